Context: an optimization exercise on an open-source flow, tuned for small area. The choices shown serve that exercise and are no tape-out recipe.
At most, simulation tests tie the RTL to the original design; equivalence was not proved.
The runs stand in the order in which they began. Some may have run side by side, so a run need not build on the results above it, and the first need not be the original design.
Some runs may be left out. An edit can pass the tests and still lose a function that they never use.
Function not checked in runs 2 and 3: the RTL went through the layout flow alone.
Power and IR drop assume default switching activity.

$ cat config.mk
export PLATFORM = sky130hd
export DESIGN_NAME = edfic_top
export DESIGN_NICKNAME = edfic_top
export VERILOG_FILES = /design/flow/design.v
export SDC_FILE = /design/flow/constraint.sdc
export NUM_CORES = 4
export LEC_CHECK = 0
export CAP_MARGIN = 20
export CORE_MARGIN = 2
export CORE_UTILIZATION = 40
export SLEW_MARGIN = 20
$ cat constraint.sdc
create_clock -name core_clock -period 40.0 [get_ports {clk_i}]
set_input_delay 8.0000 -clock core_clock [delete_from_list [all_inputs] [get_ports {clk_i}]]
set_output_delay 8.0000 -clock core_clock [all_outputs]
set_load 0.01 [all_outputs]
$ cat design.v
module edfic_gateway #(
  parameter int unsigned NrInputs = 32
)(
  input  logic                clk_i,
  input  logic                rst_ni,
  input  logic [NrInputs-1:0] trig_type_i,
  input  logic [NrInputs-1:0] trig_polarity_i,
  input  logic [NrInputs-1:0] irqs_i,
  input  logic [NrInputs-1:0] ip_i,
  output logic [NrInputs-1:0] irqs_o
);
logic [NrInputs-1:0] irqs_d, irqs_q;
assign irqs_d = irqs_i;
always @(posedge clk_i) begin
  if (~rst_ni) begin
    irqs_q <= '0;
  end else begin
    irqs_q <= irqs_d;
  end
end
for (genvar i=0; i<NrInputs; i++) begin : g_lines
  always_comb begin : output_assign
    irqs_o[i] = 1'b0;
    unique case ({trig_polarity_i[i], trig_type_i[i]})
      2'b00: begin  
        irqs_o[i] = irqs_i[i] & ~irqs_q[i];
      end
      2'b01: begin  
        irqs_o[i] = irqs_i[i] & irqs_q[i] & ~ip_i[i];
      end
      2'b10: begin  
        irqs_o[i] = ~irqs_i[i] & irqs_q[i];
      end
      2'b11: begin  
        irqs_o[i] = ~irqs_i[i] & ~irqs_q[i] & ~ip_i[i];
      end
      default:;
    endcase
  end : output_assign
end : g_lines
endmodule
module edfic_arbiter #(
  parameter  int unsigned NrInputs  = 32,
  parameter  int unsigned PrioWidth = 8,
  localparam int unsigned IdxWidth  = $clog2(NrInputs)
)(
  input  logic [NrInputs-1:0]                valid_i,
  output logic                               valid_o,
  input  logic [NrInputs-1:0][PrioWidth-1:0] prio_i,
  output logic               [PrioWidth-1:0] prio_o,
  output logic                [IdxWidth-1:0] idx_o
);
localparam int unsigned NrNodes = NrInputs-1;
typedef enum logic {SEL_A, SEL_B} sel_e;
/*verilator lint_off UNOPTFLAT*/
logic [NrNodes-1:0][PrioWidth-1:0] nodes_prio;
logic [NrNodes-1:0][IdxWidth-1:0]  nodes_idx;
logic [NrNodes-1:0]                nodes_valid;
/*verilator lint_on UNOPTFLAT*/
assign valid_o = nodes_valid[NrNodes-1];
assign idx_o   = nodes_idx[NrNodes-1];
assign prio_o  = nodes_prio[NrNodes-1];
for (genvar i=0; i<IdxWidth; i++) begin : g_levels
 if (i == IdxWidth-1) begin : g_input
    for (genvar k=0; k<NrInputs/2; k++) begin : g_result
      localparam int unsigned IdxA = 2*k;
      localparam int unsigned IdxB = 2*k+1;
      sel_e sel;
      assign sel = arbitrate( valid_i[IdxA], valid_i[IdxB],
                    prio_i[IdxA], prio_i[IdxB]);
      assign nodes_prio[k]  = (sel == SEL_A) ? prio_i[IdxA]    : prio_i[IdxB];
      assign nodes_valid[k] = (sel == SEL_A) ? valid_i[IdxA]   : valid_i[IdxB];
      assign nodes_idx[k]   = (sel == SEL_A) ? IdxWidth'(IdxA) : IdxWidth'(IdxB);
    end : g_result
  end : g_input
  else begin : g_sort_nodes
    localparam int unsigned LayerBaseIdx  = NrInputs-(2**(i+2));
    localparam int unsigned OutputBaseIdx = NrInputs-(2**(i+1));
    localparam int unsigned LayerSizeOut  = 2**i;
    for (genvar k=0; k<LayerSizeOut; k++) begin : g_result
      localparam int unsigned IdxA = LayerBaseIdx  + 2*k;
      localparam int unsigned IdxB = LayerBaseIdx  + 2*k+1;
      localparam int unsigned IdxO = OutputBaseIdx + k;
/*verilator lint_off UNOPTFLAT*/
      sel_e sel;
/*verilator lint_on UNOPTFLAT*/
      assign sel = arbitrate( nodes_valid[IdxA], nodes_valid[IdxB],
                    nodes_prio[IdxA], nodes_prio[IdxB]);
      assign nodes_prio[IdxO]  = (sel == SEL_A) ? nodes_prio[IdxA]  : nodes_prio[IdxB];
      assign nodes_idx[IdxO]   = (sel == SEL_A) ? nodes_idx[IdxA]   : nodes_idx[IdxB];
      assign nodes_valid[IdxO] = (sel == SEL_A) ? nodes_valid[IdxA] : nodes_valid[IdxB];
    end : g_result
  end : g_sort_nodes
end : g_levels
function automatic sel_e arbitrate(
  input logic valid_a,
  input logic valid_b,
  input logic [PrioWidth-1:0] prio_a,
  input logic [PrioWidth-1:0] prio_b
);
  sel_e sel;
  sel = SEL_A;
  if(valid_b) begin
    if (~valid_a) sel = SEL_B;
    else if ($signed(prio_a) > $signed(prio_b)) sel = SEL_B;
  end
  arbitrate = sel;
endfunction
endmodule
module edfic_top #(
    parameter  int unsigned NrIrqs     = 16,
    parameter  int unsigned TsWidth    = 24,
    parameter  int unsigned TsClip     = 0,
    parameter  int unsigned BaseAddr   = 0,
    localparam int unsigned OutTsWidth = TsWidth + TsClip,
    localparam int unsigned IdWidth    = $clog2(NrIrqs)
) (
    input logic clk_i,
    input logic rst_ni,
    input  logic        cfg_req_i,
    input  logic        cfg_we_i,
    input  logic [31:0] cfg_addr_i,
    input  logic [31:0] cfg_wdata_i,
    output logic [31:0] cfg_rdata_o,
    input  logic [63:0] mtime_i,
    input  logic [NrIrqs-1:0] irq_i,
    output logic [IdWidth-1:0] irq_id_o,
    input  logic [IdWidth-1:0] irq_id_i,
    output logic [OutTsWidth-1:0] irq_dl_o,
    output logic irq_valid_o,
    input  logic irq_ack_i
);
logic [NrIrqs-1:0]                ip_d, ip_q;
logic [NrIrqs-1:0]                ie_d, ie_q;
logic [NrIrqs-1:0]                type_d, type_q;
logic [NrIrqs-1:0]                pol_d, pol_q;
logic [NrIrqs-1:0][TsWidth-2:0]   dl_d, dl_q;  
logic [NrIrqs-1:0][TsWidth-1:0]   ts_d, ts_q;
logic [IdWidth-1:0] local_addr;
assign local_addr = cfg_addr_i[(IdWidth+2)-1:2];
logic [TsWidth-1:0] irq_dl_arb;
logic read_event, write_event;
assign read_event  = cfg_req_i & ~cfg_we_i;
assign write_event = cfg_req_i &  cfg_we_i;
logic [NrIrqs-1:0]              trig_type;
logic [NrIrqs-1:0]              trig_polarity;
logic [NrIrqs-1:0]              valid;
logic [NrIrqs-1:0]              ip;
logic [NrIrqs-1:0]              gated;
logic [NrIrqs-1:0][TsWidth-1:0] ts;
for (genvar i=0;i<NrIrqs;i++) begin : g_line
  assign ip[i]            = ip_q[i];
  assign valid[i]         = ie_q[i] & ip_q[i];
  assign ts[i]            = ts_q[i] - mtime_i[(TsWidth-1)+TsClip:TsClip];  
  assign trig_type[i]     = type_q[i];
  assign trig_polarity[i] = pol_q[i];
end
always_ff @(posedge clk_i or negedge rst_ni) begin
  if (~rst_ni) begin
    ip_q   <= '0;
    ie_q   <= '0;
    type_q <= '0;
    pol_q  <= '0;
    dl_q   <= '0;
    ts_q   <= '0;
  end else begin
    ip_q   <= ip_d;
    ie_q   <= ie_d;
    type_q <= type_d;
    pol_q  <= pol_d;
    dl_q   <= dl_d;
    ts_q   <= ts_d;
  end
end
always_comb begin : main_comb
  ip_d   = ip_q;
  ie_d   = ie_q;
  type_d = type_q;
  pol_d  = pol_q;
  dl_d   = dl_q;
  ts_d   = ts_q;
  cfg_rdata_o = 32'h0;
  if (write_event) begin
    dl_d[local_addr]   = cfg_wdata_i[(TsWidth+8-1)-1:8];
    pol_d[local_addr]  = cfg_wdata_i[3];
    type_d[local_addr] = cfg_wdata_i[2];
    ip_d[local_addr]   = cfg_wdata_i[1];
    ie_d[local_addr]   = cfg_wdata_i[0];
    if (cfg_wdata_i[1]) begin
      ts_d[local_addr] = {1'b0, dl_q[local_addr]} + mtime_i[(TsWidth-1)+TsClip:TsClip];
    end
  end
  else if (read_event) begin
    cfg_rdata_o = 32'({
      1'b0,
      dl_q[local_addr],
      4'b0,
      pol_q[local_addr],
      type_q[local_addr],
      ip_q[local_addr],
      ie_q[local_addr]
      });
  end
  if (|gated) begin
    for(int i=0; i<NrIrqs; i++) begin
      if(gated[i]) begin
        ip_d[i] = 1'b1;
        ts_d[i] = {1'b0, dl_q[i]} + mtime_i[(TsWidth-1)+TsClip:TsClip];
      end
    end
  end
  if (irq_ack_i) begin
    ip_d[irq_id_i] = 1'b0;
  end
end : main_comb
edfic_arbiter #(
  .NrInputs (NrIrqs),
  .PrioWidth(TsWidth)
) i_arb (
  .valid_i (valid),
  .valid_o (irq_valid_o),
  .prio_i  (ts),
  .prio_o  (irq_dl_arb),
  .idx_o   (irq_id_o)
);
edfic_gateway #(
  .NrInputs (NrIrqs)
) i_gw (
  .clk_i,
  .rst_ni,
  .trig_polarity_i (trig_polarity),
  .trig_type_i     (trig_type),
  .ip_i            (ip),
  .irqs_i          (irq_i),
  .irqs_o          (gated)
);
if (TsClip == 0) begin
  assign irq_dl_o = irq_dl_arb;
end else begin
  assign irq_dl_o = {irq_dl_arb, (TsClip'(0))};
end
endmodule
$ cat run.sh
#!/bin/bash
# synth_recipe.tcl (not shown) runs the flow's synth.tcl, then flattens the netlist and writes it again
# the make line also repeats each setting of config.mk as NAME=value (left out here)
make -C /OpenROAD-flow-scripts/flow DESIGN_CONFIG=/design/flow/config.mk WORK_HOME=/design/flow/orfs CLKGATE_MAP_FILE= SYNTH_SCRIPT=/design/flow/synth_recipe.tcl finish
==> summary.txt, run 1 <==
Synth
  • Number of different library cells in the post-synthesis netlist: 110
  • Average footprint of a synthesized cell: 8.70 um^2
  • Synth Cell Area: 0.0866 mm^2
  • Portion of the post-synthesis area used by sequential elements: 23.9%
  • Gate count after technology mapping: 9960
  • Dominant register cell in the synthesized netlist: dfrtp_1
  • Seq cells post-synth: 832
  • EDFF count, synth: 0
  • FFs w/ async S/R, synth: 98.1%
  • Number of warnings reported in the yosys synthesis log: 3

CTS
  • Cell at the root of the clock tree: clkbuf_16
  • Clock transition time at the flip-flop clock pins of the worst setup and hold paths: 0.06 ns
  • Post-cts repair resize count: 0
  • Number of sinks handled by clock tree synthesis: 832
  • Clock Tree Buf Depth: 3
  • Number of H-tree levels: 3
  • Total clock buffers created by CTS: 91
  • Number of post-CTS setup repair buffers: 0
  • Clock latency of the later-clocked register in the worst-skew pair: 0.78 ns
  • Quantity of hold-fixing buffers added after cts: 0
  • Clock tree from TritonCTS: built

Placement
  • Final estimated routing congestion in global placement: 1.06
  • Post-detailed-placement half-perimeter wirelength: 382000 um
  • Input/output buffers: 135
  • Total placed cells including tap cells: 12800
  • Dpl ws: 3.76 ns

Hold path
  • Hold/Removal Path Class: reg2reg

Global routing
  • Maximum number of pins on one net before global-route repair: 153
  • Global-route wire length before repair: 634000 um
  • Initial antenna violation count: 32
  • Overall fraction of global-route tracks in use: 41.0%
  • Vias in the first global route: 78700
  • Leftover overflow at the end of global routing: 0

Power and ir drop
  • Sequential cell fraction of total power: 14.2%
  • Cell Int Power: 0.00485 W
  • Power Dens Cells: 116 mW/mm^2
  • Share of total power consumed by net switching: 56.2%
  • P_leak: 43.1 nW
  • Maximum resistive drop on vdd: 0.123 mV
  • Part of the total power dissipated in combinational logic: 77.5%
  • Proportion of power drawn by the clock network: 8.4%
  • Psw: 0.00622 W

Status
  • Run status: complete, no violations

Routing
  • Remaining DRCs: 0
  • Iteration-0 DRC Markers: 11900
  • Router iterations before antenna repair: 9
  • Overall routed net length: 471000 um
  • Via-per-instance ratio: 6.69
  • Count of vias placed by the detailed router: 86800
  • Final antenna-violating net count: 0
  • Routed wirelength normalized by instance count: 36.3 um

Finish
  • Post-route insts no fill: 13000
  • Relative area change from synthesis to final layout: 10.3%
  • Commonest non-fill, non-tap cell in the layout: ha_1
  • Final net count: 11400
  • Leading cell types in the layout, fill and taps excluded: ha_1 (1120), a21oi_1 (943), dfrtp_1 (816), nor2_1 (690), nand2_1 (584)
  • Ratio of cells with drive above 1 in the final layout: 8.97%

Critical path
  • Critical path's slowest cell: a2111oi_1
  • CP required: 32.00 ns
  • Data arrival time at the worst-slack endpoint: 28.76 ns
  • Startpoint kind of the worst setup timing path: primary input
  • Setup crit end kind: primary output
  • WS Path Type: in2out
  • Dominant cell type by count on the critical path: o21a_1
  • Worst-path fanout max: 34
  • Longest individual stage delay on the worst path: 0.89 ns

Job
  • Max-Cap Viols: 0

Floorplan
  • Number of rows in the core area: 170
  • Initial core utilization: 40.3%
  • Die ar.: 0.220 mm^2
  • Die Y: 469 um
  • Die W: 469 um
  • Placeable Area: 0.215 mm^2
  • Total I/O pin count: 214

Timing
  • Summed negative setup slack over all endpoints: 0 ns
  • Share of the clock period used by the worst path: 91.9%
  • Worst clock skew: 0.0506 ns
  • Time the final worst path needs with I/O delays and setup: 36.76 ns
  • Upper clock frequency limit: 27.2 MHz
  • Setup repair after global routing missed its margin: false
  • Slew Limit Fails: 0
  • Measured slew at the worst slew-check pin: 1.35 ns
  • Post-route setup slack: 3.24 ns
  • Number of setup violations in the final report: 0
  • Normalized max-slew margin: 10.1%
  • Hold Vio Cnt, Final: 0
[kinds of logic (layout without fill, tap and decap cells)]
group / count (synthesis) / in the layout / share of synthesized area [%]
flip-flops: 832 / 832 / 23.9
adder cells (fa/ha/maj): 1159 / 1159 / 17.0
other: 1 / 23 / 0.00433
XOR/XNOR: 652 / 652 / 6.62
AO/OA/AOI/OAI: 3405 / 3405 / 26.6
AND/OR/NAND/NOR: 2537 / 2537 / 14.3
buffers and inverters: 922 / 1083 / 4.09
multiplexers: 452 / 452 / 7.42
[cells in the mapped netlist, types with 85 or more instances]
master	number	area share (%)
nand3_1	214	1.2
mux4_2	135	3.5
and3_1	87	0.63
nor3_1	192	1.1
o21a_1	136	1.2
a31oi_1	88	0.64
a21o_1	318	2.8
nor2b_1	111	0.80
a221oi_1	237	2.4
nand2b_1	143	1.0
a22oi_1	104	0.90
nor2_1	702	3.0
xnor2_1	405	4.1
a211oi_1	85	0.74
dfrtp_1	816	24
mux2_2	171	2.2
clkbuf_1	309	1.3
and2_1	132	0.95
a22o_1	326	3.3
mux2i_1	146	1.7
o21ai_0	525	3.0
xor2_1	245	2.5
inv_1	547	2.4
a21oi_1	949	5.5
nand4_1	94	0.68
nand2_1	586	2.5
ha_1	1120	16
[registers in the layout (all words and copies together) (netlist names)]
signal       flops
ts_q           384
dl_q           368
i_gw.irqs_q     16
ie_q            16
ip_q            16
pol_q           16
type_q          16
[power by group through the flow]
stage,sequential (W),clock [W],combinational [W]
after floorplan,0.00128,0,0.00521
after global placement,0.00153,0,0.00817
after detailed placement,0.00154,0,0.00827
after CTS,0.00152,0.000922,0.00832
after global routing,0.00156,0.000952,0.00918
final,0.00157,0.000925,0.00857
[critical path, delay by kind of cell]
family	cells	cell delay, ns
compound gates	37	8.99
xor+xnor	1	0.29
fa+ha+maj	5	1.90
buf+inv	11	4.53
mux	2	0.89
simple gates	11	3.95
[per-stage QoR]
step	total power [W]	area (um^2)	hold slack [ns]	utilization, %
after floorplan	0.00649	86700	0.471	-
after detailed placement	0.00980	92300	0.517	42.9
final	0.0111	95600	0.530	44.5
after global placement	0.00970	92300	0.506	42.9
after CTS	0.0108	95400	0.531	44.4
after global routing	0.0117	95600	0.549	44.4
[layer usage]
metal / global-route usage [%] / routed length [um] / vias up / part of all wire, %
met5: 0 / 265 / - / 0.056
met4: 24.6 / 33200 / 8 / 7.1
met3: 13.5 / 59000 / 891 / 13
met2: 55.5 / 182000 / 5255 / 39
met1: 56.0 / 197000 / 42900 / 42
li1: - / - / 37800 / -
[final timing paths]
check,from,endpoint,slack [ns],depth (start not counted)
min reg2reg,ie_q[8]$_DFFE_PN0P_,ie_q[8]$_DFFE_PN0P_,0.53,1
min in group asynchronous,rst_ni,ts_q[191]$_DFF_PN0_,7.21,1
max in group asynchronous,rst_ni,dl_q[354]$_DFFE_PN0P_,28.94,5
min,ie_q[8]$_DFFE_PN0P_,ie_q[8]$_DFFE_PN0P_,0.53,1
max,mtime_i[1],irq_dl_o[22],3.24,67
max reg2reg,dl_q[162]$_DFFE_PN0P_,ts_q[287]$_DFF_PN0_,33.29,17
[area by class of cell]
type,instances,area (um^2)
fill,21000,119000
multi-input combinational,8210,62900
sequential,832,20700
tap,2838,3550
timing repair buffer,369,3160
clock buffer,122,2560
inverter,551,2070
clock inverter,41,528
antenna,18,45.0
==> run 2, diff against run 1 <==
==> design.v (replaced) <==
module edfic_gateway (
  input  logic irq_i,
  input  logic prev_i,
  input  logic pol_i,
  input  logic type_i,
  input  logic ip_i,
  output logic trig_o
);
logic x, p;
assign x = irq_i  ^ pol_i;
assign p = prev_i ^ pol_i;
assign trig_o = x & (type_i ? (p & ~ip_i) : ~p);
endmodule
module edfic_arbiter #(
  parameter int unsigned W = 25
)(
  input  logic [15:0]        valid_i,
  input  logic [15:0][W-1:0] key_i,
  output logic               valid_o,
  output logic [W-1:0]       key_o,
  output logic [3:0]         idx_o
);
function automatic logic lt(input logic [W-1:0] a, input logic [W-1:0] b);
  logic c;
  c = 1'b0;
  for (int k = 0; k < W; k++) c = (~a[k] & b[k]) | (~a[k] & c) | (b[k] & c);
  lt = c;
endfunction
logic [7:0]        v1;
logic [7:0][W-1:0] k1;
logic [7:0][0:0]   i1;
for (genvar n = 0; n < 8; n++) begin : g_l1
  logic selb;
  assign selb  = valid_i[2*n+1] & (~valid_i[2*n] | lt(key_i[2*n+1], key_i[2*n]));
  assign v1[n] = valid_i[2*n] | valid_i[2*n+1];
  assign k1[n] = selb ? key_i[2*n+1] : key_i[2*n];
  assign i1[n] = selb;
end
logic [3:0]        v2;
logic [3:0][W-1:0] k2;
logic [3:0][1:0]   i2;
for (genvar n = 0; n < 4; n++) begin : g_l2
  logic selb;
  assign selb  = v1[2*n+1] & (~v1[2*n] | lt(k1[2*n+1], k1[2*n]));
  assign v2[n] = v1[2*n] | v1[2*n+1];
  assign k2[n] = selb ? k1[2*n+1] : k1[2*n];
  assign i2[n] = selb ? {1'b1, i1[2*n+1]} : {1'b0, i1[2*n]};
end
logic [1:0]        v3;
logic [1:0][W-1:0] k3;
logic [1:0][2:0]   i3;
for (genvar n = 0; n < 2; n++) begin : g_l3
  logic selb;
  assign selb  = v2[2*n+1] & (~v2[2*n] | lt(k2[2*n+1], k2[2*n]));
  assign v3[n] = v2[2*n] | v2[2*n+1];
  assign k3[n] = selb ? k2[2*n+1] : k2[2*n];
  assign i3[n] = selb ? {1'b1, i2[2*n+1]} : {1'b0, i2[2*n]};
end
logic sel4;
assign sel4    = v3[1] & (~v3[0] | lt(k3[1], k3[0]));
assign valid_o = v3[0] | v3[1];
assign key_o   = sel4 ? k3[1] : k3[0];
assign idx_o   = sel4 ? {1'b1, i3[1]} : {1'b0, i3[0]};
endmodule
module edfic_top #(
    parameter  int unsigned NrIrqs     = 16,
    parameter  int unsigned TsWidth    = 24,
    parameter  int unsigned TsClip     = 0,
    parameter  int unsigned BaseAddr   = 0,
    localparam int unsigned OutTsWidth = TsWidth + TsClip,
    localparam int unsigned IdWidth    = $clog2(NrIrqs)
) (
    input logic clk_i,
    input logic rst_ni,
    input  logic        cfg_req_i,
    input  logic        cfg_we_i,
    input  logic [31:0] cfg_addr_i,
    input  logic [31:0] cfg_wdata_i,
    output logic [31:0] cfg_rdata_o,
    input  logic [63:0] mtime_i,
    input  logic [NrIrqs-1:0] irq_i,
    output logic [IdWidth-1:0] irq_id_o,
    input  logic [IdWidth-1:0] irq_id_i,
    output logic [OutTsWidth-1:0] irq_dl_o,
    output logic irq_valid_o,
    input  logic irq_ack_i
);
localparam int unsigned N = 16;
logic [23:0] mt;
assign mt = mtime_i[23:0];
logic [3:0] addr;
assign addr = cfg_addr_i[5:2];
logic write_event;
assign write_event = cfg_req_i & cfg_we_i;
logic [N-1:0]         ip_q, ie_q, type_q, pol_q, prev_q;
logic [N-1:0][22:0]   dl_q;
logic [N-1:0][23:0]   ts_q;
logic [N-1:0]         trig, wsel, ack, ld;
logic [N-1:0][23:0]   stamp;
logic [N-1:0]         flag;
logic [N-1:0][24:0]   key;
logic [N-1:0]         valid;
logic [23:0] mthr;
assign mthr = {~mt[23], mt[22:0]};
function automatic logic [23:0] add_dl(input logic [22:0] a, input logic [23:0] b);
  logic c;
  c = 1'b0;
  for (int k = 0; k < 23; k++) begin
    add_dl[k] = a[k] ^ b[k] ^ c;
    c = (a[k] & b[k]) | (a[k] & c) | (b[k] & c);
  end
  add_dl[23] = b[23] ^ c;
endfunction
function automatic logic lt24(input logic [23:0] a, input logic [23:0] b);
  logic c;
  c = 1'b0;
  for (int k = 0; k < 24; k++) c = (~a[k] & b[k]) | (~a[k] & c) | (b[k] & c);
  lt24 = c;
endfunction
for (genvar i = 0; i < N; i++) begin : g_line
  assign wsel[i]  = write_event & (addr == 4'(i));
  assign ack[i]   = irq_ack_i & (irq_id_i == 4'(i));
  assign ld[i]    = trig[i] | (wsel[i] & cfg_wdata_i[1]);
  assign stamp[i] = add_dl(dl_q[i], mt);
  assign valid[i] = ie_q[i] & ip_q[i];
  assign flag[i]  = lt24(ts_q[i], mthr);
  assign key[i]   = {flag[i], ts_q[i]};
  edfic_gateway i_gw (
    .irq_i  (irq_i[i]),
    .prev_i (prev_q[i]),
    .pol_i  (pol_q[i]),
    .type_i (type_q[i]),
    .ip_i   (ip_q[i]),
    .trig_o (trig[i])
  );
  always_ff @(posedge clk_i or negedge rst_ni) begin
    if (~rst_ni) begin
      ip_q[i]   <= 1'b0;
      ie_q[i]   <= 1'b0;
      type_q[i] <= 1'b0;
      pol_q[i]  <= 1'b0;
      dl_q[i]   <= '0;
    end else begin
      if (wsel[i]) begin
        ie_q[i]   <= cfg_wdata_i[0];
        type_q[i] <= cfg_wdata_i[2];
        pol_q[i]  <= cfg_wdata_i[3];
        dl_q[i]   <= cfg_wdata_i[30:8];
      end
      ip_q[i] <= ~ack[i] & (trig[i] | (wsel[i] ? cfg_wdata_i[1] : ip_q[i]));
    end
  end
  always_ff @(posedge clk_i) begin
    if (ld[i]) ts_q[i] <= stamp[i];
    prev_q[i] <= rst_ni & irq_i[i];
  end
end
always_comb begin
  cfg_rdata_o = '0;
  for (int i = 0; i < N; i++)
    if (addr == 4'(i))
      cfg_rdata_o = {1'b0, dl_q[i], 4'b0, pol_q[i], type_q[i], ip_q[i], ie_q[i]};
end
logic [24:0] win_key;
edfic_arbiter #(.W(25)) i_arb (
  .valid_i (valid),
  .key_i   (key),
  .valid_o (irq_valid_o),
  .key_o   (win_key),
  .idx_o   (irq_id_o)
);
assign irq_dl_o = win_key[23:0] - mt;
endmodule
==> run 2 against run 1 <==
Net effect:
- still clean
- utilization is 0.17 points higher
- maximum frequency is 6.7% higher
- synthesized area is 31% lower
- global-route usage is 8.3 points lower
- die area is 31% lower
==> summary.txt, run 2 <==
Placement
  • Final estimated routing congestion in global placement: 1.03
  • Post-detailed-placement half-perimeter wirelength: 198000 um
  • Cell area after placement: 0.0633 mm^2
  • Input/output buffers: 135

Routing
  • Count of vias placed by the detailed router: 49800
  • Routed wirelength normalized by instance count: 32.5 um
  • Iteration-0 DRC Markers: 6813
  • Router iterations before antenna repair: 9
  • Remaining DRCs: 0
  • Final antenna-violating net count: 0
  • Overall routed net length: 253000 um
  • Via-per-instance ratio: 6.40

Finish
  • Relative area change from synthesis to final layout: 11.1%
  • Largest register by flop count: ts_q
  • Area of all sequential standard cells: 0.0227 mm^2
  • Post-Route Utilization: 44.6%
  • Commonest non-fill, non-tap cell in the layout: mux2_2
  • Multi-input logic area: 0.0344 mm^2
  • Final net count: 6294
  • Max FFs per register: 384
  • Leading cell types in the layout, fill and taps excluded: mux2_2 (441), dfrtp_1 (432), edfxtp_1 (384), inv_1 (381), fa_1 (353)
  • Count of fill cells added during filler insertion: 14000
  • Ratio of cells with drive above 1 in the final layout: 15.8%
  • Largest regs: ts_q: 384 flops, dl_q: 368 flops
  • Final Instance Area: 0.0666 mm^2

Synth
  • Gate count after technology mapping: 5647
  • Synth Cell Area: 0.0599 mm^2
  • Portion of the post-synthesis area used by sequential elements: 37.8%
  • EDFF count, synth: 384
  • Average footprint of a synthesized cell: 10.6 um^2
  • Dominant register cell in the synthesized netlist: dfrtp_1
  • Number of different library cells in the post-synthesis netlist: 136
  • Number of warnings reported in the yosys synthesis log: 2
  • Main area contributors after synthesis: edfxtp_1 (19%), dfrtp_1 (18%), fa_1 (12%)
  • Dominant cell by count in the synthesized netlist: mux2_2
  • Area share of the largest cell type after synthesis: 19.2%
  • Most common library cells after synthesis: mux2_2 (441), dfrtp_1 (432), edfxtp_1 (384), inv_1 (382), fa_1 (353)
  • Seq cells post-synth: 832
  • Top cell type by total area after synthesis: edfxtp_1
  • FFs w/ async S/R, synth: 51.9%

Critical path
  • CP required: 32.00 ns
  • Gate family responsible for the most delay along the worst path: compound AO/OA/AOI/OAI gates
  • WS Path Type: in2out
  • Critical R2R Capture: ts_q[71]$_DFFE_PP_
  • Dominant cell type by count on the critical path: a21oi_1
  • Worst-path fanout max: 30
  • Data arrival time at the worst-slack endpoint: 26.45 ns
  • Critical path's slowest cell: clkdlybuf4s50_1
  • Setup crit end kind: primary output
  • Startpoint of the worst-slack reg-to-reg timing path: dl_q[46]$_DFFE_PN0P_
  • Crit path buffers/inverters: 8
  • Startpoint kind of the worst setup timing path: primary input
  • Cell count of the worst reg-to-reg path: 26
  • Longest individual stage delay on the worst path: 1.05 ns
  • Worst-case register-to-register setup slack: 29.87 ns

Power and ir drop
  • Total power of the final layout: 0.00489 W
  • Psw: 0.00217 W
  • Part of the total power dissipated in combinational logic: 53.0%
  • Share of total power consumed by net switching: 44.5%
  • Proportion of power drawn by the clock network: 19.2%
  • Power Dens Cells: 73.4 mW/mm^2
  • Maximum resistive drop on vdd: 0.0645 mV
  • P_leak: 26.6 nW
  • Sequential cell fraction of total power: 27.8%
  • Cell Int Power: 0.00271 W

Floorplan
  • Die ar.: 0.153 mm^2
  • Die Y: 391 um
  • Initial core utilization: 40.2%
  • Total I/O pin count: 214
  • Number of rows in the core area: 142
  • Placeable Area: 0.149 mm^2
  • Die W: 391 um

CTS
  • Quantity of hold-fixing buffers added after cts: 0
  • Clock latency of the later-clocked register in the worst-skew pair: 0.74 ns
  • Clock tree from TritonCTS: built
  • Clock Tree Buf Depth: 3
  • Number of sinks handled by clock tree synthesis: 832
  • Total clock buffers created by CTS: 94
  • Clock transition time at the flip-flop clock pins of the worst setup and hold paths: 0.05 ns
  • Cell at the root of the clock tree: clkbuf_16
  • Post-cts repair resize count: 0
  • Number of post-CTS setup repair buffers: 0
  • Number of H-tree levels: 3

Global routing
  • Leftover overflow at the end of global routing: 0
  • Global-route wire length before repair: 356000 um
  • Initial antenna violation count: 21
  • Vias in the first global route: 47400
  • Overall fraction of global-route tracks in use: 32.7%
  • Maximum number of pins on one net before global-route repair: 140

Timing
  • Upper clock frequency limit: 29.0 MHz
  • Slew Limit Fails: 0
  • Hold Vio Cnt, Final: 0
  • Number of setup violations in the final report: 0
  • Summed negative setup slack over all endpoints: 0 ns
  • Time the final worst path needs with I/O delays and setup: 34.45 ns
  • Share of the clock period used by the worst path: 86.1%
  • Normalized max-slew margin: 16.4%
  • Setup repair after global routing missed its margin: false
  • Worst clock skew: 0.0367 ns
  • Measured slew at the worst slew-check pin: 1.22 ns
  • Hold Slack: 0.532 ns

Hold path
  • WHS Endpoint: ie_q[12]$_DFFE_PN0P_
  • Hold/Removal Path Class: reg2reg
  • Startpoint of the lowest-slack hold path: ie_q[12]$_DFFE_PN0P_
  • Worst Hold Depth: 1

Job
  • Max-Cap Viols: 0

Status
  • Run status: complete, no violations
## run 2: changes by cell type in the layout (fill, tap and decap cells not counted), sizes merged, moves of 190 or more
cell    before  now
ha        1120   39
a21oi      949  341
xnor2      405   13
dfrtp      816  432
edfxtp       0  384
nor2       703  340
fa          34  353
a22o       326   35
a21o       318   30
mux2       171  452
o21ai      541  270
nand2      588  353
xor2       245   25
a221oi     243   53
## run 2: area by class of cell
class	instances	area share (%)
Clock buffer	136	4.12
Tap cell	1944	3.65
Antenna cell	6	0.0225
Timing Repair Buffer	272	3.46
Inverter	407	2.29
Multi-Input combinational cell	4142	51.6
Clock inverter	42	0.798
Sequential cell	832	34.0
## run 2: cells by family (layout without fill, tap and decap cells)
logic type	count (synthesis)	count (layout)	share of synthesized area, %
other cells	1	11	0.00626
buf+inv	677	857	5.13
simple gates	1326	1326	10.9
flops	832	832	37.8
fa+ha+maj	547	547	15.2
compound gates	1593	1593	18.7
xor+xnor	38	38	0.555
mux	633	633	11.6
## run 2: power by group through the flow
stage	Combinational [W]	Sequential [W]	Clock [W]
2_1_floorplan	0.00160	0.00127	0
5_1_grt	0.00279	0.00138	0.000974
3_5_place_dp	0.00253	0.00137	0
3_3_place_gp	0.00249	0.00136	0
4_1_cts	0.00254	0.00135	0.000945
6_report	0.00259	0.00136	0.000937
## run 2: metrics by stage
stage	instances	worst slack [ns]
finish	7781	5.55
global route	7776	4.56
CTS	7774	6.29
detailed placement	7596	6.33
global placement	7595	6.37
floorplan	5651	12.18
## run 2: worst max path at each step
stage / end / slack (ns) / start / cells past startpoint
global route: irq_dl_o[23] / 4.56 / mtime_i[1] / 65
CTS: irq_dl_o[23] / 6.29 / mtime_i[1] / 64
finish: irq_dl_o[23] / 5.55 / mtime_i[1] / 64
global placement: irq_dl_o[23] / 6.37 / mtime_i[1] / 63
floorplan: irq_dl_o[23] / 12.18 / mtime_i[1] / 67
detailed placement: irq_dl_o[23] / 6.33 / mtime_i[1] / 65
## run 2: worst reg2reg max path, stage by stage (launching register included)
cell	delay, ns
dfrtp_1	0.40
ha_1	0.19
inv_1	0.06
fa_1	0.16
inv_1	0.06
fa_1	0.38
fa_1	0.42
fa_1	0.42
fa_1	0.42
fa_1	0.44
fa_1	0.43
fa_1	0.41
fa_1	0.42
fa_1	0.41
fa_1	0.44
fa_1	0.43
fa_1	0.40
fa_1	0.41
fa_1	0.48
fa_1	0.48
fa_1	0.41
fa_1	0.40
fa_1	0.40
fa_1	0.47
fa_1	0.42
fa_1	0.38
xor2_1	0.15
## run 2: layer usage
metal,up-vias,track usage (%),wire length (um)
li1,21200,-,-
met2,2981,46.7,105000
met3,467,10.6,31000
met5,-,0,13
met4,2,13.5,11000
met1,25100,45.5,106000
==> run 3, diff against run 2 <==
--- a/design.v
+++ b/design.v
@@ -22,8 +22,8 @@
 );
 function automatic logic lt(input logic [W-1:0] a, input logic [W-1:0] b);
-  logic c;
-  c = 1'b0;
-  for (int k = 0; k < W; k++) c = (~a[k] & b[k]) | (~a[k] & c) | (b[k] & c);
-  lt = c;
+  logic nc;
+  nc = 1'b1;
+  for (int k = 0; k < W; k++) nc = (a[k] & ~b[k]) | (a[k] & nc) | (~b[k] & nc);
+  lt = ~nc;
 endfunction
 logic [7:0]        v1;
@@ -113,8 +113,8 @@
 endfunction
 function automatic logic lt24(input logic [23:0] a, input logic [23:0] b);
-  logic c;
-  c = 1'b0;
-  for (int k = 0; k < 24; k++) c = (~a[k] & b[k]) | (~a[k] & c) | (b[k] & c);
-  lt24 = c;
+  logic nc;
+  nc = 1'b1;
+  for (int k = 0; k < 24; k++) nc = (a[k] & ~b[k]) | (a[k] & nc) | (~b[k] & nc);
+  lt24 = ~nc;
 endfunction
 for (genvar i = 0; i < N; i++) begin : g_line
==> flow/run.sh (new file) <==
#!/bin/bash
# Layout flow: the standard flow (standard.sh), with one change in
# synthesis: ABC maps the logic with an area-oriented script (area.abc)
# instead of ORFS's speed script. Everything else, including the
# synthesis steps before and after ABC and the register mapping, is
# synth_recipe.tcl unchanged.
set -euo pipefail
WORK=$(cd "$(dirname "${BASH_SOURCE[0]}")/.." && pwd)
cd "$WORK"

# synth_recipe.tcl, preceded by a wrapper that swaps abc's -script
{
  cat <<TCL
proc abc {args} {
  set i [lsearch -exact \$args -script]
  if {\$i >= 0} { set args [lreplace \$args [expr {\$i + 1}] [expr {\$i + 1}] {$WORK/flow/area.abc}] }
  yosys abc {*}\$args
}
TCL
  cat synth_recipe.tcl
} > area_synth.tcl

grep -q 'SYNTH_SCRIPT=' standard.sh
sed "s|SYNTH_SCRIPT=[^ ]*|SYNTH_SCRIPT=$WORK/area_synth.tcl|" standard.sh > area_standard.sh

# the whole ORFS run's output; each step's own log is under orfs/logs/
bash area_standard.sh > "$WORK/flow_make.log" 2>&1
==> flow/area.abc (new file) <==
strash
&get -n
&st
&dch
&nf -a
&put
topo
==> standard.sh (new file) <==
#!/bin/bash
# synth_recipe.tcl (not shown) runs the flow's synth.tcl, then flattens the netlist and writes it again
# the make line also repeats each setting of config.mk as NAME=value (left out here)
make -C /OpenROAD-flow-scripts/flow DESIGN_CONFIG=/design/flow/config.mk WORK_HOME=/design/flow/orfs CLKGATE_MAP_FILE= SYNTH_SCRIPT=/design/flow/synth_recipe.tcl "${@:-finish}"
--- a/config.mk
+++ b/config.mk
@@ -6,6 +6,9 @@
 export NUM_CORES = 4
 export LEC_CHECK = 0
-export CAP_MARGIN = 20
+export CAP_MARGIN = 0
 export CORE_MARGIN = 2
-export CORE_UTILIZATION = 40
-export SLEW_MARGIN = 20
+export CORE_UTILIZATION = 65
+export CTS_CLUSTER_DIAMETER = 80
+export CTS_CLUSTER_SIZE = 30
+export PLACE_DENSITY = 0.75
+export SLEW_MARGIN = 0
removed: run.sh
==> run 3 against run 2 <==
Net effect:
- still clean on timing, DRC and antenna
- count of clock-buffer cells in the layout is 91 lower
- sequential share of layout area is 5.7 points higher
- flip-flop and latch count stayed put
- global-route usage is 3.0 points higher
- first-iteration DRC count is 35% lower
- routed wire length is 43% lower
- power is 17% lower
- worst hold slack worse by 0.0077 ns
- sequential power hardly changed
- critical path type unchanged
- largest cell class unchanged
- largest power group unchanged
- highest routed layer is now met4
==> summary.txt, run 3 <==
Global routing
  • Global-route wire length before repair: 222000 um
  • Overall fraction of global-route tracks in use: 35.7%
  • Initial antenna violation count: 3
  • Vias in the first global route: 39600
  • Leftover overflow at the end of global routing: 0
  • Maximum number of pins on one net before global-route repair: 150

Hold path
  • Hold/Removal Path Class: reg2reg

Critical path
  • Critical path's slowest cell: clkinv_1
  • WS Path Type: in2out
  • Startpoint kind of the worst setup timing path: primary input
  • Setup crit end kind: primary output
  • CP required: 32.00 ns
  • Worst-path fanout max: 33
  • Dominant cell type by count on the critical path: a21oi_1
  • Data arrival time at the worst-slack endpoint: 29.74 ns
  • Worst-case register-to-register setup slack: 30.07 ns
  • Longest individual stage delay on the worst path: 0.93 ns

Synth
  • Portion of the post-synthesis area used by sequential elements: 43.6%
  • Most common library cells after synthesis: dfrtp_1 (432), mux2_1 (425), clkinv_1 (391), edfxtp_1 (384), nand2_1 (383)
  • EDFF count, synth: 384
  • Number of different library cells in the post-synthesis netlist: 49
  • Dominant register cell in the synthesized netlist: dfrtp_1
  • Number of warnings reported in the yosys synthesis log: 2
  • Area share of the largest cell type after synthesis: 22.2%
  • Synth Cell Area: 0.0520 mm^2
  • Main area contributors after synthesis: edfxtp_1 (22%), dfrtp_1 (21%), fa_1 (14%)
  • Dominant cell by count in the synthesized netlist: dfrtp_1
  • Seq cells post-synth: 832
  • Top cell type by total area after synthesis: edfxtp_1
  • Gate count after technology mapping: 4480
  • Average footprint of a synthesized cell: 11.6 um^2
  • FFs w/ async S/R, synth: 51.9%

Power and ir drop
  • Total power of the final layout: 0.00407 W
  • Power Dens Cells: 71.3 mW/mm^2
  • P_leak: 22.3 nW
  • Maximum resistive drop on vdd: 0.0760 mV

Placement
  • Final estimated routing congestion in global placement: 0.921
  • Dpl ws: 2.41 ns
  • Post-detailed-placement half-perimeter wirelength: 112000 um
  • Input/output buffers: 135

Job
  • Max-Cap Viols: 0

CTS
  • Quantity of hold-fixing buffers added after cts: 0
  • Clock tree from TritonCTS: built
  • Total clock buffers created by CTS: 40
  • Clock transition time at the flip-flop clock pins of the worst setup and hold paths: 0.10 ns
  • Clock Tree Buf Depth: 3
  • Number of H-tree levels: 2
  • Cell at the root of the clock tree: clkbuf_16
  • Number of post-CTS setup repair buffers: 0
  • Clock latency of the later-clocked register in the worst-skew pair: 0.62 ns
  • Post-cts repair resize count: 0
  • Number of sinks handled by clock tree synthesis: 832

Timing
  • Share of the clock period used by the worst path: 94.4%
  • Setup repair after global routing missed its margin: false
  • Measured slew at the worst slew-check pin: 1.06 ns
  • Normalized max-slew margin: 29.0%
  • Slew Limit Fails: 0
  • Time the final worst path needs with I/O delays and setup: 37.74 ns
  • Post-route setup slack: 2.26 ns
  • Upper clock frequency limit: 26.5 MHz
  • Hold Slack: 0.525 ns
  • Worst clock skew: 0.0221 ns
  • Summed negative setup slack over all endpoints: 0 ns
  • Hold Vio Cnt, Final: 0
  • Number of setup violations in the final report: 0

Routing
  • Iteration-0 DRC Markers: 4415
  • Remaining DRCs: 0
  • Count of vias placed by the detailed router: 39600
  • Routed wirelength normalized by instance count: 24.8 um
  • Final antenna-violating net count: 0
  • Via-per-instance ratio: 6.76
  • Overall routed net length: 145000 um
  • Router iterations before antenna repair: 9

Floorplan
  • Initial core utilization: 65.7%
  • Placeable Area: 0.0791 mm^2
  • Die Y: 287 um
  • Die W: 287 um
  • Number of rows in the core area: 103
  • Total I/O pin count: 214
  • Die ar.: 0.0823 mm^2

Finish
  • Ratio of cells with drive above 1 in the final layout: 5.11%
  • Final net count: 5312
  • Leading cell types in the layout, fill and taps excluded: dfrtp_1 (432), mux2_1 (425), clkinv_1 (393), edfxtp_1 (384), nand2_1 (383)
  • Max FFs per register: 384
  • Largest register by flop count: ts_q
  • Relative area change from synthesis to final layout: 9.76%
  • Largest regs: ts_q: 384 flops, dl_q: 368 flops
  • Commonest non-fill, non-tap cell in the layout: dfrtp_1

Status
  • Run status: complete, no violations
-- run 3: cell type report --
type,instances,area [um^2]
Tap cell,1050,1310
Inverter,391,1470
Clock inverter,27,302
Fill cell,5739,22100
Clock buffer,45,1040
Sequential cell,832,22700
Timing Repair Buffer,247,2120
Antenna cell,6,15.0
Multi-Input combinational cell,3255,28100
-- run 3: final timing paths --
kind,start,endpoint,cells after the start
max in group asynchronous,rst_ni,ie_q[5]$_DFFE_PN0P_,3
setup reg to reg,dl_q[276]$_DFFE_PN0P_,ts_q[311]$_DFFE_PP_,24
setup / recovery,mtime_i[4],irq_dl_o[22],92
min in group asynchronous,rst_ni,dl_q[115]$_DFFE_PN0P_,1
hold / removal,ie_q[5]$_DFFE_PN0P_,ie_q[5]$_DFFE_PN0P_,1
hold reg to reg,ie_q[5]$_DFFE_PN0P_,ie_q[5]$_DFFE_PN0P_,1
-- run 3: cells by family (layout without fill, tap and decap cells) --
family                   after synthesis  count (layout)  synth area share [%]
AO/OA/AOI/OAI                       1346            1346                  19.0
XOR/XNOR                              71              71                  1.20
adder cells (fa/ha/maj)              406             406                  14.8
buffers and inverters                397             710                  2.91
flip-flops                           832             832                  43.6
multiplexers                         501             501                  10.7
other                                  1              11               0.00721
AND/OR/NAND/NOR                      926             926                  7.88
-- run 3: metrics by stage --
step	area, um^2	std cells	utilization (%)
finish	57100	5853	72.1
global placement	55700	5775	70.4
floorplan	52000	4484	-
CTS	57100	5847	72.1
global route	57100	5850	72.1
detailed placement	55700	5775	70.4
-- run 3: metal layers --
| layer | vias to the layer above | GRT usage [%] | routed length [um] |
|---|---|---|---|
| met5 | - | 0 | 0 |
| met4 | 0 | 12.2 | 4790 |
| met3 | 215 | 4.72 | 12300 |
| met2 | 1752 | 58.7 | 69600 |
| met1 | 19900 | 49.7 | 58800 |
| li1 | 17700 | - | - |
-- run 3: worst max-delay path: cells and delay by family --
kind                     cells  cell delay, ns
AO/OA/AOI/OAI               70           15.01
buffers and inverters        7            2.81
AND/OR/NAND/NOR              5            0.51
adder cells (fa/ha/maj)      6            1.99
multiplexers                 3            1.15
XOR/XNOR                     1            0.16
-- run 3: where the power goes --
part           switching, W  leakage, nW  internal, W
Clock              0.000300        0.655     0.000209
Combinational       0.00129         12.5     0.000923
Sequential         0.000191         9.17      0.00116
Total               0.00178         22.3      0.00229
==> run 4, diff against run 3 <==
--- a/design.v
+++ b/design.v
@@ -21,10 +21,4 @@
   output logic [3:0]         idx_o
 );
-function automatic logic lt(input logic [W-1:0] a, input logic [W-1:0] b);
-  logic nc;
-  nc = 1'b1;
-  for (int k = 0; k < W; k++) nc = (a[k] & ~b[k]) | (a[k] & nc) | (~b[k] & nc);
-  lt = ~nc;
-endfunction
 logic [7:0]        v1;
 logic [7:0][W-1:0] k1;
@@ -32,5 +26,7 @@
 for (genvar n = 0; n < 8; n++) begin : g_l1
   logic selb;
-  assign selb  = valid_i[2*n+1] & (~valid_i[2*n] | lt(key_i[2*n+1], key_i[2*n]));
+  logic blt;
+  edfic_lt #(.W(W)) i_lt (.a_i(key_i[2*n+1]), .b_i(key_i[2*n]), .lt_o(blt));
+  assign selb  = valid_i[2*n+1] & (~valid_i[2*n] | blt);
   assign v1[n] = valid_i[2*n] | valid_i[2*n+1];
   assign k1[n] = selb ? key_i[2*n+1] : key_i[2*n];
@@ -42,5 +38,7 @@
 for (genvar n = 0; n < 4; n++) begin : g_l2
   logic selb;
-  assign selb  = v1[2*n+1] & (~v1[2*n] | lt(k1[2*n+1], k1[2*n]));
+  logic blt;
+  edfic_lt #(.W(W)) i_lt (.a_i(k1[2*n+1]), .b_i(k1[2*n]), .lt_o(blt));
+  assign selb  = v1[2*n+1] & (~v1[2*n] | blt);
   assign v2[n] = v1[2*n] | v1[2*n+1];
   assign k2[n] = selb ? k1[2*n+1] : k1[2*n];
@@ -52,5 +50,7 @@
 for (genvar n = 0; n < 2; n++) begin : g_l3
   logic selb;
-  assign selb  = v2[2*n+1] & (~v2[2*n] | lt(k2[2*n+1], k2[2*n]));
+  logic blt;
+  edfic_lt #(.W(W)) i_lt (.a_i(k2[2*n+1]), .b_i(k2[2*n]), .lt_o(blt));
+  assign selb  = v2[2*n+1] & (~v2[2*n] | blt);
   assign v3[n] = v2[2*n] | v2[2*n+1];
   assign k3[n] = selb ? k2[2*n+1] : k2[2*n];
@@ -58,8 +58,33 @@
 end
 logic sel4;
-assign sel4    = v3[1] & (~v3[0] | lt(k3[1], k3[0]));
+logic lt4;
+edfic_lt #(.W(W)) i_lt4 (.a_i(k3[1]), .b_i(k3[0]), .lt_o(lt4));
+assign sel4    = v3[1] & (~v3[0] | lt4);
 assign valid_o = v3[0] | v3[1];
 assign key_o   = sel4 ? k3[1] : k3[0];
 assign idx_o   = sel4 ? {1'b1, i3[1]} : {1'b0, i3[0]};
+endmodule
+module edfic_lt #(
+  parameter int unsigned W = 24
+)(
+  input  logic [W-1:0] a_i,
+  input  logic [W-1:0] b_i,
+  output logic         lt_o
+);
+logic [W-1:0] bn_i;
+logic [W:0]   nc;
+assign bn_i = ~b_i;
+assign nc   = {(a_i & bn_i) | (a_i & nc[W-1:0]) | (bn_i & nc[W-1:0]), 1'b1};
+assign lt_o = ~nc[W];
+endmodule
+module edfic_add_dl (
+  input  logic [22:0] a_i,
+  input  logic [23:0] b_i,
+  output logic [23:0] s_o
+);
+logic [23:0] a, c;
+assign a   = {1'b0, a_i};
+assign c   = {(a[22:0] & b_i[22:0]) | (a[22:0] & c[22:0]) | (b_i[22:0] & c[22:0]), 1'b0};
+assign s_o = a ^ b_i ^ c;
 endmodule
 module edfic_top #(
@@ -103,26 +128,11 @@
 logic [23:0] mthr;
 assign mthr = {~mt[23], mt[22:0]};
-function automatic logic [23:0] add_dl(input logic [22:0] a, input logic [23:0] b);
-  logic c;
-  c = 1'b0;
-  for (int k = 0; k < 23; k++) begin
-    add_dl[k] = a[k] ^ b[k] ^ c;
-    c = (a[k] & b[k]) | (a[k] & c) | (b[k] & c);
-  end
-  add_dl[23] = b[23] ^ c;
-endfunction
-function automatic logic lt24(input logic [23:0] a, input logic [23:0] b);
-  logic nc;
-  nc = 1'b1;
-  for (int k = 0; k < 24; k++) nc = (a[k] & ~b[k]) | (a[k] & nc) | (~b[k] & nc);
-  lt24 = ~nc;
-endfunction
 for (genvar i = 0; i < N; i++) begin : g_line
   assign wsel[i]  = write_event & (addr == 4'(i));
   assign ack[i]   = irq_ack_i & (irq_id_i == 4'(i));
   assign ld[i]    = trig[i] | (wsel[i] & cfg_wdata_i[1]);
-  assign stamp[i] = add_dl(dl_q[i], mt);
+  edfic_add_dl i_add (.a_i(dl_q[i]), .b_i(mt), .s_o(stamp[i]));
   assign valid[i] = ie_q[i] & ip_q[i];
-  assign flag[i]  = lt24(ts_q[i], mthr);
+  edfic_lt #(.W(24)) i_lt (.a_i(ts_q[i]), .b_i(mthr), .lt_o(flag[i]));
   assign key[i]   = {flag[i], ts_q[i]};
   edfic_gateway i_gw (
==> flow/area.abc (replaced) <==
strash
&get -n
&st
&dch
&nf -a
&put
topo
stime -c
buffer -c
upsize -c
dnsize -c
==> run 4 against run 3 <==
Net effect:
- sequential share of layout area is essentially flat
- final cell count shrank 1.4%
- global-route usage grew 2.3 points
- register-to-register slack worse by 0.14 ns
- largest power group unchanged
- die area grew 1.6%
- sequential power about the same
- highest routed layer is now met5
- critical path type unchanged
- synthesized area is 1.7% higher
- non-clock buffer count shrank 12
- via count up 0.93%
==> summary.txt, run 4 <==
Synth
  • Area share of the largest cell type after synthesis: 21.8%
  • Average footprint of a synthesized cell: 11.4 um^2
  • EDFF count, synth: 384
  • FFs w/ async S/R, synth: 51.9%
  • Seq cells post-synth: 832
  • Number of warnings reported in the yosys synthesis log: 1
  • Synth Cell Area: 0.0529 mm^2
  • Dominant register cell in the synthesized netlist: dfrtp_1
  • Portion of the post-synthesis area used by sequential elements: 42.9%
  • Number of different library cells in the post-synthesis netlist: 68
  • Dominant cell by count in the synthesized netlist: mux2_2
  • Most common library cells after synthesis: mux2_2 (433), dfrtp_1 (432), nand2_1 (389), edfxtp_1 (384), fa_1 (353)
  • Gate count after technology mapping: 4637
  • Top cell type by total area after synthesis: edfxtp_1
  • Main area contributors after synthesis: edfxtp_1 (22%), dfrtp_1 (20%), fa_1 (13%)

Critical path
  • Startpoint of the worst-slack reg-to-reg timing path: dl_q[322]$_DFFE_PN0P_
  • Startpoint kind of the worst setup timing path: primary input
  • Data arrival time at the worst-slack endpoint: 30.22 ns
  • CP required: 32.00 ns
  • Critical path's slowest cell: clkdlybuf4s50_1
  • Setup crit end kind: primary output
  • Worst-path fanout max: 42
  • WS Path Type: in2out
  • Critical R2R Capture: ts_q[359]$_DFFE_PP_
  • Longest individual stage delay on the worst path: 1.08 ns
  • Cell count of the worst reg-to-reg path: 24
  • Worst-case register-to-register setup slack: 29.93 ns

Timing
  • Hold Vio Cnt, Final: 0
  • Share of the clock period used by the worst path: 95.5%
  • Normalized max-slew margin: 13.7%
  • Number of setup violations in the final report: 0
  • Measured slew at the worst slew-check pin: 1.30 ns
  • Setup repair after global routing missed its margin: false
  • Slew Limit Fails: 0
  • Upper clock frequency limit: 26.2 MHz
  • Worst clock skew: 0.0389 ns
  • Summed negative setup slack over all endpoints: 0 ns
  • Time the final worst path needs with I/O delays and setup: 38.22 ns

Global routing
  • Overall fraction of global-route tracks in use: 38.1%
  • Maximum number of pins on one net before global-route repair: 121
  • Leftover overflow at the end of global routing: 0
  • Initial antenna violation count: 4
  • Vias in the first global route: 39400
  • Global-route wire length before repair: 234000 um

Power and ir drop
  • Cell Int Power: 0.00238 W
  • Sequential cell fraction of total power: 32.5%
  • Total power of the final layout: 0.00423 W
  • Psw: 0.00185 W
  • Maximum resistive drop on vdd: 0.0863 mV
  • Power Dens Cells: 74.0 mW/mm^2
  • Proportion of power drawn by the clock network: 13.5%
  • P_leak: 23.3 nW
  • Part of the total power dissipated in combinational logic: 54.0%
  • Share of total power consumed by net switching: 43.7%

Floorplan
  • Die W: 289 um
  • Number of rows in the core area: 104
  • Die ar.: 0.0836 mm^2
  • Total I/O pin count: 214
  • Initial core utilization: 65.6%
  • Die Y: 289 um
  • Placeable Area: 0.0805 mm^2

Routing
  • Overall routed net length: 159000 um
  • Iteration-0 DRC Markers: 4961
  • Final antenna-violating net count: 0
  • Router iterations before antenna repair: 10
  • Routed wirelength normalized by instance count: 27.5 um
  • Via-per-instance ratio: 6.92
  • Remaining DRCs: 0
  • Count of vias placed by the detailed router: 39900

Hold path
  • Startpoint of the lowest-slack hold path: ie_q[3]$_DFFE_PN0P_
  • Worst Hold Depth: 1
  • Hold/Removal Path Class: reg2reg
  • WHS Endpoint: ie_q[3]$_DFFE_PN0P_

Finish
  • Ratio of cells with drive above 1 in the final layout: 14.9%
  • Max FFs per register: 384
  • Post-Route Utilization: 70.9%
  • Relative area change from synthesis to final layout: 8.02%
  • Largest regs: ts_q: 384 flops, dl_q: 368 flops
  • Largest register by flop count: ts_q
  • Commonest non-fill, non-tap cell in the layout: mux2_2
  • Leading cell types in the layout, fill and taps excluded: mux2_2 (433), dfrtp_1 (432), nand2_1 (389), edfxtp_1 (384), fa_1 (353)
  • Final net count: 5221

CTS
  • Clock latency of the later-clocked register in the worst-skew pair: 0.66 ns
  • Total clock buffers created by CTS: 44
  • Quantity of hold-fixing buffers added after cts: 0
  • Cell at the root of the clock tree: clkbuf_16
  • Clock transition time at the flip-flop clock pins of the worst setup and hold paths: 0.10 ns
  • Clock tree from TritonCTS: built
  • Clock Tree Buf Depth: 3
  • Number of post-CTS setup repair buffers: 0
  • Number of H-tree levels: 2
  • Post-cts repair resize count: 0
  • Number of sinks handled by clock tree synthesis: 832

Status
  • Run status: complete, no violations

Placement
  • Input/output buffers: 135
  • Post-detailed-placement half-perimeter wirelength: 120000 um
  • Final estimated routing congestion in global placement: 0.946

Job
  • Max-Cap Viols: 0
run 4: cell types whose count changed in the layout (fill, tap and decap cells not counted), moves of 9 or more:
cell / change
a21oi_1: -12
and2_0: -22
and2_1: +25
buf_4: -11
clkinv_1: -384
inv_1: +313
mux2_1: -420
mux2_2: +433
nor2_1: -38
nor2b_1: -9
o21ai_0: -50
o21ai_1: +53
or2_2: +11
run 4: worst max path at each step:
stage	slack, ns	to	start	cells past startpoint
4_1_cts	1.99	irq_dl_o[23]	mtime_i[0]	93
3_3_place_gp	2.16	irq_dl_o[23]	mtime_i[0]	95
2_1_floorplan	8.81	irq_dl_o[23]	mtime_i[2]	93
3_5_place_dp	2.09	irq_dl_o[23]	mtime_i[0]	93
5_1_grt	0.82	irq_dl_o[23]	mtime_i[0]	94
6_report	1.78	irq_dl_o[23]	mtime_i[0]	93
run 4: cell families after synthesis:
| family | share of synthesized area (%) |
|---|---|
| AOI/OAI and AO/OA | 18.8 |
| xor gates and xnor gates | 1.18 |
| adders and majority gates | 14.5 |
| buffers and inverters | 4.16 |
| DFF | 42.9 |
| muxes | 10.7 |
| other | 0.00710 |
| and+or+nand+nor | 7.72 |
run 4: area by class of cell:
| class | count | area (um^2) |
|---|---|---|
| Antenna cell | 2 | 5.00 |
| Clock buffer | 50 | 1180 |
| Clock inverter | 31 | 427 |
| Fill cell | 5839 | 23500 |
| Inverter | 326 | 1220 |
| Multi-Input combinational cell | 3237 | 28300 |
| Sequential cell | 832 | 22700 |
| Tap cell | 1060 | 1330 |
| Timing Repair Buffer | 235 | 2020 |
run 4: per-stage QoR:
stage	instance area, um^2	setup WS (ns)	hold WS (ns)	cells
CTS	57100	1.99	0.550	5771
global placement	55500	2.16	0.516	5690
floorplan	52900	8.81	0.504	4641
finish	57100	1.78	0.550	5773
detailed placement	55500	2.09	0.523	5690
global route	57100	0.818	0.560	5773
run 4: worst max-delay path, delay by kind of cell:
kind            cells  cell delay [ns]
mux                 2             0.75
fa+ha+maj           4             1.47
buf+inv             3             2.09
simple gates        8             1.58
xor+xnor            2             0.31
compound gates     74            15.92
run 4: routing by layer:
| metal | global-route usage (%) | wire length, um |
|---|---|---|
| met5 | 0 | 12 |
| met4 | 14.1 | 6300 |
| met3 | 7.43 | 16400 |
| met2 | 62.0 | 75500 |
| met1 | 51.2 | 60600 |
run 4: power groups by stage:
stage | clock network, W | logic (W) | registers, W
finish | 0.000569 | 0.00228 | 0.00137
global route | 0.000603 | 0.00247 | 0.00140
CTS | 0.000573 | 0.00225 | 0.00137
detailed placement | 0 | 0.00224 | 0.00139
global placement | 0 | 0.00219 | 0.00138
floorplan | 0 | 0.00142 | 0.00132
==> run 5, diff against run 4 <==
==> run.sh (new file) <==
#!/bin/bash
# synth_recipe.tcl (not shown) runs the flow's synth.tcl, then flattens the netlist and writes it again
# the make line also repeats each setting of config.mk as NAME=value (left out here)
make -C /OpenROAD-flow-scripts/flow DESIGN_CONFIG=/design/flow/config.mk WORK_HOME=/design/flow/orfs CLKGATE_MAP_FILE= SYNTH_SCRIPT=/design/flow/synth_recipe.tcl finish
removed: flow/run.sh
removed: flow/area.abc
removed: standard.sh
==> run 5 against run 4 <==
Net effect:
- the layout now fails its checks (max-capacitance violations, max-slew violations)
- die area up 11%
- worst hold slack better by 0.0041 ns
- sequential share of layout area down 3.6 points
- sequential power about the same
- final cell count up 19%
- clock power down 4.0%
- maximum frequency up 10%
- critical endpoint unchanged
==> summary.txt, run 5 <==
Status
  • Run status: failed layout checks
  • Layout Check Fail Reasons: max-capacitance violations, max-slew violations

Power and ir drop
  • Cell Int Power: 0.00237 W
  • P_leak: 25.4 nW
  • Psw: 0.00199 W
  • Sequential cell fraction of total power: 31.0%
  • Proportion of power drawn by the clock network: 12.5%
  • Total power of the final layout: 0.00436 W
  • Power Dens Cells: 69.5 mW/mm^2
  • Share of total power consumed by net switching: 45.6%
  • Maximum resistive drop on vdd: 0.0978 mV
  • Part of the total power dissipated in combinational logic: 56.5%

CTS
  • Clock latency of the later-clocked register in the worst-skew pair: 0.65 ns
  • Number of sinks handled by clock tree synthesis: 832
  • Number of post-CTS setup repair buffers: 0
  • Cell at the root of the clock tree: clkbuf_16
  • Post-cts repair resize count: 0
  • Total clock buffers created by CTS: 42
  • Clock tree from TritonCTS: built
  • Number of H-tree levels: 2
  • Clock transition time at the flip-flop clock pins of the worst setup and hold paths: 0.12 ns
  • Quantity of hold-fixing buffers added after cts: 0
  • Clock Tree Buf Depth: 3

Routing
  • Routed wirelength normalized by instance count: 31.9 um
  • Via-per-instance ratio: 7.20
  • Remaining DRCs: 0
  • Count of vias placed by the detailed router: 49400
  • Final antenna-violating net count: 0
  • Overall routed net length: 219000 um
  • Router iterations before antenna repair: 10
  • Iteration-0 DRC Markers: 7524

Synth
  • Synthesized-area fraction occupied by adder cells: 15.5%
  • Area share of the largest cell type after synthesis: 19.6%
  • Seq cells post-synth: 832
  • Top cell type by total area after synthesis: edfxtp_1
  • Average footprint of a synthesized cell: 10.5 um^2
  • Simple logic cell fraction of the synthesized area: 10.7%
  • Main area contributors after synthesis: edfxtp_1 (20%), dfrtp_1 (18%), fa_1 (12%)
  • Number of warnings reported in the yosys synthesis log: 1
  • Portion of the post-synthesis area used by sequential elements: 38.6%
  • Post-synthesis compound-gate area fraction: 18.1%
  • Number of different library cells in the post-synthesis netlist: 117
  • Dominant register cell in the synthesized netlist: dfrtp_1
  • Most common library cells after synthesis: a21oi_1 (484), mux2_2 (451), nor2_1 (438), dfrtp_1 (432), edfxtp_1 (384)
  • Gate count after technology mapping: 5598
  • Main combinational cell family by area after synthesis: compound AO/OA/AOI/OAI gates
  • Synth Cell Area: 0.0587 mm^2
  • EDFF count, synth: 384
  • Dominant cell by count in the synthesized netlist: a21oi_1
  • XOR/XNOR Fraction of Synth Area: 0.582%
  • Proportion of synthesized area in mux cells: 12.0%
  • FFs w/ async S/R, synth: 51.9%

Hold path
  • Worst Hold Depth: 1
  • WHS Endpoint: ie_q[0]$_DFFE_PN0P_
  • Hold/Removal Path Class: reg2reg
  • Startpoint of the lowest-slack hold path: ie_q[0]$_DFFE_PN0P_

Critical path
  • Startpoint of the worst-slack reg-to-reg timing path: dl_q[69]$_DFFE_PN0P_
  • Setup crit end kind: primary output
  • Worst-path fanout max: 37
  • Longest individual stage delay on the worst path: 1.16 ns
  • Cell count of the worst reg-to-reg path: 24
  • CP required: 32.00 ns
  • Startpoint kind of the worst setup timing path: primary input
  • Critical R2R Capture: ts_q[95]$_DFFE_PP_
  • Data arrival time at the worst-slack endpoint: 26.70 ns
  • Critical path's slowest cell: a41oi_1
  • Worst-case register-to-register setup slack: 29.65 ns
  • Dominant cell type by count on the critical path: a21oi_1
  • WS Path Type: in2out

Finish
  • Leading cell types in the layout, fill and taps excluded: a21oi_1 (483), mux2_2 (451), dfrtp_1 (432), nor2_1 (423), edfxtp_1 (384)
  • Count of fill cells added during filler insertion: 6626
  • Ratio of cells with drive above 1 in the final layout: 14.1%
  • Relative area change from synthesis to final layout: 6.95%
  • Max FFs per register: 384
  • Largest regs: ts_q: 384 flops, dl_q: 368 flops
  • Commonest non-fill, non-tap cell in the layout: a21oi_1
  • Post-Route Utilization: 70.0%
  • Largest register by flop count: ts_q
  • Final net count: 6189

Timing
  • Normalized max-slew margin: -5.88%
  • Setup repair after global routing missed its margin: false
  • Upper clock frequency limit: 28.8 MHz
  • Worst clock skew: 0.0601 ns
  • Hold Vio Cnt, Final: 0
  • Slew Limit Fails: 3
  • Number of setup violations in the final report: 0
  • Measured slew at the worst slew-check pin: 1.58 ns
  • Summed negative setup slack over all endpoints: 0 ns
  • Share of the clock period used by the worst path: 86.7%
  • Time the final worst path needs with I/O delays and setup: 34.70 ns

Placement
  • Final estimated routing congestion in global placement: 1.07
  • Post-detailed-placement half-perimeter wirelength: 169000 um
  • Input/output buffers: 135

Floorplan
  • Die W: 305 um
  • Die ar.: 0.0928 mm^2
  • Number of rows in the core area: 110
  • Total I/O pin count: 214
  • Initial core utilization: 65.4%
  • Die Y: 305 um
  • Placeable Area: 0.0897 mm^2

Global routing
  • GR peak layer: met2
  • Grt met2 use: 63.8%
  • Maximum number of pins on one net before global-route repair: 149
  • Overall fraction of global-route tracks in use: 46.7%
  • Global-route wire length before repair: 316000 um
  • Vias in the first global route: 46800
  • Met3 track utilization from global routing: 23.1%
  • Initial antenna violation count: 14
  • Leftover overflow at the end of global routing: 0
  • Global routing usage on met1: 63.0%

Job
  • Max-Cap Viols: 1
## run 5: cell count changes after synthesis, sizes merged, moves of 57 or more
| cell | before | now |
|---|---|---|
| a2bb2oi | 86 | 12 |
| nor2 | 227 | 441 |
| o21ai | 176 | 242 |
| maj3 | 13 | 151 |
| o221ai | 129 | 43 |
| a21oi | 261 | 494 |
| nor2b | 82 | 167 |
| a222oi | 125 | 66 |
| a221o | 150 | 10 |
| buf | 42 | 113 |
| nand2 | 389 | 332 |
| inv | 317 | 378 |
| mux2i | 72 | 187 |
## run 5: cell families (layout without fill, tap and decap cells)
logic type,after synthesis,in the layout
other,1,18
AND/OR/NAND/NOR,1316,1316
buffers and inverters,645,720
adder cells (fa/ha/maj),543,543
XOR/XNOR,39,39
AO/OA/AOI/OAI,1578,1578
multiplexers,644,644
flip-flops,832,832
## run 5: power groups by stage
stage | Sequential, W | Clock, W | Combinational, W
6_report | 0.00135 | 0.000546 | 0.00247
5_1_grt | 0.00137 | 0.000569 | 0.00263
4_1_cts | 0.00134 | 0.000545 | 0.00238
3_5_place_dp | 0.00136 | 0 | 0.00237
3_3_place_gp | 0.00135 | 0 | 0.00231
2_1_floorplan | 0.00128 | 0 | 0.00152
## run 5: metal layers
layer,up-vias,routed length [um]
met5,-,258
met2,3882,87400
met1,24200,81700
met3,642,38600
li1,20700,-
met4,16,11200
## run 5: layout make-up
class | instances | area (um^2) | share of cell area, %
tap | 1176 | 1470 | 2.34
inverter | 380 | 1430 | 2.27
sequential | 832 | 22700 | 36.1
clock buffer | 54 | 1170 | 1.86
antenna | 13 | 32.5 | 0.0518
timing repair buffer | 263 | 2210 | 3.52
multi-input combinational | 4125 | 33500 | 53.4
clock inverter | 23 | 307 | 0.488
## run 5: how the worst max path moves through the flow
stage | from | cells after the start | to
2_1_floorplan | mtime_i[11] | 62 | irq_dl_o[23]
3_3_place_gp | mtime_i[9] | 65 | irq_dl_o[23]
3_5_place_dp | mtime_i[9] | 65 | irq_dl_o[23]
4_1_cts | mtime_i[9] | 65 | irq_dl_o[23]
5_1_grt | mtime_i[9] | 65 | irq_dl_o[23]
6_report | mtime_i[9] | 65 | irq_dl_o[23]
## run 5: critical path: cells and delay by family
family | cells | cell delay (ns)
compound gates | 41 | 11.09
xor+xnor | 2 | 0.31
fa+ha+maj | 2 | 0.36
buf+inv | 10 | 3.33
mux | 2 | 1.43
simple gates | 8 | 2.06
## run 5: metrics by stage
stage | cells | hold slack (ns) | area (um^2) | setup WS (ns)
2_1_floorplan | 5602 | 0.494 | 58700 | 13.06
3_3_place_gp | 6776 | 0.504 | 61300 | 6.90
3_5_place_dp | 6776 | 0.515 | 61300 | 6.56
4_1_cts | 6853 | 0.542 | 62800 | 6.50
5_1_grt | 6853 | 0.560 | 62800 | 4.60
6_report | 6866 | 0.554 | 62800 | 5.30
==> run 6, diff against run 5 <==
--- a/config.mk
+++ b/config.mk
@@ -6,5 +6,5 @@
 export NUM_CORES = 4
 export LEC_CHECK = 0
-export CAP_MARGIN = 0
+export CAP_MARGIN = 20
 export CORE_MARGIN = 2
 export CORE_UTILIZATION = 65
@@ -12,3 +12,3 @@
 export CTS_CLUSTER_SIZE = 30
 export PLACE_DENSITY = 0.75
-export SLEW_MARGIN = 0
+export SLEW_MARGIN = 20
==> run 6 against run 5 <==
Net effect:
- now clean on timing, DRC and antenna
- die area unchanged
- worst hold slack improved by 0.0051 ns
- maximum frequency increased by 1.1%
- synthesized cell count unchanged
- design area about the same
- first-iteration DRC count increased by 3.0%
- non-clock buffer count unchanged
- clock skew decreased by 0.0034 ns
- utilization about the same
- combinational power about the same
- setup slack improved by 0.37 ns
==> summary.txt, run 6 <==
Status
  • Run status: complete, no violations

Critical path
  • Dominant cell type by count on the critical path: a21oi_1
  • WS Path Type: in2out
  • Critical R2R Capture: ts_q[95]$_DFFE_PP_
  • Critical path's slowest cell: mux2i_1
  • Worst-case register-to-register setup slack: 29.67 ns
  • Data arrival time at the worst-slack endpoint: 26.33 ns
  • Startpoint kind of the worst setup timing path: primary input
  • Worst-path fanout max: 37
  • Cell count of the worst reg-to-reg path: 24
  • Setup crit end kind: primary output
  • Launching element of the worst setup path: mtime_i[9]
  • Longest individual stage delay on the worst path: 0.97 ns
  • CP required: 32.00 ns
  • Startpoint of the worst-slack reg-to-reg timing path: dl_q[69]$_DFFE_PN0P_

Global routing
  • Maximum number of pins on one net before global-route repair: 149
  • Global-route wire length before repair: 316000 um
  • Initial antenna violation count: 15
  • Vias in the first global route: 46800
  • Leftover overflow at the end of global routing: 0
  • Overall fraction of global-route tracks in use: 46.7%

Timing
  • Setup repair after global routing missed its margin: false
  • Slew Limit Fails: 0
  • Upper clock frequency limit: 29.1 MHz
  • Normalized max-slew margin: 12.9%
  • Summed negative setup slack over all endpoints: 0 ns
  • Worst clock skew: 0.0567 ns
  • Post-route setup slack: 5.67 ns
  • Hold Vio Cnt, Final: 0
  • Measured slew at the worst slew-check pin: 1.27 ns
  • Number of setup violations in the final report: 0
  • Share of the clock period used by the worst path: 85.8%
  • Time the final worst path needs with I/O delays and setup: 34.33 ns

Floorplan
  • Die ar.: 0.0928 mm^2
  • Number of rows in the core area: 110
  • Placeable Area: 0.0897 mm^2
  • Die Y: 305 um
  • Die W: 305 um
  • Total I/O pin count: 214
  • Initial core utilization: 65.4%

Synth
  • Portion of the post-synthesis area used by sequential elements: 38.6%
  • Most common library cells after synthesis: a21oi_1 (484), mux2_2 (451), nor2_1 (438), dfrtp_1 (432), edfxtp_1 (384)
  • Main area contributors after synthesis: edfxtp_1 (20%), dfrtp_1 (18%), fa_1 (12%)
  • Dominant register cell in the synthesized netlist: dfrtp_1
  • Gate count after technology mapping: 5598
  • FFs w/ async S/R, synth: 51.9%
  • Top cell type by total area after synthesis: edfxtp_1
  • Synth Cell Area: 0.0587 mm^2
  • Area share of the largest cell type after synthesis: 19.6%
  • Number of warnings reported in the yosys synthesis log: 1
  • Seq cells post-synth: 832
  • EDFF count, synth: 384
  • Average footprint of a synthesized cell: 10.5 um^2
  • Dominant cell by count in the synthesized netlist: a21oi_1
  • Number of different library cells in the post-synthesis netlist: 117

Hold path
  • Hold/Removal Path Class: reg2reg
  • Startpoint of the lowest-slack hold path: ie_q[0]$_DFFE_PN0P_
  • Worst Hold Depth: 1
  • WHS Endpoint: ie_q[0]$_DFFE_PN0P_

Finish
  • Area of all sequential standard cells: 0.0227 mm^2
  • Ratio of cells with drive above 1 in the final layout: 14.2%
  • Max FFs per register: 384
  • Commonest non-fill, non-tap cell in the layout: a21oi_1
  • Count of fill cells added during filler insertion: 6615
  • Leading cell types in the layout, fill and taps excluded: a21oi_1 (483), mux2_2 (451), dfrtp_1 (432), nor2_1 (423), edfxtp_1 (384)
  • Multi-input logic area: 0.0336 mm^2
  • Relative area change from synthesis to final layout: 7.02%
  • Largest register by flop count: ts_q
  • Largest regs: ts_q: 384 flops, dl_q: 368 flops
  • Final net count: 6189

Routing
  • Remaining DRCs: 0
  • Count of vias placed by the detailed router: 49200
  • Router iterations before antenna repair: 10
  • Routed wirelength normalized by instance count: 31.9 um
  • Iteration-0 DRC Markers: 7747
  • Via-per-instance ratio: 7.16
  • Final antenna-violating net count: 0
  • Overall routed net length: 219000 um

Power and ir drop
  • Psw: 0.00199 W
  • Share of total power consumed by net switching: 45.6%
  • Power Dens Cells: 69.4 mW/mm^2
  • Proportion of power drawn by the clock network: 12.5%
  • Part of the total power dissipated in combinational logic: 56.5%
  • P_leak: 25.4 nW
  • Cell Int Power: 0.00237 W
  • Maximum resistive drop on vdd: 0.0979 mV
  • Sequential cell fraction of total power: 31.0%

CTS
  • Clock Tree Buf Depth: 3
  • Clock transition time at the flip-flop clock pins of the worst setup and hold paths: 0.12 ns
  • Number of post-CTS setup repair buffers: 0
  • Cell at the root of the clock tree: clkbuf_16
  • Post-cts repair resize count: 0
  • Clock tree from TritonCTS: built
  • Quantity of hold-fixing buffers added after cts: 0
  • Total clock buffers created by CTS: 42
  • Number of H-tree levels: 2
  • Number of sinks handled by clock tree synthesis: 832
  • Clock latency of the later-clocked register in the worst-skew pair: 0.65 ns

Placement
  • Final estimated routing congestion in global placement: 1.07
  • Post-detailed-placement half-perimeter wirelength: 169000 um
  • Dpl ws: 6.56 ns
  • Input/output buffers: 135

Job
  • Max-Cap Viols: 0
[run 6: cell count changes in the layout (fill, tap and decap cells not counted), sizes merged]
cell   before  now
diode      13   14
[run 6: metrics by stage]
step           utilization, %  hold WS [ns]  area [um^2]  std cells  total power, W
2_1_floorplan               -         0.494        58700       5602         0.00280
3_3_place_gp             68.3         0.504        61300       6776         0.00365
3_5_place_dp             68.3         0.515        61300       6776         0.00372
4_1_cts                  70.0         0.542        62800       6853         0.00426
5_1_grt                  70.0         0.560        62800       6853         0.00457
6_report                 70.0         0.559        62800       6867         0.00436
[run 6: how the worst max path moves through the flow]
stage / endpoint / slack (ns) / cells past startpoint
finish: irq_dl_o[23] / 5.67 / 65
global route: irq_dl_o[23] / 4.97 / 64
CTS: irq_dl_o[23] / 6.50 / 65
detailed placement: irq_dl_o[23] / 6.56 / 65
global placement: irq_dl_o[23] / 6.90 / 65
floorplan: irq_dl_o[23] / 13.06 / 62
[run 6: critical path, delay by kind of cell]
| family | cells | cell delay (ns) |
|---|---|---|
| adders and majority gates | 2 | 0.35 |
| AOI/OAI and AO/OA | 41 | 10.73 |
| muxes | 2 | 1.40 |
| and+or+nand+nor | 8 | 2.09 |
| xor gates and xnor gates | 2 | 0.31 |
| buffers and inverters | 10 | 3.32 |
[run 6: power groups by stage]
stage	logic, W	clock network, W	registers, W
detailed placement	0.00237	0	0.00136
floorplan	0.00152	0	0.00128
CTS	0.00238	0.000545	0.00134
finish	0.00247	0.000545	0.00135
global route	0.00263	0.000569	0.00137
global placement	0.00231	0	0.00135
[run 6: area by class of cell]
type,count,share of cell area [%]
clock buffers,54,1.86
flip-flops and latches,832,36.1
diodes,14,0.0557
multi-input cells,4125,53.4
inverters,380,2.27
well taps,1176,2.34
clock inverters,23,0.488
repair buffers,263,3.52
[run 6: cells by family after synthesis]
| group | after synthesis | synth area share, % |
|---|---|---|
| AOI/OAI and AO/OA | 1578 | 18.1 |
| xor gates and xnor gates | 39 | 0.582 |
| adders and majority gates | 543 | 15.5 |
| buffers and inverters | 645 | 4.59 |
| DFF | 832 | 38.6 |
| muxes | 644 | 12.0 |
| other | 1 | 0.00639 |
| and+or+nand+nor | 1316 | 10.7 |
[run 6: layer usage]
metal / vias up / global-route usage [%] / share of wire, %
li1: 20700 / - / -
met1: 24000 / 63.0 / 37
met2: 3807 / 63.8 / 40
met3: 664 / 23.1 / 17
met4: 22 / 19.7 / 5.1
met5: - / 1.45 / 0.15
==> run 7, diff against run 6 <==
==> flow/run.sh (new file) <==
#!/bin/bash
# Layout flow: the standard flow (standard.sh), with one change in
# synthesis: ABC maps the logic with an area-oriented script (area.abc)
# instead of ORFS's speed script. Everything else, including the
# synthesis steps before and after ABC and the register mapping, is
# synth_recipe.tcl unchanged.
set -euo pipefail
WORK=$(cd "$(dirname "${BASH_SOURCE[0]}")/.." && pwd)
cd "$WORK"

# synth_recipe.tcl, preceded by a wrapper that swaps abc's -script
{
  cat <<TCL
proc abc {args} {
  set i [lsearch -exact \$args -script]
  if {\$i >= 0} { set args [lreplace \$args [expr {\$i + 1}] [expr {\$i + 1}] {$WORK/flow/area.abc}] }
  yosys abc {*}\$args
}
TCL
  cat synth_recipe.tcl
} > area_synth.tcl

grep -q 'SYNTH_SCRIPT=' standard.sh
sed "s|SYNTH_SCRIPT=[^ ]*|SYNTH_SCRIPT=$WORK/area_synth.tcl|" standard.sh > area_standard.sh

# the whole ORFS run's output; each step's own log is under orfs/logs/
bash area_standard.sh > "$WORK/flow_make.log" 2>&1
==> flow/area.abc (new file) <==
strash
&get -n
&st
&dch
&nf -a
&put
topo
stime -c
buffer -c
upsize -c
dnsize -c
==> standard.sh (new file) <==
#!/bin/bash
# synth_recipe.tcl (not shown) runs the flow's synth.tcl, then flattens the netlist and writes it again
# the make line also repeats each setting of config.mk as NAME=value (left out here)
make -C /OpenROAD-flow-scripts/flow DESIGN_CONFIG=/design/flow/config.mk WORK_HOME=/design/flow/orfs CLKGATE_MAP_FILE= SYNTH_SCRIPT=/design/flow/synth_recipe.tcl "${@:-finish}"
--- a/config.mk
+++ b/config.mk
@@ -6,9 +6,9 @@
 export NUM_CORES = 4
 export LEC_CHECK = 0
-export CAP_MARGIN = 20
+export CAP_MARGIN = 0
 export CORE_MARGIN = 2
-export CORE_UTILIZATION = 65
+export CORE_UTILIZATION = 78
 export CTS_CLUSTER_DIAMETER = 80
 export CTS_CLUSTER_SIZE = 30
-export PLACE_DENSITY = 0.75
-export SLEW_MARGIN = 20
+export PLACE_DENSITY = 0.88
+export SLEW_MARGIN = 0
removed: run.sh
==> run 7 against run 6 <==
Net effect:
- routed wire length decreased by 28%
- maximum frequency decreased by 10%
- count of clock-buffer cells in the layout decreased by 8
- register-to-register slack improved by 0.16 ns
- highest routed layer unchanged
- critical path depth increased by 29
- synthesized area decreased by 10%
- critical path type unchanged
- utilization increased by 14 points
- non-clock buffer count decreased by 29
- largest power group unchanged
- combinational power decreased by 6%
==> summary.txt, run 7 <==
Finish
  • Largest regs: ts_q: 384 flops, dl_q: 368 flops
  • Ratio of cells with drive above 1 in the final layout: 14.5%
  • Leading cell types in the layout, fill and taps excluded: mux2_2 (433), dfrtp_1 (432), nand2_1 (389), edfxtp_1 (384), fa_1 (353)
  • Commonest non-fill, non-tap cell in the layout: mux2_2
  • Final net count: 5214
  • Largest register by flop count: ts_q
  • Max FFs per register: 384
  • Relative area change from synthesis to final layout: 6.92%

Hold path
  • Hold/Removal Path Class: reg2reg
  • Startpoint of the lowest-slack hold path: ie_q[11]$_DFFE_PN0P_
  • WHS Endpoint: ie_q[11]$_DFFE_PN0P_
  • Worst Hold Depth: 1

CTS
  • Number of sinks handled by clock tree synthesis: 832
  • Clock tree from TritonCTS: built
  • Clock transition time at the flip-flop clock pins of the worst setup and hold paths: 0.10 ns
  • Cell at the root of the clock tree: clkbuf_16
  • Number of post-CTS setup repair buffers: 0
  • Quantity of hold-fixing buffers added after cts: 0
  • Number of H-tree levels: 2
  • Total clock buffers created by CTS: 38
  • Clock latency of the later-clocked register in the worst-skew pair: 0.63 ns
  • Post-cts repair resize count: 0
  • Clock Tree Buf Depth: 3

Global routing
  • Leftover overflow at the end of global routing: 0
  • Overall fraction of global-route tracks in use: 45.7%
  • Vias in the first global route: 41800
  • Maximum number of pins on one net before global-route repair: 151
  • Initial antenna violation count: 9
  • Global-route wire length before repair: 240000 um

Synth
  • Seq cells post-synth: 832
  • Average footprint of a synthesized cell: 11.4 um^2
  • Gate count after technology mapping: 4637
  • Dominant cell by count in the synthesized netlist: mux2_2
  • Synth Cell Area: 0.0529 mm^2
  • Top cell type by total area after synthesis: edfxtp_1
  • Number of warnings reported in the yosys synthesis log: 1
  • Dominant register cell in the synthesized netlist: dfrtp_1
  • Number of different library cells in the post-synthesis netlist: 68
  • FFs w/ async S/R, synth: 51.9%
  • Portion of the post-synthesis area used by sequential elements: 42.9%
  • EDFF count, synth: 384
  • Main area contributors after synthesis: edfxtp_1 (22%), dfrtp_1 (20%), fa_1 (13%)
  • Most common library cells after synthesis: mux2_2 (433), dfrtp_1 (432), nand2_1 (389), edfxtp_1 (384), fa_1 (353)
  • Area share of the largest cell type after synthesis: 21.8%

Routing
  • Routed wirelength normalized by instance count: 28.3 um
  • Iteration-0 DRC Markers: 6491
  • Overall routed net length: 158000 um
  • Router iterations before antenna repair: 9
  • Remaining DRCs: 0
  • Final antenna-violating net count: 0
  • Via-per-instance ratio: 7.38
  • Count of vias placed by the detailed router: 41200

Critical path
  • Startpoint kind of the worst setup timing path: primary input
  • Critical path's slowest cell: a31oi_4
  • Critical R2R Capture: ts_q[23]$_DFFE_PP_
  • Worst-case register-to-register setup slack: 29.83 ns
  • Startpoint of the worst-slack reg-to-reg timing path: dl_q[0]$_DFFE_PN0P_
  • Data arrival time at the worst-slack endpoint: 30.13 ns
  • Worst-path fanout max: 46
  • Setup crit end kind: primary output
  • Longest individual stage delay on the worst path: 1.05 ns
  • Cell count of the worst reg-to-reg path: 24
  • WS Path Type: in2out
  • CP required: 32.00 ns

Power and ir drop
  • Total power of the final layout: 0.00419 W
  • Maximum resistive drop on vdd: 0.0724 mV
  • P_leak: 23.1 nW
  • Power Dens Cells: 74.1 mW/mm^2

Timing
  • Time the final worst path needs with I/O delays and setup: 38.13 ns
  • Summed negative setup slack over all endpoints: 0 ns
  • Hold Vio Cnt, Final: 0
  • Slew Limit Fails: 0
  • Upper clock frequency limit: 26.2 MHz
  • Measured slew at the worst slew-check pin: 1.25 ns
  • Share of the clock period used by the worst path: 95.3%
  • Setup repair after global routing missed its margin: false
  • Normalized max-slew margin: 16.9%
  • Worst clock skew: 0.0291 ns
  • Post-route setup slack: 1.87 ns
  • Number of setup violations in the final report: 0

Floorplan
  • Number of rows in the core area: 95
  • Die W: 264 um
  • Die ar.: 0.0699 mm^2
  • Total I/O pin count: 214
  • Placeable Area: 0.0672 mm^2
  • Die Y: 264 um
  • Initial core utilization: 78.7%

Status
  • Run status: complete, no violations

Job
  • Max-Cap Viols: 0

Placement
  • Final estimated routing congestion in global placement: 0.980
  • Input/output buffers: 135
  • Dpl ws: 2.39 ns
  • Post-detailed-placement half-perimeter wirelength: 119000 um
## run 7: changes by cell type in the layout (fill, tap and decap cells not counted), sizes merged, moves of 86 or more
cell / previous run / this run
a221o: 10 / 150
maj3: 151 / 13
a21oi: 494 / 261
o221ai: 43 / 129
mux2i: 187 / 72
nor2: 441 / 227
## run 7: through the flow
stage / instance area (um^2) / utilization, % / cells / hold slack [ns]
after floorplan: 52900 / - / 4641 / 0.504
after global placement: 55200 / 82.2 / 5502 / 0.514
after detailed placement: 55200 / 82.2 / 5502 / 0.523
after CTS: 56500 / 84.1 / 5570 / 0.546
after global routing: 56500 / 84.1 / 5579 / 0.568
final: 56500 / 84.1 / 5580 / 0.552
## run 7: critical path: cells and delay by family
family	cells	cell delay (ns)
buf+inv	3	1.43
fa+ha+maj	4	1.54
simple gates	7	1.47
xor+xnor	2	0.30
mux	2	0.77
compound gates	76	16.56
## run 7: final cells by class
class	instances	area (um^2)
repair buffers	234	2020
diodes	10	25.0
multi-input cells	3237	28200
clock buffers	46	1000
flip-flops and latches	832	22700
fillers	3600	10600
clock inverters	22	256
inverters	326	1220
well taps	873	1090
## run 7: kinds of logic (layout without fill, tap and decap cells)
kind of cell             count (synthesis)  count (layout)  synth area share (%)
AO/OA/AOI/OAI                         1339            1339                  18.8
AND/OR/NAND/NOR                        906             906                  7.72
flip-flops                             832             832                  42.9
buffers and inverters                  572             628                  4.16
multiplexers                           511             511                  10.7
adder cells (fa/ha/maj)                405             405                  14.5
XOR/XNOR                                71              71                  1.18
other                                    1              15               0.00710
## run 7: worst max-delay path by stage
stage | depth (start not counted) | slack, ns | endpoint | start
global placement | 95 | 2.53 | irq_dl_o[23] | mtime_i[2]
detailed placement | 94 | 2.39 | irq_dl_o[23] | mtime_i[0]
global route | 94 | 0.85 | irq_dl_o[23] | mtime_i[0]
floorplan | 93 | 8.81 | irq_dl_o[23] | mtime_i[2]
CTS | 96 | 2.32 | irq_dl_o[23] | mtime_i[0]
finish | 94 | 1.87 | irq_dl_o[23] | mtime_i[0]
## run 7: routing by layer
layer	share of wire, %	GRT usage [%]
met4	5.5	23.0
met2	47	73.2
met3	12	9.12
met1	35	60.3
met5	0.013	0
## run 7: where the power goes
part           switching [W]  total [W]  internal (W)
clock network       0.000292   0.000496      0.000204
logic                0.00134    0.00232      0.000977
registers           0.000207    0.00137       0.00117
total                0.00184    0.00419       0.00235

==> static timing again, ports no longer ideal <==
How much do the figures lean on ideal ports? The routed layouts below were timed once more, with nothing changed but the port constraints. Step 1: set_driving_cell puts a clkbuf_16 on clk_i and a buf_2 on each other input, an assumption about the parent block. Step 2 times the ports against the registers' clock, not the clock port: input delays grow and output delays shrink by t, the midpoint of the rising clock arrivals with the driver on. Slacks: no drivers / after step 1 / after step 2; pairs: no drivers / after step 1.
| run | t (ns) | setup WS [ns] | worst setup path after step 2 | latest minus earliest clock arrival (ns) | worst slew at a driven data input, ns |
|---|---|---|---|---|---|
| run 1 | 0.845 | 3.239 / 3.215 / 3.215 | input to output | 0.051 / 0.050 | 0.08 |
| run 2 | 0.799 | 5.555 / 5.529 / 5.529 | input to output | 0.041 / 0.040 | 0.16 |
| run 3 | 0.685 | 2.258 / 2.235 / 2.235 | input to output | 0.027 / 0.026 | 0.08 |
| run 4 | 0.708 | 1.781 / 1.754 / 1.754 | input to output | 0.044 / 0.044 | 0.10 |
| run 5 | 0.707 | 5.301 / 5.282 / 5.282 | input to output | 0.079 / 0.079 | 0.23 |
| run 6 | 0.712 | 5.669 / 5.651 / 5.651 | input to output | 0.079 / 0.079 | 0.21 |
| run 7 | 0.690 | 1.869 / 1.838 / 1.838 | input to output | 0.031 / 0.031 | 0.11 |
For run 7, which loses most, drivers alone change the setup slack by -0.031 ns; drivers and shift together by -0.031 ns.
